Background: an optimization exercise with open tools, aiming at small area, a short achievable clock period and few clock cycles. Do not read the settings as production practice. At most, simulation tests tie the RTL to the original design; equivalence was not proved. The runs stand in the order in which they began. Some may have run side by side, so a run need not build on the results above it, and the first need not be the original design. The series may have gaps, and a smaller design here may also do less where the tests do not look. No functional check of the RTL was part of runs 2 to 5. Power and IR drop assume default switching activity.

--- flow/constraint.sdc ---
create_clock -name core_clock -period 10.0 [get_ports {clk}]
set_input_delay 2.0000 -clock core_clock [delete_from_list [all_inputs] [get_ports {clk}]]
set_output_delay 2.0000 -clock core_clock [all_outputs]
set_load 0.01 [all_outputs]
--- flow/design.v ---
module mux2 #(parameter WIDTH = 8)
             (input  wire [WIDTH-1:0] d0, d1, 
              input  wire             s, 
              output wire [WIDTH-1:0] y);
  assign y = s ? d1 : d0; 
endmodule
module mux3 #(parameter WIDTH = 8)
             (input  wire [WIDTH-1:0] d0, d1, d2,
              input  wire [1:0]       s, 
              output wire [WIDTH-1:0] y);
  assign y = s[1] ? d2 : (s[0] ? d1 : d0); 
endmodule
module flopr #(parameter WIDTH = 8)
              (input                  clk, rst_n,
               input  [WIDTH-1:0]     d, 
               output reg [WIDTH-1:0] q);
  always @(posedge clk, negedge rst_n)
    if (!rst_n) q <= 0;
    else        q <= d;
endmodule
module flopenr #(parameter WIDTH = 8)
               (input                  clk, rst_n, en,
                input  [WIDTH-1:0]     d, 
                output reg [WIDTH-1:0] q);
    always @(posedge clk, negedge rst_n)
        if (!rst_n) q <= 0;
        else if (en) q <= d;
endmodule
module flopclr #(parameter WIDTH = 8)
                (input                  clk, rst_n, clr,
                 input  [WIDTH-1:0]     d, 
                 output reg [WIDTH-1:0] q);
  always @(posedge clk or negedge rst_n)
    if (!rst_n) q <= 0;
    else if (clr) q <= 0;
    else q <= d;
endmodule
module flopenclr #(parameter WIDTH = 8)
                  (input                  clk, rst_n, clr, en, 
                   input      [WIDTH-1:0] d, 
                   output reg [WIDTH-1:0] q);
  always @(posedge clk or negedge rst_n) begin
    if (!rst_n) 
        q <= 0;
    else if (en) begin       
        if (clr) q <= 0;     
        else     q <= d;     
    end
  end
endmodule
module Sign_Extend(Ins, sel_ext, ImmExt);
    input [2:0]  sel_ext;
    input [31:0] Ins;
    output reg [31:0] ImmExt;
    wire [2:0] funct3 = Ins[14:12];
    always@(*) begin
        case(sel_ext)
            3'b000: begin
            if (funct3 == 3'b110 || funct3  == 3'b100|| funct3 == 3'b111) begin
                ImmExt = {20'b0,Ins[31:20]};
            end else begin
                ImmExt = {{20{Ins[31]}}, Ins[31:20]};
                end
            end
            3'b001: ImmExt = {{20{Ins[31]}}, Ins[31:25], Ins[11:7]};
            3'b010: ImmExt = {{19{Ins[31]}}, Ins[31], Ins[7], Ins[30:25], Ins[11:8], 1'b0};
            3'b011: ImmExt = {Ins[31:12], 12'b0};
            3'b100: ImmExt = {{11{Ins[31]}}, Ins[31], Ins[19:12], Ins[20], Ins[30:21], 1'b0};
            default:   ImmExt = 32'b0;
        endcase
    end
endmodule
module ALU(
    input  signed [31:0] A, B,
    input         [3:0]  alu_control,  
    output [31:0]        Result,
    output               Zero
);
   reg [31:0] res;
   always @(*) begin
      case (alu_control)
          4'b0100:         res = A + B;
          4'b0110:         res = A - B; 
          4'b1001:         res = A ^ B;
          4'b1000:          res = A | B;
          4'b0111:         res = A & B;
          4'b0001:      res = A << B[4:0]; 
          4'b0010:      res = A >> B[4:0];  
          4'b0011: res = $signed(A) >>> B[4:0];
          4'b1011: res = (A < B) ? 32'b1 : 32'b0;  
          4'b1010:        res = ($unsigned(A) < $unsigned(B)) ? 32'b1 : 32'b0; 
          4'b1100:      res = B; 
          4'b0000:        res = A;
          default:          res = A;
      endcase
   end 
   assign Result = res;
   assign Zero = (res == 32'b0);  
endmodule
module ALU_Decoder(
    input  [1:0] ALUOp,   
    input  [2:0] funct3,
    input  funct7b5,
    input opb5,
    output reg [3:0] alu_control
);
    wire r_sub;
    assign r_sub = funct7b5 & opb5;
    always @(*) begin
        case (ALUOp)
            2'b00: alu_control = 4'b0100; 
            2'b01: alu_control = 4'b0110;
            2'b10: begin
                case (funct3)
                    3'b000: begin
                        if (r_sub)
                            alu_control = 4'b0110;
                        else
                            alu_control = 4'b0100;
                    end
                    3'b100: alu_control = 4'b1001;
                    3'b110: alu_control = 4'b1000;
                    3'b111: alu_control = 4'b0111;
                    3'b001: alu_control = 4'b0001;
                    3'b101: alu_control = (funct7b5) ? 4'b0011 : 4'b0010;
                    3'b010: alu_control = 4'b1011;
                    3'b011: alu_control = 4'b1010;
                    default: alu_control = 4'b0000;
                endcase
            end
            2'b11: begin
                alu_control = 4'b1100; 
            end
            default: alu_control = 4'b0000;
        endcase
    end
endmodule
module Op_Decoder(
    input      [6:0] Op,
    output reg       RegWrite,
    output reg [2:0] ImmSrc,
    output reg       ALUSrc,
    output reg       MemWrite,
    output reg [1:0] ResultSrc,
    output reg       Branch,
    output reg [1:0] ALUOp,
    output reg       Jump
);
    always @* begin
        RegWrite   = 1'b0;
        ImmSrc     = 3'b000;
        ALUSrc     = 1'b0;
        MemWrite   = 1'b0;
        ResultSrc  = 2'b00;
        ALUOp      = 2'b00;
        Branch     = 1'b0;
        Jump       = 1'b0;
        case (Op)
            7'b0000011: begin 
                RegWrite   = 1'b1;
                ImmSrc     = 3'b000;
                ALUSrc     = 1'b1;
                MemWrite   = 1'b0;
                ResultSrc  = 2'b01;
                ALUOp      = 2'b00;
                Branch     = 1'b0;
                Jump       = 1'b0;
            end
            7'b0100011: begin
                RegWrite   = 1'b0;
                ImmSrc     = 3'b001;
                ALUSrc     = 1'b1;
                MemWrite   = 1'b1;
                ResultSrc  = 2'b00;
                ALUOp      = 2'b00;
                Branch     = 1'b0;
                Jump       = 1'b0;
            end
            7'b0110011: begin  
                RegWrite   = 1'b1;
                ImmSrc     = 3'b000;
                ALUSrc     = 1'b0;
                MemWrite   = 1'b0;
                ResultSrc  = 2'b00;
                ALUOp      = 2'b10;
                Branch     = 1'b0;
                Jump       = 1'b0;
            end
            7'b0010011: begin  
                RegWrite   = 1'b1;
                ImmSrc     = 3'b000;
                ALUSrc     = 1'b1;
                MemWrite   = 1'b0;
                ResultSrc  = 2'b00;
                ALUOp      = 2'b10;
                Branch     = 1'b0;
                Jump       = 1'b0;
            end
            7'b1100011: begin
                RegWrite   = 1'b0;
                ImmSrc     = 3'b010;
                ALUSrc     = 1'b0;
                MemWrite   = 1'b0;
                ResultSrc  = 2'b00;
                ALUOp      = 2'b01;
                Branch     = 1'b1;
                Jump       = 1'b0;
            end
            7'b1101111: begin 
                RegWrite   = 1'b1;
                ImmSrc     = 3'b100;
                ALUSrc     = 1'b0;
                MemWrite   = 1'b0;
                ResultSrc  = 2'b10;
                ALUOp      = 2'b00;
                Branch     = 1'b0;
                Jump       = 1'b1;
            end
            7'b0110111: begin 
                RegWrite   = 1'b1;
                ImmSrc     = 3'b011;
                ALUSrc     = 1'b1;
                MemWrite   = 1'b0;
                ResultSrc  = 2'b00;
                ALUOp      = 2'b11;
                Branch     = 1'b0;
                Jump       = 1'b0;
            end
            default: ;
        endcase
    end
endmodule
module Hazard_Unit(
    input  wire [4:0] D_rf_a1, D_rf_a2,     
    input  wire [4:0] E_rf_a1, E_rf_a2,     
    input  wire [4:0] E_rf_a3, M_rf_a3, W_rf_a3,  
    input  wire       E_pcsrc,         
    input  wire       E_sel_result0,    
    input  wire       M_we_rf,      
    input  wire       W_we_rf,      
    output wire       F_stall,         
    output wire       D_flush,         
    output wire       D_stall,         
    output wire       E_flush,         
    output reg [1:0]  E_fd_A,      
    output reg [1:0]  E_fd_B       
);
    wire lwStall; 
    always @(*) begin
        if (((E_rf_a1 == M_rf_a3) && M_we_rf) && (E_rf_a1 != 0)) 
            E_fd_A = 2'b10;
        else if (((E_rf_a1 == W_rf_a3) && W_we_rf) && (E_rf_a1 != 0)) 
            E_fd_A = 2'b01;
        else 
            E_fd_A = 2'b00;
        if (((E_rf_a2 == M_rf_a3) && M_we_rf) && (E_rf_a2 != 0)) 
            E_fd_B = 2'b10;
        else if (((E_rf_a2 == W_rf_a3) && W_we_rf) && (E_rf_a2 != 0)) 
            E_fd_B = 2'b01;
        else 
            E_fd_B = 2'b00;
    end
    assign lwStall = ((D_rf_a1 == E_rf_a3) || (D_rf_a2 == E_rf_a3)) && E_sel_result0;
    assign F_stall = lwStall;
    assign D_stall = lwStall;
    assign D_flush = E_pcsrc;
    assign E_flush = lwStall || E_pcsrc;
endmodule
module Register_File(
    input  wire        clk,
    input  wire        rst_n,
    input  wire        WE,
    input  wire [31:0] WD,
    input  wire [4:0]  A1, A2, A3,
    output wire [31:0] RD1, RD2
);
    reg [31:0] Register [31:0];
    always @(posedge clk) begin
        if (WE && A3 != 5'd0) begin
            Register[A3] <= WD; 
        end
    end
    assign RD1 = (A1 == 5'd0) ? 32'd0 : 
                 ((WE && (A1 == A3)) ? WD : Register[A1]);
    assign RD2 = (A2 == 5'd0) ? 32'd0 : 
                 ((WE && (A2 == A3)) ? WD : Register[A2]);
endmodule
module Controller(
    input  clk, rst_n,
    input  axi_stall,           
    input  [6:0] op,           
    input  [2:0] funct3,        
    input  [6:0] funct7,      
    input  E_flush,        
    input  ZeroE,        
    output M_we_rf,    
    output W_we_rf,    
    output M_we_dm,    
    output E_pcsrc,        
    output [1:0] E_sel_result,   
    output [1:0] M_sel_result,  
    output [1:0] W_sel_result,   
    output [3:0] E_alu_control,  
    output E_sel_alu_src_b,      
    output [2:0] D_sel_ext,
    output E_we_rf       
);
    wire D_we_rf, D_we_dm, D_jump, D_branch, D_sel_alu_src_b;
    wire [1:0] D_sel_result;
    wire [3:0] D_alu_control;
    wire [1:0] ALUOp;
    Op_Decoder md(
        .Op(op), .RegWrite(D_we_rf), .ImmSrc(D_sel_ext),
        .ALUSrc(D_sel_alu_src_b), .MemWrite(D_we_dm),
        .ResultSrc(D_sel_result), .Branch(D_branch),
        .ALUOp(ALUOp), .Jump(D_jump)
    );
    ALU_Decoder alu_dec(
        .ALUOp(ALUOp), .funct3(funct3),
        .funct7b5(funct7[5]), .opb5(op[5]),
        .alu_control(D_alu_control)
    );
    wire E_we_dm, E_jump, E_branch;
    flopenclr #(1) RWE_reg(clk, rst_n, E_flush, ~axi_stall, D_we_rf, E_we_rf); 
    flopenclr #(2) RSE_reg(clk, rst_n, E_flush, ~axi_stall, D_sel_result, E_sel_result); 
    flopenclr #(1) MWE_reg(clk, rst_n, E_flush, ~axi_stall, D_we_dm, E_we_dm);
    flopenclr #(1) JE_reg(clk, rst_n, E_flush, ~axi_stall, D_jump, E_jump);
    flopenclr #(1) BE_reg(clk, rst_n, E_flush, ~axi_stall, D_branch, E_branch);
    flopenclr #(4) ALUConE_reg(clk, rst_n, E_flush, ~axi_stall, D_alu_control, E_alu_control);
    flopenclr #(1) ASrcE_reg(clk, rst_n, E_flush, ~axi_stall, D_sel_alu_src_b, E_sel_alu_src_b);
    assign E_pcsrc = (E_branch & ZeroE) | E_jump;
    flopenr #(1) RWM_reg(clk, rst_n, ~axi_stall, E_we_rf, M_we_rf);
    flopenr #(2) RSM_reg(clk, rst_n, ~axi_stall, E_sel_result, M_sel_result);
    flopenr #(1) MWM_reg(clk, rst_n, ~axi_stall, E_we_dm, M_we_dm);
    flopenr #(1) RWWB_reg(clk, rst_n, ~axi_stall, M_we_rf, W_we_rf);
    flopenr #(2) RSWB_reg(clk, rst_n, ~axi_stall, M_sel_result, W_sel_result);
endmodule
module Datapath(
    input  wire        clk, rst_n,
    input  wire        axi_stall,   
    output wire [31:0] F_pc,
    input  wire [31:0] F_instr,
    output wire [31:0] D_instr,
    input  wire        E_pcsrc,
    output wire [31:0] M_alu_o,
    output wire [31:0] M_rf_wd,
    input  wire [31:0] M_dm_rd,
    input  wire        W_we_rf,
    input  wire [1:0]  W_sel_result,
    input  wire        E_sel_alu_src_b,
    input  wire [2:0]  D_sel_ext,
    input  wire [3:0]  E_alu_control,
    output wire        ZeroE,
    input  wire        F_stall, D_flush, D_stall, E_flush,
    input  wire [1:0]  E_fd_A, E_fd_B,
    output wire [4:0]  D_rf_a1, D_rf_a2,
    output wire [4:0]  E_rf_a1, E_rf_a2, E_rf_a3, M_rf_a3, W_rf_a3,
    input  wire [31:0] D_rf_rd1, D_rf_rd2,
    output wire [31:0] W_result
);
    wire [31:0] F_PC_P4, E_target_PC, F_pc_next;
    wire [31:0] D_pc, D_PC_P4;
    wire [31:0] D_imm_ext;
    wire [31:0] E_rf_rd1, E_rf_rd2;
    wire [31:0] E_pc, E_imm_ext;
    wire [31:0] E_PC_P4;
    wire [31:0] E_alu_src_a, E_rf_wd_fwd, E_alu_src_b;
    wire [31:0] E_alu_result;
    wire [31:0] M_PC_P4;
    wire [31:0] W_alu_o;
    wire [31:0] W_dm_rd;
    wire [31:0] W_PC_P4;
    mux2 #(32) pcfmux(F_PC_P4, E_target_PC, E_pcsrc, F_pc_next);
    flopenr #(32) pcfflopen(clk, rst_n, ~F_stall & ~axi_stall, F_pc_next, F_pc);
    assign F_PC_P4 = F_pc + 32'd4;
    flopenclr #(32) InstrDflopenclr(clk, rst_n, D_flush, ~D_stall & ~axi_stall, F_instr, D_instr);
    flopenclr #(32) PCDflopenclr(clk, rst_n, D_flush, ~D_stall & ~axi_stall, F_pc, D_pc);
    flopenclr #(32) PCPlus4Dflopenclr(clk, rst_n, D_flush, ~D_stall & ~axi_stall, F_PC_P4, D_PC_P4);
    assign D_rf_a1 = D_instr[19:15];
    assign D_rf_a2 = D_instr[24:20];
    Sign_Extend ext(
        .Ins(D_instr),
        .sel_ext(D_sel_ext),
        .ImmExt(D_imm_ext)
    );
    flopenclr #(32) RD1Eflopclr(clk, rst_n, E_flush, ~axi_stall, D_rf_rd1, E_rf_rd1);
    flopenclr #(32) RD2Eflopclr(clk, rst_n, E_flush, ~axi_stall, D_rf_rd2, E_rf_rd2);
    flopenclr #(32) PCEflopclr(clk, rst_n, E_flush, ~axi_stall, D_pc, E_pc);
    flopenclr #(5)  Rs1Eflopclr(clk, rst_n, E_flush, ~axi_stall, D_rf_a1, E_rf_a1);
    flopenclr #(5)  Rs2Eflopclr(clk, rst_n, E_flush, ~axi_stall, D_rf_a2, E_rf_a2);
    flopenclr #(5)  RdEflopclr(clk, rst_n, E_flush, ~axi_stall, D_instr[11:7], E_rf_a3);
    flopenclr #(32) ImmExtEflopclr(clk, rst_n, E_flush, ~axi_stall, D_imm_ext, E_imm_ext);
    flopenclr #(32) PCPlus4Eflopclr(clk, rst_n, E_flush, ~axi_stall, D_PC_P4, E_PC_P4);
    mux3 #(32) SrcAEMux(E_rf_rd1, W_result, M_alu_o, E_fd_A, E_alu_src_a);
    mux3 #(32) WDEMux(E_rf_rd2, W_result, M_alu_o, E_fd_B, E_rf_wd_fwd);
    mux2 #(32) SrcBEmux(E_rf_wd_fwd, E_imm_ext, E_sel_alu_src_b, E_alu_src_b);
    assign E_target_PC = E_pc + E_imm_ext;
    ALU alu_inst(
        .A(E_alu_src_a),
        .B(E_alu_src_b),
        .alu_control(E_alu_control),
        .Result(E_alu_result),
        .Zero(ZeroE)
    );
    flopenr #(32) ALUReMflop(clk, rst_n, ~axi_stall, E_alu_result, M_alu_o);
    flopenr #(32) WMMflop(clk, rst_n, ~axi_stall, E_rf_wd_fwd, M_rf_wd);
    flopenr #(5)  RdMflop(clk, rst_n, ~axi_stall, E_rf_a3, M_rf_a3);
    flopenr #(32) PCPlus4Mflop(clk, rst_n, ~axi_stall, E_PC_P4, M_PC_P4);
    flopenr #(32) ALUReWBflop(clk, rst_n, ~axi_stall, M_alu_o, W_alu_o);
    flopenr #(32) rdWflop(clk, rst_n, ~axi_stall, M_dm_rd, W_dm_rd);
    flopenr #(5)  RdWflop(clk, rst_n, ~axi_stall, M_rf_a3, W_rf_a3);
    flopenr #(32) PCPlus4Wflop(clk, rst_n, ~axi_stall, M_PC_P4, W_PC_P4);
    mux3 #(32) ResultWMux(W_alu_o, W_dm_rd, W_PC_P4, W_sel_result, W_result);
endmodule
module rv_pl(
    (* X_INTERFACE_INFO = "xilinx.com:signal:clock:1.0 clk CLK" *)
    (* X_INTERFACE_PARAMETER = "ASSOCIATED_BUSIF M_INST_AXI:M_DATA_AXI, ASSOCIATED_RESET rst_n" *)
    input  wire        clk,
    (* X_INTERFACE_INFO = "xilinx.com:signal:reset:1.0 rst_n RST" *)
    (* X_INTERFACE_PARAMETER = "POLARITY ACTIVE_LOW" *)
    input  wire        rst_n,
    (* X_INTERFACE_INFO = "xilinx.com:interface:aximm:1.0 M_INST_AXI ARADDR" *)  output wire [31:0] m_inst_axi_araddr,
    (* X_INTERFACE_INFO = "xilinx.com:interface:aximm:1.0 M_INST_AXI ARVALID" *) output wire        m_inst_axi_arvalid,
    (* X_INTERFACE_INFO = "xilinx.com:interface:aximm:1.0 M_INST_AXI ARREADY" *) input  wire        m_inst_axi_arready,
    (* X_INTERFACE_INFO = "xilinx.com:interface:aximm:1.0 M_INST_AXI RDATA" *)   input  wire [31:0] m_inst_axi_rdata,
    (* X_INTERFACE_INFO = "xilinx.com:interface:aximm:1.0 M_INST_AXI RRESP" *)   input  wire [1:0]  m_inst_axi_rresp,
    (* X_INTERFACE_INFO = "xilinx.com:interface:aximm:1.0 M_INST_AXI RVALID" *)  input  wire        m_inst_axi_rvalid,
    (* X_INTERFACE_INFO = "xilinx.com:interface:aximm:1.0 M_INST_AXI RREADY" *)  output wire        m_inst_axi_rready,
    (* X_INTERFACE_INFO = "xilinx.com:interface:aximm:1.0 M_INST_AXI ARPROT" *)  output wire [2:0]  m_inst_axi_arprot,
    (* X_INTERFACE_INFO = "xilinx.com:interface:aximm:1.0 M_DATA_AXI AWADDR" *)  output wire [31:0] m_data_axi_awaddr,
    (* X_INTERFACE_INFO = "xilinx.com:interface:aximm:1.0 M_DATA_AXI AWVALID" *) output wire        m_data_axi_awvalid,
    (* X_INTERFACE_INFO = "xilinx.com:interface:aximm:1.0 M_DATA_AXI AWREADY" *) input  wire        m_data_axi_awready,
    (* X_INTERFACE_INFO = "xilinx.com:interface:aximm:1.0 M_DATA_AXI WDATA" *)   output wire [31:0] m_data_axi_wdata,
    (* X_INTERFACE_INFO = "xilinx.com:interface:aximm:1.0 M_DATA_AXI WSTRB" *)   output wire [3:0]  m_data_axi_wstrb,
    (* X_INTERFACE_INFO = "xilinx.com:interface:aximm:1.0 M_DATA_AXI WVALID" *)  output wire        m_data_axi_wvalid,
    (* X_INTERFACE_INFO = "xilinx.com:interface:aximm:1.0 M_DATA_AXI WREADY" *)  input  wire        m_data_axi_wready,
    (* X_INTERFACE_INFO = "xilinx.com:interface:aximm:1.0 M_DATA_AXI BRESP" *)   input  wire [1:0]  m_data_axi_bresp,
    (* X_INTERFACE_INFO = "xilinx.com:interface:aximm:1.0 M_DATA_AXI BVALID" *)  input  wire        m_data_axi_bvalid,
    (* X_INTERFACE_INFO = "xilinx.com:interface:aximm:1.0 M_DATA_AXI BREADY" *)  output wire        m_data_axi_bready,
    (* X_INTERFACE_INFO = "xilinx.com:interface:aximm:1.0 M_DATA_AXI ARADDR" *)  output wire [31:0] m_data_axi_araddr,
    (* X_INTERFACE_INFO = "xilinx.com:interface:aximm:1.0 M_DATA_AXI ARVALID" *) output wire        m_data_axi_arvalid,
    (* X_INTERFACE_INFO = "xilinx.com:interface:aximm:1.0 M_DATA_AXI ARREADY" *) input  wire        m_data_axi_arready,
    (* X_INTERFACE_INFO = "xilinx.com:interface:aximm:1.0 M_DATA_AXI RDATA" *)   input  wire [31:0] m_data_axi_rdata,
    (* X_INTERFACE_INFO = "xilinx.com:interface:aximm:1.0 M_DATA_AXI RRESP" *)   input  wire [1:0]  m_data_axi_rresp,
    (* X_INTERFACE_INFO = "xilinx.com:interface:aximm:1.0 M_DATA_AXI RVALID" *)  input  wire        m_data_axi_rvalid,
    (* X_INTERFACE_INFO = "xilinx.com:interface:aximm:1.0 M_DATA_AXI RREADY" *)  output wire        m_data_axi_rready,
    (* X_INTERFACE_INFO = "xilinx.com:interface:aximm:1.0 M_DATA_AXI ARPROT" *)  output wire [2:0]  m_data_axi_arprot,
    (* X_INTERFACE_INFO = "xilinx.com:interface:aximm:1.0 M_DATA_AXI AWPROT" *)  output wire [2:0]  m_data_axi_awprot,
    output reg         done
);
    wire [31:0] F_pc, F_instr, D_instr, D_rf_rd1, D_rf_rd2, W_result, M_alu_o, M_rf_wd, M_dm_rd;
    wire [4:0]  D_rf_a1, D_rf_a2, E_rf_a1, E_rf_a2, E_rf_a3, M_rf_a3, W_rf_a3;
    wire [3:0]  E_alu_control;
    wire [2:0]  D_sel_ext;
    wire [1:0]  E_sel_result, M_sel_result, W_sel_result, E_fd_A, E_fd_B;
    wire        E_pcsrc, E_sel_alu_src_b, E_we_rf, M_we_rf, M_we_dm, W_we_rf, ZeroE;
    wire        F_stall, D_flush, D_stall, E_flush;
    wire axi_stall; 
    localparam IF_REQ   = 2'd0;
    localparam IF_WAIT  = 2'd1;
    localparam IF_DONE  = 2'd2; 
    reg [1:0] if_state;
    reg [31:0] inst_latch; 
    wire data_waiting; 
    always @(posedge clk or negedge rst_n) begin
        if (!rst_n) begin
            if_state   <= IF_REQ;
            inst_latch <= 32'h00000013;  
        end else begin
            case (if_state)
                IF_REQ: begin
                    if (m_inst_axi_arready && !data_waiting) begin
                        if_state <= IF_WAIT;
                    end
                end
                IF_WAIT: begin
                    if (m_inst_axi_rvalid) begin
                        inst_latch <= m_inst_axi_rdata; 
                        if (axi_stall) begin
                            if_state <= IF_DONE;
                        end else begin
                            if_state <= IF_REQ; 
                        end
                    end
                end
                IF_DONE: begin
                    if (!axi_stall) begin
                        if_state <= IF_REQ;
                    end
                end
                default: if_state <= IF_REQ;
            endcase
        end
    end
   assign m_inst_axi_arvalid = rst_n && (if_state == IF_REQ) && !data_waiting;
    assign m_inst_axi_araddr  = F_pc + 32'h4000_0000;  
    assign m_inst_axi_arprot  = 3'b000;
    assign m_inst_axi_rready  = rst_n && (if_state == IF_WAIT);
    wire inst_waiting = (if_state == IF_REQ) || (if_state == IF_WAIT && !m_inst_axi_rvalid);
    assign F_instr = (if_state == IF_WAIT && m_inst_axi_rvalid) ? m_inst_axi_rdata : inst_latch;
    localparam MEM_IDLE  = 3'd0;
    localparam MEM_WADDR = 3'd1;
    localparam MEM_WDATA = 3'd2;
    localparam MEM_WRESP = 3'd3;
    localparam MEM_RADDR = 3'd4;
    localparam MEM_RDATA = 3'd5;
    localparam MEM_DONE  = 3'd6; 
    reg [2:0] mem_state;
    reg [31:0] data_latch;
    wire is_load  = (M_sel_result == 2'b01);
    wire is_store = M_we_dm;
    wire mem_req  = is_load || is_store;
    always @(posedge clk or negedge rst_n) begin
        if (!rst_n) begin
            mem_state  <= MEM_IDLE;
            data_latch <= 32'd0;
        end else begin
            case (mem_state)
                MEM_IDLE: begin
                    if (mem_req) begin
                        mem_state <= is_store ? MEM_WADDR : MEM_RADDR;
                    end
                end
                MEM_WADDR: if (m_data_axi_awready) mem_state <= MEM_WDATA;
                MEM_WDATA: if (m_data_axi_wready)  mem_state <= MEM_WRESP;
                MEM_WRESP: begin
                    if (m_data_axi_bvalid) begin
                        if (axi_stall) mem_state <= MEM_DONE;
                        else mem_state <= MEM_IDLE;
                    end
                end
                MEM_RADDR: if (m_data_axi_arready) mem_state <= MEM_RDATA;
                MEM_RDATA: begin
                    if (m_data_axi_rvalid) begin
                        data_latch <= m_data_axi_rdata;
                        if (axi_stall) mem_state <= MEM_DONE;
                        else mem_state <= MEM_IDLE;
                    end
                end
                MEM_DONE: begin
                    if (!axi_stall) mem_state <= MEM_IDLE;
                end
                default: mem_state <= MEM_IDLE;
            endcase
        end
    end
    assign m_data_axi_awvalid = rst_n && (mem_state == MEM_WADDR);
    assign m_data_axi_awaddr  = M_alu_o;
    assign m_data_axi_awprot  = 3'b000;
    assign m_data_axi_wvalid  = rst_n && (mem_state == MEM_WDATA);
    assign m_data_axi_wdata   = M_rf_wd;
    assign m_data_axi_wstrb   = 4'b1111;
    assign m_data_axi_bready  = rst_n && (mem_state == MEM_WRESP);
    assign m_data_axi_arvalid = rst_n && (mem_state == MEM_RADDR);
    assign m_data_axi_araddr  = M_alu_o;
    assign m_data_axi_arprot  = 3'b000;
    assign m_data_axi_rready  = rst_n && (mem_state == MEM_RDATA);
    assign data_waiting = mem_req && !(mem_state == MEM_DONE || 
                                      (mem_state == MEM_RDATA && m_data_axi_rvalid) || 
                                      (mem_state == MEM_WRESP && m_data_axi_bvalid) );
    assign M_dm_rd = (mem_state == MEM_RDATA && m_data_axi_rvalid) ? m_data_axi_rdata : data_latch;
    assign axi_stall = inst_waiting || data_waiting;
    always @(posedge clk or negedge rst_n) begin
        if (!rst_n) begin
            done <= 1'b0;
        end else if (mem_state == MEM_WRESP && m_data_axi_bvalid) begin
            if (M_alu_o == 32'h42001FFC && M_rf_wd == 32'hDEADBEEF)
                done <= 1'b1;
        end
    end
    Register_File RF (
        .clk(clk),            
        .rst_n(rst_n), 
        .WE(W_we_rf), .A1(D_rf_a1), .A2(D_rf_a2), .A3(W_rf_a3), 
        .WD(W_result), .RD1(D_rf_rd1), .RD2(D_rf_rd2)
    );
    Datapath datapath_inst ( 
        .clk(clk), .rst_n(rst_n), 
        .axi_stall(axi_stall), 
        .F_pc(F_pc), .F_instr(F_instr), .D_instr(D_instr), 
        .D_rf_a1(D_rf_a1), .D_rf_a2(D_rf_a2), .D_sel_ext(D_sel_ext), 
        .E_pcsrc(E_pcsrc), .E_sel_alu_src_b(E_sel_alu_src_b), .E_alu_control(E_alu_control), 
        .E_rf_a1(E_rf_a1), .E_rf_a2(E_rf_a2), .E_rf_a3(E_rf_a3), 
        .E_fd_A(E_fd_A), .E_fd_B(E_fd_B), .ZeroE(ZeroE), 
        .M_alu_o(M_alu_o), .M_rf_wd(M_rf_wd), .M_dm_rd(M_dm_rd), .M_rf_a3(M_rf_a3), 
        .W_we_rf(W_we_rf), .W_sel_result(W_sel_result), .W_rf_a3(W_rf_a3), 
        .D_rf_rd1(D_rf_rd1), .D_rf_rd2(D_rf_rd2), .W_result(W_result), 
        .F_stall(F_stall), .D_flush(D_flush), .D_stall(D_stall), .E_flush(E_flush)
    );
    Controller controller_inst ( 
        .clk(clk), .rst_n(rst_n), 
        .axi_stall(axi_stall), 
        .op(D_instr[6:0]), .funct3(D_instr[14:12]), .funct7(D_instr[31:25]), 
        .D_sel_ext(D_sel_ext), .E_flush(E_flush), .ZeroE(ZeroE), .E_pcsrc(E_pcsrc), 
        .E_sel_result(E_sel_result), .M_sel_result(M_sel_result), 
        .E_alu_control(E_alu_control), .E_sel_alu_src_b(E_sel_alu_src_b), 
        .E_we_rf(E_we_rf), .M_we_rf(M_we_rf), .M_we_dm(M_we_dm), 
        .W_we_rf(W_we_rf), .W_sel_result(W_sel_result)
    );
    Hazard_Unit hazard_inst ( 
        .D_rf_a1(D_rf_a1), .D_rf_a2(D_rf_a2), .E_rf_a1(E_rf_a1), .E_rf_a2(E_rf_a2), 
        .E_rf_a3(E_rf_a3), .E_pcsrc(E_pcsrc), .E_sel_result0(E_sel_result[0]), 
        .M_rf_a3(M_rf_a3), .M_we_rf(M_we_rf), .W_rf_a3(W_rf_a3), .W_we_rf(W_we_rf), 
        .F_stall(F_stall), .D_flush(D_flush), .D_stall(D_stall), .E_flush(E_flush), 
        .E_fd_A(E_fd_A), .E_fd_B(E_fd_B)
    );
endmodule
--- flow/run.sh ---
#!/bin/bash
# synth_recipe.tcl (not shown) runs the flow's synth.tcl, then flattens the netlist and writes it again
# the make line also repeats each setting of config.mk as NAME=value (left out here)
make -C /OpenROAD-flow-scripts/flow DESIGN_CONFIG=/design/flow/config.mk WORK_HOME=/design/flow/orfs CLKGATE_MAP_FILE= SYNTH_SCRIPT=/design/flow/synth_recipe.tcl finish
--- flow/config.mk ---
export PLATFORM = sky130hd
export DESIGN_NAME = rv_pl
export DESIGN_NICKNAME = rv_pl
export VERILOG_FILES = /design/flow/design.v
export SDC_FILE = /design/flow/constraint.sdc
export NUM_CORES = 8
export LEC_CHECK = 0
export CAP_MARGIN = 20
export CORE_MARGIN = 2
export CORE_UTILIZATION = 40
export SLEW_MARGIN = 20
==> impl_metrics.ini, run 1 <==
[clock_tree]
cts_buffers = 174
ctsResizeCount = 0
cts_tree = yes
postCtsSetupRepairBufs = 0
cts-root-buf = clkbuf_16
cts_buffer_depth = 3
clock_sinks = 1613
ctsHoldBuffers = 0
clk_latency_ns = 0.86
cts_max_level = 4
clk_pin_slew_worst_paths_ns = 0.06

[synthesis]
synth_edf_count = 1024
ys_warn_count = 16
async_flop_share = 0.3652
ys_ff_latch = 1613
synthCells = 6707
synth.area.top_cells = edfxtp_1, dfrtp_1, mux4_2, nand2_1, mux2i_1
synth_common_cells = edfxtp_1, nand2_1, mux4_2
syn_area_mm2 = 0.08605
synth.distinct_cells = 103
seq_area_frac_synth = 0.5287
synth.top_cell.area_share = 0.3574
avgSynthCellArea_um2 = 12.83
synth_area_leader_cell = edfxtp_1
synth_most_common_cell = edfxtp_1
synth_flop_cell = edfxtp_1

[floorplan]
rows = 170
die_area_mm2 = 0.2188
die_w_um = 467.8
core-area_mm2 = 0.2142
io_pins = 228
start_util = 0.4017
fp.dieH_um = 467.8

[placement]
dpl.hpwl_mm = 220.9
port_buffers = 208
gp_congestion = 1.040

[critical_path]
path_class = reg2reg
crit_arrival_ns = 10.15
cp_slowest_cell = dfrtp_1
start_kind = flip-flop
setup.worst_path.end_class = flip-flop
cp_max_fo = 25
worst_ep_required_time_ns = 10.70
max_stage_delay_ns = 1.00

[sta]
tns_ns = 0
fin_crit_sh = 0.9452
hold_viol = 0
worst_pin_slew_ns = 1.305
relSlewSlack = 0.1299
clock_skew_ns = 0.06918
finalSetupViolCount = 0
min_period_ns = 9.452
rsz0062_at_grt = no
slew_violations = 0
fmax_mhz = 105.8

[layout]
final_core_util = 0.4572
nFillCells = 18960
nets = 7020
drive_gt1_frac = 0.2033
areaGrowthSynthToFinish_pct = 13.82

[pwr]
leakagePower_uw = 0.03564
irDropWorstVdd_mv = 0.2208
cellPowerDensity_mw_per_mm2 = 347.3

[global_routing]
grt_max_degree = 190
grt_overflow = 0
grt_pass1_wl_mm = 459.1
grt_pass1_vias = 60260
grt_use_total = 0.2946
antenna_found_initial = 12

[flow_run]
cap_violations = 0

[route]
ant_nets = 0
viasPerCell = 6.308
first_iter_violations = 7845
detail_route.first_pass.iterations = 5
wl_mm = 325.5
vias = 61690
post_drt_wl_per_cell_um = 33.28
drc = 0

[min_path]
hold_class = reg2reg

[run_status]
status = complete, no violations
[registers in the layout, indices dropped and copies added (netlist names), 30 cells and up]
| name | count |
|---|---|
| datapath_inst.PCDflopenclr.q | 30 |
| datapath_inst.PCPlus4Wflop.q | 32 |
| datapath_inst.pcfflopen.q | 32 |
| datapath_inst.ImmExtEflopclr.q | 32 |
| datapath_inst.WMMflop.q | 32 |
| datapath_inst.PCEflopclr.q | 30 |
| datapath_inst.rdWflop.q | 32 |
| datapath_inst.PCPlus4Eflopclr.q | 32 |
| datapath_inst.ALUReMflop.q | 32 |
| RF.Register | 1024 |
| inst_latch | 32 |
| datapath_inst.PCPlus4Mflop.q | 32 |
| data_latch | 32 |
| datapath_inst.PCPlus4Dflopenclr.q | 32 |
| datapath_inst.RD2Eflopclr.q | 32 |
| datapath_inst.ALUReWBflop.q | 32 |
| datapath_inst.InstrDflopenclr.q | 32 |
| datapath_inst.RD1Eflopclr.q | 32 |
[critical path: cells and delay by family, from the launching register on]
kind	cells	cell delay, ns
and+or+nand+nor	8	2.47
AOI/OAI and AO/OA	10	3.07
adders and majority gates	1	0.47
xor gates and xnor gates	2	0.33
DFF	1	1.00
buffers and inverters	6	1.12
muxes	2	0.83
[layer usage]
metal / vias to the layer above / wire (µm) / GRT usage
met5: - / 51 / 0
met4: 8 / 19980 / 0.1531
met3: 709 / 27820 / 0.05267
met2: 3223 / 149000 / 0.4569
met1: 31800 / 128600 / 0.3969
li1: 25950 / - / -
[where the power goes]
part	total (µW)	internal [µW]	switching, µW	leakage, µW
clock network	6650	3850	2800	0.00287
registers	10300	8800	1520	0.0166
logic	17000	6430	10600	0.0161
total	34000	19100	14900	0.0356
[metrics by stage]
stage	hold slack [ns]	std cells	cell area, µm²	worst slack, ns	power (µW)
final	0.4578	9780	97940	0.5480	34010
after global routing	0.4880	9779	97930	0.3247	35260
after detailed placement	0.4589	9463	92020	0.8767	27030
after floorplan	0.4386	6750	86210	2.317	20220
after global placement	0.4574	9462	92010	0.9005	26950
after CTS	0.4536	9777	97910	0.8066	33710
[cell type report]
type                       count  area (µm²)  share of cell area
antenna                        2       5.005          0.00005110
clock buffer                 229        4830             0.04931
clock inverter                85        1051             0.01073
inverter                     122       457.9            0.004676
multi-input combinational   4409       38120              0.3892
sequential                  1613       45530              0.4649
tap                         2838        3551             0.03626
timing repair buffer         482        4395             0.04488
[logic make-up (layout without fill, tap and decap cells)]
group / after synthesis / count (layout) / synth area share
AND/OR/NAND/NOR: 1796 / 1796 / 0.09157
flip-flops: 1613 / 1613 / 0.5287
AO/OA/AOI/OAI: 1385 / 1385 / 0.1082
multiplexers: 921 / 921 / 0.2016
buffers and inverters: 728 / 918 / 0.03677
adder cells (fa/ha/maj): 140 / 140 / 0.02059
XOR/XNOR: 122 / 122 / 0.01242
other: 2 / 47 / 0.00008728
[cell usage in the layout (no fill, tap or decap), types with 27 or more instances in the layout]
master / n
and3_1: 29
a21o_1: 37
a221oi_1: 30
o21ai_2: 33
inv_1: 116
mux4_2: 642
a31oi_1: 45
a22oi_1: 27
a22o_1: 157
nor3_1: 125
xor2_1: 28
o31ai_1: 59
mux2_2: 78
mux2i_1: 201
or3_1: 30
xnor2_1: 94
o211ai_1: 50
edfxtp_1: 1024
clkbuf_1: 32
o21ai_0: 352
nand2_1: 967
a211oi_1: 64
buf_4: 252
nor4_1: 29
conb_1: 45
dfrtp_1: 574
nor2_1: 295
clkdlybuf4s50_1: 207
ha_1: 136
nand3_1: 113
clkbuf_16: 178
a21oi_1: 220
[path summary, 6_finish.rpt]
path	to	depth (start not counted)	from	slack [ns]
setup / recovery	datapath_inst.pcfflopen.q[14]	29	datapath_inst.RdWflop.q[2]	0.55
hold / removal	datapath_inst.PCPlus4Wflop.q[3]	2	datapath_inst.PCPlus4Mflop.q[3]	0.46
setup reg to reg	datapath_inst.pcfflopen.q[14]	29	datapath_inst.RdWflop.q[2]	0.55
hold reg to reg	datapath_inst.PCPlus4Wflop.q[3]	2	datapath_inst.PCPlus4Mflop.q[3]	0.46
max in group asynchronous	data_latch[17]	4	rst_n	6.19
min in group asynchronous	datapath_inst.PCEflopclr.q[15]	1	rst_n	1.04
Testbench counts, summed over its fixed seeds: cycles 441,894.
==> inputs of run 2 (changes only) <==
==> flow/design.v (replaced) <==
module rv_pl(
    input  wire        clk,
    input  wire        rst_n,
    output wire [31:0] m_inst_axi_araddr,
    output wire        m_inst_axi_arvalid,
    input  wire        m_inst_axi_arready,
    input  wire [31:0] m_inst_axi_rdata,
    input  wire [1:0]  m_inst_axi_rresp,
    input  wire        m_inst_axi_rvalid,
    output wire        m_inst_axi_rready,
    output wire [2:0]  m_inst_axi_arprot,
    output wire [31:0] m_data_axi_awaddr,
    output wire        m_data_axi_awvalid,
    input  wire        m_data_axi_awready,
    output wire [31:0] m_data_axi_wdata,
    output wire [3:0]  m_data_axi_wstrb,
    output wire        m_data_axi_wvalid,
    input  wire        m_data_axi_wready,
    input  wire [1:0]  m_data_axi_bresp,
    input  wire        m_data_axi_bvalid,
    output wire        m_data_axi_bready,
    output wire [31:0] m_data_axi_araddr,
    output wire        m_data_axi_arvalid,
    input  wire        m_data_axi_arready,
    input  wire [31:0] m_data_axi_rdata,
    input  wire [1:0]  m_data_axi_rresp,
    input  wire        m_data_axi_rvalid,
    output wire        m_data_axi_rready,
    output wire [2:0]  m_data_axi_arprot,
    output wire [2:0]  m_data_axi_awprot,
    output reg         done
);
    localparam QD      = 3;      
    localparam MAXOUT  = 4;      
    localparam [2:0] SKIPMAX = 3'd4;
    function [31:0] to_bus(input [31:0] pc);
        to_bus = {pc[31] ^ pc[30], ~pc[30], pc[29:0]};
    endfunction
    reg        ar_v;             
    reg [31:0] ar_addr;          
    reg        stale;            
    reg [2:0]  out_cnt;          
    reg [2:0]  drop_cnt;         
    reg [MAXOUT-1:0] out_pt;     
    reg [31:0] qd [0:QD-1];      
    reg [QD-1:0] qv;             
    reg [QD-1:0] qpt;            
    reg        bt_v;             
    reg [31:1] bt_tag, bt_tgt;
    reg [31:0] d_pc;             
    reg [2:0]  skip_cnt;         
    reg        ev;
    reg [31:0] op_a, op_b, e_x;  
    reg [4:0]  e_rd;
    reg [4:0]  e_sh;             
    reg        e_sub, e_sra, e_shl, e_wr, e_lw, e_sw, e_beq;
    reg        e_add, e_shf, e_slt, e_sltu, e_xor, e_or, e_and;    
    reg        e_skip;           
    reg [2:0]  e_skipn;
    reg        d_arv, d_awv, d_wv;
    reg        ld_busy, st_busy;
    reg [31:0] d_addr, d_wdata;
    reg [4:0]  ld_rd;
    reg [31:0] rf [1:31];
    wire [32:0] sum = {1'b0, op_a} + {1'b0, op_b ^ {32{e_sub}}} + {32'd0, e_sub};
    wire ltu = ~sum[32];
    wire lts = (op_a[31] ^ op_b[31]) ? op_a[31] : sum[31];
    function [31:0] rev32(input [31:0] x);
        integer k;
        for (k = 0; k < 32; k = k + 1) rev32[k] = x[31-k];
    endfunction
    wire [31:0] sh_in = e_shl ? rev32(op_a) : op_a;
    wire [32:0] sh_r  = $signed({e_sra & op_a[31], sh_in}) >>> e_sh;
    wire [31:0] e_res = ({32{e_add}} & sum[31:0])
                      | ({32{e_shf & ~e_shl}} & sh_r[31:0])
                      | ({32{e_shf & e_shl}} & rev32(sh_r[31:0]))
                      | {31'd0, (e_slt & lts) | (e_sltu & ltu)}
                      | ({32{e_xor}} & (op_a ^ op_b))
                      | ({32{e_or}} & (op_a | op_b))
                      | ({32{e_and}} & (op_a & op_b));
    wire e_mem   = e_lw | e_sw;
    wire mem_wait = (st_busy & ~m_data_axi_bvalid) | (ld_busy & ~m_data_axi_rvalid);
    wire e_block = ev & e_mem & mem_wait;      
    wire e_fire  = ev & ~e_block;
    wire e_taken = ev & e_beq & (op_a == op_b);
    wire e_redir = e_taken & ~e_skip;
    wire e_sk    = e_taken & e_skip;
    wire        ld_ret = ld_busy & m_data_axi_rvalid;
    wire        e_wb   = ev & e_wr;             
    wire        wb_en  = ld_busy ? m_data_axi_rvalid : e_wb;
    wire [4:0]  wb_rd  = ld_busy ? ld_rd : e_rd;
    wire [31:0] wb_val = ld_busy ? m_data_axi_rdata : e_res;
    always @(posedge clk) begin
        if (wb_en && wb_rd != 5'd0) rf[wb_rd] <= wb_val;
    end
    wire [31:0] ins = qd[0];
    wire        dv  = qv[0];
    wire [4:0]  opc = ins[6:2];
    wire is_lui = (opc == 5'b01101);
    wire is_jal = (opc == 5'b11011);
    wire is_beq = (opc == 5'b11000);
    wire is_lw  = (opc == 5'b00000);
    wire is_sw  = (opc == 5'b01000);
    wire is_opi = (opc == 5'b00100);
    wire is_op  = (opc == 5'b01100);
    wire [2:0] f3 = ins[14:12];
    wire [4:0] rs1 = ins[19:15];
    wire [4:0] rs2 = ins[24:20];
    wire sgn  = ins[31];
    wire zext = is_opi & f3[2] & (f3[1] | ~f3[0]);    
    wire [31:0] imm_i = {{20{sgn & ~zext}}, ins[31:20]};
    wire [31:0] imm_s = {{20{sgn}}, ins[31:25], ins[11:7]};
    wire [31:0] imm_b = {{20{sgn}}, ins[7], ins[30:25], ins[11:8], 1'b0};
    wire [31:0] imm_j = {{12{sgn}}, ins[19:12], ins[20], ins[30:21], 1'b0};
    wire [31:0] imm_u = {ins[31:12], 12'b0};
    reg [31:0] rf1, rf2;
    integer r;
    always @(*) begin
        rf1 = 32'd0;
        rf2 = 32'd0;
        for (r = 1; r < 32; r = r + 1) begin
            rf1 = rf1 | (rf[r] & {32{rs1 == r}});
            rf2 = rf2 | (rf[r] & {32{rs2 == r}});
        end
    end
    wire [31:0] d_pc4 = d_pc + 32'd4;
    wire [31:0] d_tgt = d_pc + (ins[2] ? imm_j : imm_b);
    wire d_mem   = is_lw | is_sw;
    wire d_dep   = ((rs1 == ld_rd) & (rs1 != 5'd0)) | (is_sw & (rs2 == ld_rd) & (rs2 != 5'd0));
    wire d_ok    = ~e_block & ~(ev & e_lw) & (~ld_busy | ld_ret | (d_mem & ~d_dep));
    wire squash  = (skip_cnt != 3'd0) | e_sk;
    wire d_load  = dv & d_ok;                            
    wire d_adv   = d_load & ~squash & ~e_redir;          
    wire d_sq    = dv & squash;                          
    wire d_take  = dv & (d_ok | squash);                 
    wire d_jal   = is_jal & ~squash;
    wire d_redir = d_take & ~e_redir & (d_jal ^ qpt[0]);
    wire [31:0] d_next = d_jal ? d_tgt : d_pc4;
    wire d_short = is_beq & ~sgn & (ins[30:25] == 6'd0) & ~ins[7] & ~ins[8]
                 & (ins[11:10] != 2'b00) & (ins[11:9] <= SKIPMAX);
    wire [2:0] skip_n = (e_sk ? e_skipn : skip_cnt) - {2'b0, d_sq};
    assign m_inst_axi_arvalid = ar_v;
    assign m_inst_axi_araddr  = ar_addr;
    assign m_inst_axi_arprot  = 3'b000;
    assign m_inst_axi_rready  = ~qv[QD-1];    
    wire redirect = e_redir | d_redir;
    wire [31:0] redir_pc = e_redir ? e_x : d_next;
    wire hs_ar   = ar_v & m_inst_axi_arready;
    wire hs_r    = m_inst_axi_rvalid & ~qv[QD-1];
    wire dropped = hs_r & (drop_cnt != 3'd0);
    wire keep    = hs_r & (drop_cnt == 3'd0) & ~redirect;
    wire pend_n  = ar_v & ~m_inst_axi_arready;
    wire bt_hit  = bt_v & (bt_tag == ar_addr[31:1]);
    wire [2:0] out_n  = out_cnt + {2'b0, hs_ar} - {2'b0, hs_r};
    wire [2:0] drop_n = redirect ? out_n : (drop_cnt - {2'b0, dropped} + {2'b0, hs_ar & stale});
    wire issue  = ~pend_n & (({2'b0, out_cnt} + {4'b0, ar_v}) < MAXOUT);
    wire [QD-1:0] qv_s = d_take ? (qv >> 1) : qv;
    wire [QD-1:0] qv_n = redirect ? {QD{1'b0}} : (keep ? {qv_s[QD-2:0], 1'b1} : qv_s);
    integer i;
    always @(posedge clk) begin
        for (i = 0; i < QD; i = i + 1) begin
            if (d_take) begin
                if (i + 1 < QD && qv[(i + 1) % QD]) qd[i] <= qd[(i + 1) % QD];
                else qd[i] <= m_inst_axi_rdata;
            end else if (!qv[i]) begin
                qd[i] <= m_inst_axi_rdata;
            end
        end
    end
    always @(posedge clk or negedge rst_n) begin
        if (!rst_n) begin
            ar_v     <= 1'b0;
            ar_addr  <= 32'h4000_0000;
            stale    <= 1'b0;
            out_cnt  <= 3'd0;
            drop_cnt <= 3'd0;
            out_pt   <= {MAXOUT{1'b0}};
            qv       <= {QD{1'b0}};
            qpt      <= {QD{1'b0}};
            bt_v     <= 1'b0;
            d_pc     <= 32'd0;
            skip_cnt <= 3'd0;
        end else begin
            out_cnt  <= out_n;
            drop_cnt <= drop_n;
            qv       <= qv_n;
            skip_cnt <= skip_n;
            begin : optq
                reg [MAXOUT-1:0] o;
                o = hs_r ? (out_pt >> 1) : out_pt;
                if (hs_ar) o[out_cnt - {2'b0, hs_r}] = bt_hit & ~stale;
                out_pt <= o;
            end
            begin : qptq
                reg [QD-1:0] q;
                q = d_take ? (qpt >> 1) : qpt;
                for (i = 0; i < QD; i = i + 1) if (!qv_s[i]) q[i] = out_pt[0];
                qpt <= q;
            end
            if (e_redir) d_pc <= e_x;
            else if (d_take) d_pc <= d_next;
            if (d_redir & d_jal) begin
                bt_v   <= 1'b1;
                bt_tag <= ar_tag(d_pc);
                bt_tgt <= ar_tag(d_tgt);
            end
            if (redirect & pend_n) stale <= 1'b1;
            else if (hs_ar) stale <= 1'b0;
            if (redirect) begin
                if (!pend_n) ar_addr <= to_bus(redir_pc);
            end else if (hs_ar) begin
                ar_addr <= stale ? to_bus(d_pc) : (bt_hit ? {bt_tgt, 1'b0} : ar_addr + 32'd4);
            end
            ar_v <= pend_n | issue;
        end
    end
    function [31:1] ar_tag(input [31:0] pc);
        reg [31:0] t;
        begin
            t = to_bus(pc);
            ar_tag = t[31:1];
        end
    endfunction
    wire uses_b = is_op | is_beq;
    wire fwdE1 = ~ld_busy & e_wb & (e_rd == rs1) & (rs1 != 5'd0);
    wire fwdE2 = ~ld_busy & e_wb & (e_rd == rs2) & (rs2 != 5'd0);
    wire fwdL1 = ld_ret & (ld_rd == rs1) & (rs1 != 5'd0);
    wire fwdL2 = ld_ret & (ld_rd == rs2) & (rs2 != 5'd0);
    wire [31:0] rv1 = fwdL1 ? m_data_axi_rdata : rf1;
    wire [31:0] rv2 = fwdL2 ? m_data_axi_rdata : rf2;
    wire [31:0] a_src = is_jal ? d_pc4 : (is_lui ? 32'd0 : rv1);
    wire [31:0] b_src = uses_b ? rv2 : (is_sw ? imm_s : (is_lui ? imm_u : (is_jal ? 32'd0 : imm_i)));
    wire [31:0] x_src = is_sw ? rv2 : d_tgt;
    wire is_sh = (is_op | is_opi) & (f3[1:0] == 2'b01);
    always @(posedge clk) begin
        if (d_load) begin
            op_a  <= (fwdE1 & ~is_jal & ~is_lui) ? e_res : a_src;
            op_b  <= (fwdE2 & uses_b) ? e_res : b_src;
            e_x   <= (fwdE2 & is_sw) ? e_res : x_src;
            e_sh  <= ~is_sh ? 5'd0 : ((fwdE2 & is_op) ? e_res[4:0] : b_src[4:0]);
            e_rd  <= ins[11:7];
            e_sub <= (is_op & ins[30] & (f3 == 3'd0)) | ((is_op | is_opi) & (f3[2:1] == 2'b01));
            e_sra <= ins[30];
            e_shl <= ~f3[2];
            e_add <= ~(is_op | is_opi) | (f3 == 3'd0);
            e_shf <= is_sh;
            e_slt <= (is_op | is_opi) & (f3 == 3'd2);
            e_sltu <= (is_op | is_opi) & (f3 == 3'd3);
            e_xor <= (is_op | is_opi) & (f3 == 3'd4);
            e_or  <= (is_op | is_opi) & (f3 == 3'd6);
            e_and <= (is_op | is_opi) & (f3 == 3'd7);
            e_wr  <= is_lui | is_jal | is_op | is_opi;
            e_lw  <= is_lw;
            e_sw  <= is_sw;
            e_beq <= is_beq;
            e_skip  <= d_short;
            e_skipn <= ins[11:9] - 3'd1;
        end
    end
    always @(posedge clk or negedge rst_n) begin
        if (!rst_n) ev <= 1'b0;
        else ev <= e_block | d_adv;
    end
    assign m_data_axi_araddr  = d_addr;
    assign m_data_axi_awaddr  = d_addr;
    assign m_data_axi_arvalid = d_arv;
    assign m_data_axi_awvalid = d_awv;
    assign m_data_axi_wvalid  = d_wv;
    assign m_data_axi_wdata   = d_wdata;
    assign m_data_axi_wstrb   = 4'b1111;
    assign m_data_axi_arprot  = 3'b000;
    assign m_data_axi_awprot  = 3'b000;
    assign m_data_axi_rready  = 1'b1;
    assign m_data_axi_bready  = 1'b1;
    always @(posedge clk) begin
        if (e_fire & e_mem) d_addr <= sum[31:0];
        if (e_fire & e_sw)  d_wdata <= e_x;
        if (e_fire & e_lw)  ld_rd <= e_rd;
    end
    always @(posedge clk or negedge rst_n) begin
        if (!rst_n) begin
            d_arv   <= 1'b0;
            d_awv   <= 1'b0;
            d_wv    <= 1'b0;
            ld_busy <= 1'b0;
            st_busy <= 1'b0;
            done    <= 1'b0;
        end else begin
            if (m_data_axi_arready) d_arv <= 1'b0;
            if (m_data_axi_awready) d_awv <= 1'b0;
            if (m_data_axi_wready)  d_wv  <= 1'b0;
            if (m_data_axi_rvalid)  ld_busy <= 1'b0;
            if (m_data_axi_bvalid) begin
                st_busy <= 1'b0;
                if (st_busy && d_addr == 32'h42001FFC && d_wdata == 32'hDEADBEEF) done <= 1'b1;
            end
            if (e_fire & e_lw) begin
                d_arv   <= 1'b1;
                ld_busy <= 1'b1;
            end
            if (e_fire & e_sw) begin
                d_awv   <= 1'b1;
                d_wv    <= 1'b1;
                st_busy <= 1'b1;
            end
        end
    end
endmodule
==> flow/flow/run.sh (new file) <==
#!/bin/bash
# Layout with the standard flow, with timing repair aimed past the clock period.
set -euo pipefail
bash standard.sh SETUP_SLACK_MARGIN=6.5 finish > standard_finish.log 2>&1
==> flow/standard.sh (new file) <==
#!/bin/bash
# synth_recipe.tcl (not shown) runs the flow's synth.tcl, then flattens the netlist and writes it again
# the make line also repeats each setting of config.mk as NAME=value (left out here)
make -C /OpenROAD-flow-scripts/flow DESIGN_CONFIG=/design/flow/config.mk WORK_HOME=/design/flow/orfs CLKGATE_MAP_FILE= SYNTH_SCRIPT=/design/flow/synth_recipe.tcl "${@:-finish}"
--- a/flow/config.mk
+++ b/flow/config.mk
@@ -8,4 +8,5 @@
 export CAP_MARGIN = 20
 export CORE_MARGIN = 2
 export CORE_UTILIZATION = 40
+export SETUP_SLACK_MARGIN = 5
 export SLEW_MARGIN = 20
removed: flow/run.sh
==> run 2 against run 1 <==
  * Maximum frequency up 120%
  * Synthesized area down 17%
  * Sequential power down 14%
  * Cell count down 7.4%
  * Sequential share of layout area down 0.27 points
  * First-iteration DRC count up 76%
  * Synthesized cell count down 11%
  * Combinational power down about 30%
  * Still clean
  * Design area down 7.4%
  * Clock skew down 0.0095 ns
  * Via count up 5.7%
  * Largest power group unchanged
  * Flip-flop and latch count down 183
==> impl_metrics.ini, run 2 <==
[global_routing]
grt_pass1_wl_mm = 476.5
grt_pass1_vias = 59770
grt_max_degree = 68
grt_use_total = 0.3768
grt_overflow = 0
antenna_found_initial = 17

[critical_path]
start_kind = flip-flop
worstSetupStartpoint = e_sub
setup.worst_path.end_class = flip-flop
rr_startpoint = e_sub
cp_slowest_cell = o211ai_1
max_stage_delay_ns = 0.59
regToRegEndpoint = e_x[21]
r2r_slack_ns = 5.63
worstPathCellList = buf_6 -> buf_12 -> xor2_2 -> ha_1 -> a21o_1 -> a21o_1 -> a2111o_1 -> a221o_1 -> buf_4 -> a31o_4 -> a221oi_4 -> xnor2_2 -> a21boi_4 -> o211ai_1 -> o21a_1
crit_end = e_x[21]
crit_top_cell = a21o_1
reg2regPathDepth = 15
cp_max_fo = 7
worst_ep_required_time_ns = 10.72
crit_arrival_ns = 5.09
path_class = reg2reg

[min_path]
hold_class = reg2reg
worstHoldPathCells = 0

[sta]
hold-worst-slack_ns = 0.4560
clock_skew_ns = 0.05971
fin_crit_sh = 0.4369
relSlewSlack = 0.2080
hold_viol = 0
worst_pin_slew_ns = 1.188
fmax_mhz = 228.9
min_period_ns = 4.369
tns_ns = 0
rsz0062_at_grt = yes
slew_violations = 0
finalSetupViolCount = 0

[route]
viasPerCell = 7.197
first_iter_violations = 13770
detail_route.first_pass.iterations = 12
post_drt_wl_per_cell_um = 39.70
vias = 65180
ant_nets = 0
drc = 0
wl_mm = 359.6

[floorplan]
io_pins = 228
die_w_um = 426.2
core-area_mm2 = 0.1767
start_util = 0.4036
die_area_mm2 = 0.1817
rows = 154
fp.dieH_um = 426.2

[clock_tree]
cts_buffers = 152
clk_pin_slew_worst_paths_ns = 0.07
cts_tree = yes
ctsHoldBuffers = 0
cts_buffer_depth = 3
clock_sinks = 1430
cts-root-buf = clkbuf_16
cts_max_level = 4
clk_latency_ns = 0.85

[synthesis]
avgSynthCellArea_um2 = 12.01
synth_common_cells = edfxtp_1, a22oi_1, nand2_1
synth.area.top_cells = edfxtp_1, a22oi_1, dfrtp_1, ha_1, nand2_1
synth_area_leader_cell = edfxtp_1
synth_edf_count = 1277
synth.top_cell.area_share = 0.5377
synth_most_common_cell = edfxtp_1
ys_ff_latch = 1430
seq_area_frac_synth = 0.5872
syn_area_mm2 = 0.07131
async_flop_share = 0.06503
ys_warn_count = 2
synth.distinct_cells = 99
synthCells = 5937
synth_flop_cell = edfxtp_1

[layout]
largest-register = rf
final_common_cell = edfxtp_1
mostFrequentLayoutCells = edfxtp_1, a22oi_1, nand2_1
reg_top3 = rf: 992 flops, qd: 90 flops
largest_register_ffs = 992
drive_gt1_frac = 0.2605
nets = 6799
areaGrowthSynthToFinish_pct = 27.19

[pwr]
leakagePower_uw = 0.03199
irDropWorstVdd_mv = 0.1860
cellPowerDensity_mw_per_mm2 = 291.7

[placement]
dpl.hpwl_mm = 193.5
gp_congestion = 1.026
port_buffers = 204

[flow_run]
cap_violations = 0

[run_status]
status = complete, no violations
run 2: cell count changes after synthesis, moves of 218 or more:
cell	before	now
mux4_2	642	51
dfrtp_1	586	92
edfxtp_1	1024	1277
o21ai_0	356	138
a22oi_1	27	894
nand2_1	968	427
run 2: power breakdown:
| part | leakage [µW] | internal, µW | switching [µW] |
|---|---|---|---|
| Sequential | 0.0130 | 8270 | 592 |
| Clock | 0.00239 | 3210 | 2500 |
| Combinational | 0.0166 | 4700 | 7200 |
run 2: logic make-up after synthesis:
| group | share of synthesized area |
|---|---|
| xor+xnor | 0.02395 |
| other cells | 0.0001053 |
| mux | 0.04746 |
| fa+ha+maj | 0.02534 |
| compound gates | 0.1832 |
| buf+inv | 0.03677 |
| flops | 0.5872 |
| simple gates | 0.09597 |
run 2: what timing repair did:
item                                    4_1_cts  5_1_grt
pin swaps                                   114      111
endpoints found under the setup margin     2489     1603
gates resized for setup                    1005      394
setup buffers                               345      103
cloned                                       60       29
run 2: how the worst min path moves through the flow:
stage | from | slack (ns) | endpoint
after floorplan | e_rd[1] | 0.42 | ld_rd[1]
after global placement | e_x[11] | 0.44 | d_wdata[11]
after detailed placement | e_x[11] | 0.44 | d_wdata[11]
after CTS | e_x[11] | 0.46 | d_wdata[11]
after global routing | e_x[11] | 0.46 | d_wdata[11]
final | e_x[11] | 0.46 | d_wdata[11]
run 2: layer usage:
layer / global-route usage / routed length, µm / vias to the layer above / part of all wire
met4: 0.2891 / 36760 / 20 / 0.10
met3: 0.1771 / 60890 / 2110 / 0.17
met1: 0.4418 / 116300 / 31340 / 0.32
li1: - / - / 24810 / -
met2: 0.5316 / 145200 / 6902 / 0.40
met5: 0.008730 / 471 / - / 0.0013
run 2: layout make-up:
class / count / area (µm²)
Timing Repair inverter: 1 / 7.507
Clock inverter: 90 / 938.4
Tap cell: 2340 / 2928
Fill cell: 14930 / 85990
Inverter: 178 / 685.7
Timing Repair Buffer: 874 / 8894
Antenna cell: 21 / 52.55
Multi-Input combinational cell: 3941 / 31310
Clock buffer: 182 / 3969
Sequential cell: 1430 / 41920
run 2: worst max-delay path, delay by kind of cell, from the launching register on:
family                     cells  cell delay [ns]
DFF                            1             0.43
buffers and inverters          3             0.46
adders and majority gates      1             0.31
AOI/OAI and AO/OA              9             2.70
xor gates and xnor gates       2             0.34
run 2: stage by stage:
| step | std cells | util | power [µW] | setup WS [ns] | instance area [µm²] |
|---|---|---|---|---|---|
| after floorplan | 5950 | - | 13400 | 5.212 | 72010 |
| after global placement | 8225 | 0.4348 | 16660 | 4.236 | 76820 |
| after detailed placement | 8225 | 0.4348 | 16780 | 4.223 | 76820 |
| after CTS | 8902 | 0.4973 | 24770 | 5.858 | 87870 |
| after global routing | 9044 | 0.5132 | 26990 | 5.579 | 90670 |
| final | 9057 | 0.5133 | 26460 | 5.631 | 90700 |
==> inputs of run 3 (changes only) <==
==> flow/flow/run.sh (replaced) <==
#!/bin/bash
# Layout with the standard flow, with timing repair aimed past the clock period.
set -euo pipefail
bash standard.sh SETUP_SLACK_MARGIN=6.0 finish > standard_finish.log 2>&1
==> run 3 against run 2 <==
  * Design area is 5.7% lower
  * Critical path depth stayed put
  * Non-clock buffer count is 268 lower
  * Hold slack worse by 0.0051 ns
  * Routed wire length is 3.8% lower
==> impl_metrics.ini, run 3 <==
[run_status]
status = complete, no violations

[critical_path]
worstPathCellList = buf_6 -> clkbuf_16 -> xor2_1 -> ha_1 -> nand3_2 -> nor3_2 -> a2111o_1 -> a221o_1 -> a31o_4 -> a221oi_4 -> xnor2_2 -> a21boi_4 -> buf_12 -> o211ai_1 -> o21a_1
cp_slowest_cell = o211ai_1
path_class = reg2reg
crit_family = compound AO/OA/AOI/OAI gates
start_kind = flip-flop
worst_ep_required_time_ns = 10.72
cp.buffers_inverters = 3
setup.worst_path.end_class = flip-flop
cp_max_fo = 5
max_stage_delay_ns = 0.65
crit_arrival_ns = 5.06

[sta]
tns_ns = 0
relSlewSlack = 0.1873
slew_violations = 0
fmax_mhz = 230.6
hold_viol = 0
rsz0062_at_grt = yes
finalSetupViolCount = 0
clock_skew_ns = 0.05617
worst_pin_slew_ns = 1.210
min_period_ns = 4.337
fin_crit_sh = 0.4337

[layout]
final_common_cell = edfxtp_1
nFillCells = 15510
final_cell_area_mm2 = 0.08556
nets = 6499
mostFrequentLayoutCells = edfxtp_1, a22oi_1, nand2_1
final_cells = 8764
drive_gt1_frac = 0.1751
reg_top3 = rf: 992 flops, qd: 90 flops
largest-register = rf
final_core_util = 0.4842
largest_register_ffs = 992
areaGrowthSynthToFinish_pct = 19.97

[synthesis]
seq_area_frac_synth = 0.5872
ys_warn_count = 2
syn_area_mm2 = 0.07131
synth.top_cell.area_share = 0.5377
synth_edf_count = 1277
async_flop_share = 0.06503
synth_area_leader_cell = edfxtp_1
synthCells = 5937
synth_most_common_cell = edfxtp_1
ys_ff_latch = 1430
synth_common_cells = edfxtp_1, a22oi_1, nand2_1
synth.area.top_cells = edfxtp_1, a22oi_1, dfrtp_1, ha_1, nand2_1
synth.distinct_cells = 99
synth_flop_cell = edfxtp_1
avgSynthCellArea_um2 = 12.01

[global_routing]
grt_overflow = 0
grt_use_total = 0.3669
grt_pass1_vias = 57310
grt_max_degree = 72
grt_pass1_wl_mm = 462.7
antenna_found_initial = 26

[placement]
gp_congestion = 1.042
dp_cells = 8246
postPlaceCellArea_mm2 = 0.07671
port_buffers = 204
dpl.hpwl_mm = 196.4

[flow_run]
cap_violations = 0

[pwr]
leakagePower_uw = 0.02967
total_power_uw = 24310
cellPowerDensity_mw_per_mm2 = 284.2
irDropWorstVdd_mv = 0.1854

[clock_tree]
clock_sinks = 1430
cts_buffers = 150
cts_tree = yes
cts_buffer_depth = 3
ctsHoldBuffers = 0
cts-root-buf = clkbuf_16
clk_pin_slew_worst_paths_ns = 0.06
clk_latency_ns = 0.85
cts_max_level = 4

[floorplan]
io_pins = 228
core-area_mm2 = 0.1767
rows = 154
die_area_mm2 = 0.1817
die_w_um = 426.2
start_util = 0.4036
fp.dieH_um = 426.2

[route]
vias = 62490
detail_route.first_pass.iterations = 13
ant_nets = 0
drc = 0
post_drt_wl_per_cell_um = 39.46
viasPerCell = 7.130
wl_mm = 345.8
first_iter_violations = 13770

[min_path]
hold_class = reg2reg
## run 3: layout make-up
class	count	area [µm²]	area share
clock buffers	188	4008	0.04684
diodes	21	52.55	0.0006142
multi-input cells	3912	29040	0.3394
well taps	2340	2928	0.03422
flip-flops and latches	1430	41890	0.4897
clock inverters	89	1196	0.01398
inverters	178	668.1	0.007809
repair buffers	606	5771	0.06745
## run 3: path summary, 6_finish.rpt
check,start,to,slack [ns],depth (start not counted)
max in group asynchronous,rst_n,ld_busy,7.42,2
hold reg to reg,e_x[15],d_wdata[15],0.45,0
setup reg to reg,e_sub,e_x[21],5.66,15
setup / recovery,e_sub,e_x[21],5.66,15
min in group asynchronous,rst_n,ar_addr[11],1.11,1
hold / removal,e_x[15],d_wdata[15],0.45,0
## run 3: power breakdown
part	leakage [µW]	total [µW]	switching [µW]	internal (µW)
sequential	0.0130	8940	671	8270
clock	0.00252	5960	2530	3430
combinational	0.0141	9410	6110	3300
## run 3: cells by family after synthesis
kind of cell	count (synthesis)	share of synthesized area
AND/OR/NAND/NOR	1466	0.09597
flip-flops	1430	0.5872
XOR/XNOR	195	0.02395
other	2	0.0001053
adder cells (fa/ha/maj)	142	0.02534
buffers and inverters	621	0.03677
AO/OA/AOI/OAI	1822	0.1832
multiplexers	259	0.04746
## run 3: per-layer routing
metal / global-route usage / up-vias / share of wire
li1: - / 24140 / -
met1: 0.4353 / 30070 / 0.33
met5: 0.003175 / - / 0.00067
met4: 0.2763 / 20 / 0.099
met3: 0.1603 / 1818 / 0.16
met2: 0.5236 / 6444 / 0.41
## run 3: timing repair
item	CTS	global route
pin swaps	43	37
buffers inserted	134	53
gates cloned	15	18
endpoints found under the setup margin	1278	966
resized for setup	144	194
## run 3: metrics by stage
step,setup WS (ns),hold slack (ns)
floorplan,5.212,0.4206
CTS,5.820,0.4522
finish,5.663,0.4509
detailed placement,4.586,0.4385
global placement,4.638,0.4417
global route,5.624,0.4701
==> inputs of run 4 (changes only) <==
--- a/flow/design.v
+++ b/flow/design.v
@@ -62,9 +62,9 @@
     reg [31:0] d_addr, d_wdata;
     reg [4:0]  ld_rd;
     reg [31:0] rf [1:31];
-    wire [32:0] sum = {1'b0, op_a} + {1'b0, op_b ^ {32{e_sub}}} + {32'd0, e_sub};
+    wire [32:0] sum = {1'b0, op_a} + {1'b0, op_b} + {32'd0, e_sub};
     wire ltu = ~sum[32];
-    wire lts = (op_a[31] ^ op_b[31]) ? op_a[31] : sum[31];
+    wire lts = (op_a[31] ^ ~op_b[31]) ? op_a[31] : sum[31];
     function [31:0] rev32(input [31:0] x);
         integer k;
         for (k = 0; k < 32; k = k + 1) rev32[k] = x[31-k];
@@ -232,14 +232,15 @@
     wire [31:0] b_src = uses_b ? rv2 : (is_sw ? imm_s : (is_lui ? imm_u : (is_jal ? 32'd0 : imm_i)));
     wire [31:0] x_src = is_sw ? rv2 : d_tgt;
     wire is_sh = (is_op | is_opi) & (f3[1:0] == 2'b01);
+    wire d_sub = (is_op & ins[30] & (f3 == 3'd0)) | ((is_op | is_opi) & (f3[2:1] == 2'b01));
     always @(posedge clk) begin
         if (d_load) begin
             op_a  <= (fwdE1 & ~is_jal & ~is_lui) ? e_res : a_src;
-            op_b  <= (fwdE2 & uses_b) ? e_res : b_src;
+            op_b  <= ((fwdE2 & uses_b) ? e_res : b_src) ^ {32{d_sub}};
             e_x   <= (fwdE2 & is_sw) ? e_res : x_src;
             e_sh  <= ~is_sh ? 5'd0 : ((fwdE2 & is_op) ? e_res[4:0] : b_src[4:0]);
             e_rd  <= ins[11:7];
-            e_sub <= (is_op & ins[30] & (f3 == 3'd0)) | ((is_op | is_opi) & (f3[2:1] == 2'b01));
+            e_sub <= d_sub;
             e_sra <= ins[30];
             e_shl <= ~f3[2];
             e_add <= ~(is_op | is_opi) | (f3 == 3'd0);
==> run 4 against run 3 <==
  * Non-clock buffer count decreased by 11
  * Synthesized area rose by 0.70%
  * Register-to-register slack got worse by 0.08 ns
  * Routed wire length rose by 1.2%
  * Design area increased by 0.37%
  * Largest power group is now sequential cells
  * Maximum frequency shrank 1.8%
  * Flip-flop and latch count did not move
==> impl_metrics.ini, run 4 <==
[route]
viasPerCell = 7.137
drc = 0
ant_nets = 0
first_iter_violations = 13460
wl_mm = 349.9
post_drt_wl_per_cell_um = 39.31
vias = 63510
detail_route.first_pass.iterations = 13

[critical_path]
cp.buffers_inverters = 1
crit_end = rf[4][0]
worst_ep_required_time_ns = 10.54
crit_arrival_ns = 4.96
reg2regPathDepth = 16
max_stage_delay_ns = 0.68
start_kind = flip-flop
setup.worst_path.end_class = flip-flop
path_class = reg2reg
cp.depth = 16
worstPathCellList = inv_2 -> ha_4 -> o21ai_0 -> o21bai_1 -> and3_4 -> o21ai_4 -> a21boi_2 -> o22ai_2 -> o21ai_2 -> a21o_1 -> a21oi_2 -> fa_2 -> a222oi_1 -> o211ai_1 -> or4_4 -> mux2_4
crit_family = compound AO/OA/AOI/OAI gates
rr_startpoint = op_a[6]
cp_slowest_cell = or4_4
cp_max_fo = 8
regToRegEndpoint = rf[4][0]
worstSetupStartpoint = op_a[6]
r2r_slack_ns = 5.59

[pwr]
power.switching_uw = 8747
pwr-share-clk = 0.251
p_seq_frac = 0.381
p_sw_frac = 0.3827
combPwrFrac = 0.368
total_power_uw = 22860
irDropWorstVdd_mv = 0.1775
internal-power_uw = 14110
leakagePower_uw = 0.02952
cellPowerDensity_mw_per_mm2 = 266.2

[clock_tree]
ctsHoldBuffers = 0
cts_buffers = 155
cts_max_level = 4
clk_latency_ns = 0.85
clock_sinks = 1430
cts_tree = yes
cts_buffer_depth = 3
clk_pin_slew_worst_paths_ns = 0.07
cts-root-buf = clkbuf_16

[global_routing]
grt_use_total = 0.3698
grt_overflow = 0
grt_max_degree = 72
grt_pass1_vias = 58280
grt_pass1_wl_mm = 470.4
antenna_found_initial = 18

[synthesis]
synth.top_cell.area_share = 0.5340
ys_ff_latch = 1430
synth_edf_count = 1277
seq_area_frac_synth = 0.5831
synth.distinct_cells = 100
synth_area_leader_cell = edfxtp_1
avgSynthCellArea_um2 = 11.75
synth.area.top_cells = edfxtp_1, a22oi_1, dfrtp_1, nand2_1, nor2_1
ys_warn_count = 2
synth_most_common_cell = edfxtp_1
synth_flop_cell = edfxtp_1
syn_area_mm2 = 0.07182
synthCells = 6112
async_flop_share = 0.06503
synth_common_cells = edfxtp_1, a22oi_1, nand2_1

[layout]
reg_top3 = rf: 992 flops, qd: 90 flops
multi_input_area_mm2 = 0.02993
nets = 6604
largest-register = rf
regArea_mm2 = 0.04190
final_cells = 8899
drive_gt1_frac = 0.1799
mostFrequentLayoutCells = edfxtp_1, a22oi_1, nand2_1
largest_register_ffs = 992
areaGrowthSynthToFinish_pct = 19.58
final_common_cell = edfxtp_1
nFillCells = 15870

[min_path]
worstHoldPathCells = 1
hold_class = reg2reg

[sta]
rsz0062_at_grt = yes
hold-worst-slack_ns = 0.4760
min_period_ns = 4.415
clock_skew_ns = 0.06081
fin_crit_sh = 0.4415
relSlewSlack = 0.1412
timing.final.ws_setup_ns = 5.585
hold_viol = 0
fmax_mhz = 226.5
worst_pin_slew_ns = 1.284
slew_violations = 0
tns_ns = 0
finalSetupViolCount = 0

[flow_run]
cap_violations = 0

[run_status]
status = complete, no violations

[floorplan]
fp.dieH_um = 427.7
die_area_mm2 = 0.1829
rows = 155
core-area_mm2 = 0.1784
die_w_um = 427.7
start_util = 0.4025
io_pins = 228

[placement]
dpl.hpwl_mm = 205.1
port_buffers = 204
dp_worst_setup_slack_ns = 4.041
dp_cells = 8404
gp_congestion = 1.000
[run 4: cells by family (layout without fill, tap and decap cells)]
| group | Yosys count | in the layout | synth area share |
|---|---|---|---|
| compound gates | 1844 | 1847 | 0.1822 |
| xor+xnor | 195 | 195 | 0.02378 |
| fa+ha+maj | 113 | 113 | 0.02031 |
| buf+inv | 631 | 1028 | 0.03662 |
| flops | 1430 | 1430 | 0.5831 |
| mux | 250 | 257 | 0.04870 |
| other cells | 2 | 23 | 0.0001046 |
| simple gates | 1647 | 1651 | 0.1052 |
[run 4: final cells by class]
| class | instances | area share |
|---|---|---|
| sequential | 1430 | 0.4879 |
| multi-input combinational | 4078 | 0.3485 |
| timing repair buffer | 595 | 0.06440 |
| clock buffer | 198 | 0.04788 |
| tap | 2355 | 0.03431 |
| clock inverter | 83 | 0.009995 |
| inverter | 152 | 0.006760 |
| antenna | 8 | 0.0002331 |
[run 4: how the worst min path moves through the flow]
stage	slack, ns	from	end
5_1_grt	0.49	bt_v	bt_v
3_3_place_gp	0.45	bt_v	bt_v
3_5_place_dp	0.46	bt_v	bt_v
2_1_floorplan	0.42	e_x[22]	d_wdata[22]
6_report	0.48	bt_v	bt_v
4_1_cts	0.48	bt_v	bt_v
[run 4: metrics by stage]
stage                     utilization  area [µm²]
after global placement         0.4319       77060
final                          0.4813       85870
after global routing           0.4812       85860
after CTS                      0.4740       84560
after floorplan                     -       72080
after detailed placement       0.4323       77120
[run 4: what timing repair did]
action                                   CTS  global route
pin swaps                                 56            48
buffers inserted                         134            50
endpoints found under the setup margin  1436          1472
gates resized for setup                  281           169
endpoints found under the hold margin      0             0
gates cloned                              14             8
[run 4: metal layers]
metal  vias to the layer above  share of wire  global-route usage
met2                      6475           0.41              0.5240
met4                        36          0.092              0.2518
met1                     30580           0.33              0.4512
met5                         -         0.0020             0.01484
li1                      24540              -                   -
met3                      1882           0.17              0.1623
[run 4: power by group through the flow]
stage	logic [µW]	clock network, µW	registers (µW)
floorplan	4140	0	8550
global placement	6800	0	8890
detailed placement	6880	0	8910
CTS	7640	5720	8690
global route	8710	5950	8750
finish	8400	5740	8710
==> inputs of run 5 (changes only) <==
--- a/flow/design.v
+++ b/flow/design.v
@@ -62,7 +62,31 @@
     reg [31:0] d_addr, d_wdata;
     reg [4:0]  ld_rd;
     reg [31:0] rf [1:31];
-    wire [32:0] sum = {1'b0, op_a} + {1'b0, op_b} + {32'd0, e_sub};
+    function [32:0] padd(input [31:0] x, input [31:0] y, input cin);
+        reg [31:0] g, p, gg, pp, g2, p2;
+        integer i, k;
+        begin
+            g = x & y;
+            p = x ^ y;
+            gg = g;
+            pp = p;
+            gg[0] = g[0] | (p[0] & cin);
+            for (k = 1; k < 32; k = k * 2) begin
+                g2 = gg;
+                p2 = pp;
+                for (i = k; i < 32; i = i + 1) begin
+                    g2[i] = gg[i] | (pp[i] & gg[i-k]);
+                    p2[i] = pp[i] & pp[i-k];
+                end
+                gg = g2;
+                pp = p2;
+            end
+            padd[0] = p[0] ^ cin;
+            for (i = 1; i < 32; i = i + 1) padd[i] = p[i] ^ gg[i-1];
+            padd[32] = gg[31];
+        end
+    endfunction
+    wire [32:0] sum = padd(op_a, op_b, e_sub);
     wire ltu = ~sum[32];
     wire lts = (op_a[31] ^ ~op_b[31]) ? op_a[31] : sum[31];
     function [31:0] rev32(input [31:0] x);
==> run 5 against run 4 <==
  * Non-clock buffer count is 25 lower
  * Critical endpoint is now op_a[0]
  * Clock skew down 0.0076 ns
  * Sequential share of layout area increased by 0.93 points
  * Highest routed layer unchanged
  * Total power fell by 2.8%
  * Critical path type unchanged
  * Critical path depth grew 4
  * Synthesized cell count down 2.7%
  * Still clean on timing, DRC and antenna
  * Clock-buffer cell count down 2
  * Cell count fell by 2.0%
==> impl_metrics.ini, run 5 <==
[critical_path]
setup.worst_path.end_class = flip-flop
worstSetupStartpoint = op_a[10]
start_kind = flip-flop
reg2regPathDepth = 20
cp_slowest_cell = edfxtp_1
crit_arrival_ns = 5.15
path_class = reg2reg
worstPathCellList = buf_4 -> ha_1 -> a21oi_2 -> o21ai_1 -> a211oi_2 -> o41a_1 -> a211oi_2 -> nor2_2 -> o21bai_1 -> a21oi_1 -> o21bai_1 -> a21oi_1 -> fa_2 -> a22oi_2 -> o211ai_1 -> a221o_1 -> a21oi_4 -> buf_12 -> o21ai_4 -> a22o_4
crit_end = op_a[0]
cp_max_fo = 5
max_stage_delay_ns = 0.42
worst_ep_required_time_ns = 10.59
rr_startpoint = op_a[10]
r2r_slack_ns = 5.44
regToRegEndpoint = op_a[0]

[floorplan]
start_util = 0.4025
fp.dieH_um = 425.0
die_w_um = 425.0
die_area_mm2 = 0.1806
core-area_mm2 = 0.1761
rows = 154
io_pins = 228

[clock_tree]
cts_buffer_depth = 3
cts_tree = yes
cts-root-buf = clkbuf_16
cts_max_level = 4
clock_sinks = 1430
cts_buffers = 151
clk_pin_slew_worst_paths_ns = 0.06
clk_latency_ns = 0.85

[run_status]
status = complete, no violations

[synthesis]
synth_most_common_cell = edfxtp_1
async_flop_share = 0.06503
synth.top_cell.area_share = 0.5410
synth_flop_cell = edfxtp_1
synth.area.top_cells = edfxtp_1, a22oi_1, dfrtp_1, nand2_1, clkbuf_1
yosys.area_share.simple = 0.09518
synth_compound_area_frac = 0.1889
ys_warn_count = 2
synth_common_cells = edfxtp_1, a22oi_1, nand2_1
seq_area_frac_synth = 0.5908
synthCells = 5946
ys_ff_latch = 1430
syn_area_mm2 = 0.07088
synth_edf_count = 1277
synthAdderAreaFrac = 0.02058
synth_mux_area_frac = 0.04182
synth_area_leader_cell = edfxtp_1
avgSynthCellArea_um2 = 11.92
synth_xor_area_frac = 0.02459
synth_top_family_by_area = compound AO/OA/AOI/OAI gates
synth.distinct_cells = 92

[global_routing]
grt_pass1_vias = 57560
antenna_found_initial = 16
grt_use_total = 0.3664
grt_pass1_wl_mm = 462.5
grt_overflow = 0
grt_max_degree = 65

[placement]
gp_congestion = 1.002
port_buffers = 204
dpl.hpwl_mm = 201.5
dp_worst_setup_slack_ns = 4.283
postPlaceCellArea_mm2 = 0.07627

[sta]
hold-worst-slack_ns = 0.4808
fmax_mhz = 219.5
hold_viol = 0
rsz0062_at_grt = yes
tns_ns = 0
finalSetupViolCount = 0
timing.final.ws_setup_ns = 5.444
slew_violations = 0
clock_skew_ns = 0.05323
fin_crit_sh = 0.4556
worst_pin_slew_ns = 1.163
relSlewSlack = 0.2225
min_period_ns = 4.556

[route]
viasPerCell = 7.109
first_iter_violations = 13390
vias = 62000
wl_mm = 342.6
detail_route.first_pass.iterations = 10
post_drt_wl_per_cell_um = 39.28
drc = 0
ant_nets = 0

[layout]
largest_register_ffs = 992
nets = 6430
reg_top3 = rf: 992 flops, qd: 90 flops
mostFrequentLayoutCells = edfxtp_1, a22oi_1, nand2_1
final_cell_area_mm2 = 0.08427
largest-register = rf
nFillCells = 15650
drive_gt1_frac = 0.1707
areaGrowthSynthToFinish_pct = 18.89
final_common_cell = edfxtp_1

[pwr]
irDropWorstVdd_mv = 0.1965
leakagePower_uw = 0.02882
cellPowerDensity_mw_per_mm2 = 263.7

[min_path]
worstHoldPathCells = 1
hold_class = reg2reg
min_from = bt_v

[flow_run]
cap_violations = 0
run 5: cell count changes after synthesis, moves of 21 or more:
cell,delta
a21oi_1,+39
a221oi_1,+103
a22o_1,+115
a22oi_1,-229
a31oi_1,-38
clkbuf_1,-21
inv_1,+37
nand2_1,-61
nor2_1,-99
nor4_1,+22
o211ai_1,+23
run 5: cell families after synthesis:
logic type      count (synthesis)
compound gates               1873
simple gates                 1457
flops                        1430
buf+inv                       654
mux                           218
xor+xnor                      199
fa+ha+maj                     113
other cells                     2
run 5: worst max-delay path, delay by kind of cell, from the launching register on:
| kind | cells | cell delay (ns) |
|---|---|---|
| adder cells (fa/ha/maj) | 2 | 0.75 |
| flip-flops | 1 | 0.42 |
| AND/OR/NAND/NOR | 1 | 0.08 |
| AO/OA/AOI/OAI | 15 | 2.62 |
| buffers and inverters | 2 | 0.41 |
run 5: per-stage QoR:
step | total power [µW] | utilization | std cells
2_1_floorplan | 12480 | - | 5959
3_3_place_gp | 15370 | 0.4330 | 8223
3_5_place_dp | 15440 | 0.4330 | 8223
4_1_cts | 21510 | 0.4731 | 8659
5_1_grt | 22760 | 0.4783 | 8708
6_report | 22220 | 0.4785 | 8721
run 5: layout make-up:
| cell class | instances | area [µm²] | area share |
|---|---|---|---|
| Inverter | 191 | 723.2 | 0.008582 |
| Antenna cell | 19 | 47.55 | 0.0005642 |
| Clock buffer | 196 | 4063 | 0.04821 |
| Tap cell | 2340 | 2928 | 0.03474 |
| Clock inverter | 81 | 640.6 | 0.007602 |
| Sequential cell | 1430 | 41900 | 0.4972 |
| Timing Repair inverter | 1 | 7.507 | 0.00008909 |
| Multi-Input combinational cell | 3893 | 28720 | 0.3408 |
| Timing Repair Buffer | 570 | 5249 | 0.06229 |
run 5: metal layers:
layer  share of wire  wire (µm)  track usage  up-vias
li1                -          -            -    24060
met2            0.41     141500       0.5295     6044
met3            0.16      54730       0.1554     1770
met4           0.095      32680       0.2669       23
met5         0.00083        286     0.006085        -
met1            0.33     113400       0.4355    30100
run 5: worst min-delay path by stage:
stage                 endpoint  slack [ns]
detailed placement    qd[2][9]        0.47
finish                    bt_v        0.48
CTS                   qd[2][5]        0.49
global placement          bt_v        0.46
global route        d_wdata[6]        0.50
floorplan           d_wdata[1]        0.42
run 5: power by group:
group | leakage (µW) | total, µW | switching, µW | internal (µW)
sequential | 0.0130 | 8640 | 615 | 8030
combinational | 0.0135 | 8080 | 5330 | 2750
clock | 0.00227 | 5500 | 2510 | 2990
total | 0.0288 | 22200 | 8450 | 13800
run 5: what timing repair did:
item,in CTS,in global routing
setup buffers,140,40
pin swaps,54,37
cloned,19,3
hold buffers,0,0
gates resized for setup,222,119
endpoints found under the setup margin,1782,994
==> inputs of run 6 (changes only) <==
--- a/flow/design.v
+++ b/flow/design.v
@@ -53,6 +53,10 @@
     reg [31:0] op_a, op_b, e_x;  
     reg [4:0]  e_rd;
     reg [4:0]  e_sh;             
+    reg        e_fa, e_fb, e_fx, e_fs;   
+    reg        w_v;
+    reg [4:0]  w_rd;
+    reg [31:0] w_res;
     reg        e_sub, e_sra, e_shl, e_wr, e_lw, e_sw, e_beq;
     reg        e_add, e_shf, e_slt, e_sltu, e_xor, e_or, e_and;    
     reg        e_skip;           
@@ -62,58 +66,48 @@
     reg [31:0] d_addr, d_wdata;
     reg [4:0]  ld_rd;
     reg [31:0] rf [1:31];
-    function [32:0] padd(input [31:0] x, input [31:0] y, input cin);
-        reg [31:0] g, p, gg, pp, g2, p2;
-        integer i, k;
-        begin
-            g = x & y;
-            p = x ^ y;
-            gg = g;
-            pp = p;
-            gg[0] = g[0] | (p[0] & cin);
-            for (k = 1; k < 32; k = k * 2) begin
-                g2 = gg;
-                p2 = pp;
-                for (i = k; i < 32; i = i + 1) begin
-                    g2[i] = gg[i] | (pp[i] & gg[i-k]);
-                    p2[i] = pp[i] & pp[i-k];
-                end
-                gg = g2;
-                pp = p2;
-            end
-            padd[0] = p[0] ^ cin;
-            for (i = 1; i < 32; i = i + 1) padd[i] = p[i] ^ gg[i-1];
-            padd[32] = gg[31];
-        end
-    endfunction
-    wire [32:0] sum = padd(op_a, op_b, e_sub);
+    wire [31:0] ea = e_fa ? w_res : op_a;
+    wire [31:0] eb = e_fb ? w_res : op_b;
+    wire [31:0] ex = e_fx ? w_res : e_x;
+    wire [4:0]  es = e_fs ? w_res[4:0] : e_sh;
+    wire [32:0] sum = {1'b0, ea} + {1'b0, eb ^ {32{e_sub}}} + {32'd0, e_sub};
     wire ltu = ~sum[32];
-    wire lts = (op_a[31] ^ ~op_b[31]) ? op_a[31] : sum[31];
+    wire lts = (ea[31] ^ eb[31]) ? ea[31] : sum[31];
     function [31:0] rev32(input [31:0] x);
         integer k;
         for (k = 0; k < 32; k = k + 1) rev32[k] = x[31-k];
     endfunction
-    wire [31:0] sh_in = e_shl ? rev32(op_a) : op_a;
-    wire [32:0] sh_r  = $signed({e_sra & op_a[31], sh_in}) >>> e_sh;
+    wire [31:0] sh_in = e_shl ? rev32(ea) : ea;
+    wire [32:0] sh_r  = $signed({e_sra & ea[31], sh_in}) >>> es;
     wire [31:0] e_res = ({32{e_add}} & sum[31:0])
                       | ({32{e_shf & ~e_shl}} & sh_r[31:0])
                       | ({32{e_shf & e_shl}} & rev32(sh_r[31:0]))
                       | {31'd0, (e_slt & lts) | (e_sltu & ltu)}
-                      | ({32{e_xor}} & (op_a ^ op_b))
-                      | ({32{e_or}} & (op_a | op_b))
-                      | ({32{e_and}} & (op_a & op_b));
+                      | ({32{e_xor}} & (ea ^ eb))
+                      | ({32{e_or}} & (ea | eb))
+                      | ({32{e_and}} & (ea & eb));
     wire e_mem   = e_lw | e_sw;
     wire mem_wait = (st_busy & ~m_data_axi_bvalid) | (ld_busy & ~m_data_axi_rvalid);
     wire e_block = ev & e_mem & mem_wait;      
     wire e_fire  = ev & ~e_block;
-    wire e_taken = ev & e_beq & (op_a == op_b);
+    wire e_taken = ev & e_beq & (ea == eb);
     wire e_redir = e_taken & ~e_skip;
     wire e_sk    = e_taken & e_skip;
     wire        ld_ret = ld_busy & m_data_axi_rvalid;
     wire        e_wb   = ev & e_wr;             
-    wire        wb_en  = ld_busy ? m_data_axi_rvalid : e_wb;
-    wire [4:0]  wb_rd  = ld_busy ? ld_rd : e_rd;
-    wire [31:0] wb_val = ld_busy ? m_data_axi_rdata : e_res;
+    wire        wb_en  = ld_busy ? m_data_axi_rvalid : w_v;
+    wire [4:0]  wb_rd  = ld_busy ? ld_rd : w_rd;
+    wire [31:0] wb_val = ld_busy ? m_data_axi_rdata : w_res;
+    always @(posedge clk or negedge rst_n) begin
+        if (!rst_n) w_v <= 1'b0;
+        else w_v <= e_wb;
+    end
+    always @(posedge clk) begin
+        if (e_wb) begin
+            w_res <= e_res;
+            w_rd  <= e_rd;
+        end
+    end
     always @(posedge clk) begin
         if (wb_en && wb_rd != 5'd0) rf[wb_rd] <= wb_val;
     end
@@ -158,7 +152,8 @@
     wire d_sq    = dv & squash;                          
     wire d_take  = dv & (d_ok | squash);                 
     wire d_jal   = is_jal & ~squash;
-    wire d_redir = d_take & ~e_redir & (d_jal ^ qpt[0]);
+    wire d_redir_raw = d_take & (d_jal ^ qpt[0]);
+    wire d_redir = d_redir_raw & ~e_redir;
     wire [31:0] d_next = d_jal ? d_tgt : d_pc4;
     wire d_short = is_beq & ~sgn & (ins[30:25] == 6'd0) & ~ins[7] & ~ins[8]
                  & (ins[11:10] != 2'b00) & (ins[11:9] <= SKIPMAX);
@@ -168,7 +163,6 @@
     assign m_inst_axi_arprot  = 3'b000;
     assign m_inst_axi_rready  = ~qv[QD-1];    
     wire redirect = e_redir | d_redir;
-    wire [31:0] redir_pc = e_redir ? e_x : d_next;
     wire hs_ar   = ar_v & m_inst_axi_arready;
     wire hs_r    = m_inst_axi_rvalid & ~qv[QD-1];
     wire dropped = hs_r & (drop_cnt != 3'd0);
@@ -230,11 +224,9 @@
             end
             if (redirect & pend_n) stale <= 1'b1;
             else if (hs_ar) stale <= 1'b0;
-            if (redirect) begin
-                if (!pend_n) ar_addr <= to_bus(redir_pc);
-            end else if (hs_ar) begin
-                ar_addr <= stale ? to_bus(d_pc) : (bt_hit ? {bt_tgt, 1'b0} : ar_addr + 32'd4);
-            end
+            if (e_redir & ~pend_n) ar_addr <= to_bus(e_x);
+            else if (d_redir_raw & ~pend_n) ar_addr <= to_bus(d_next);
+            else if (hs_ar) ar_addr <= stale ? to_bus(d_pc) : (bt_hit ? {bt_tgt, 1'b0} : ar_addr + 32'd4);
             ar_v <= pend_n | issue;
         end
     end
@@ -246,25 +238,28 @@
         end
     endfunction
     wire uses_b = is_op | is_beq;
-    wire fwdE1 = ~ld_busy & e_wb & (e_rd == rs1) & (rs1 != 5'd0);
-    wire fwdE2 = ~ld_busy & e_wb & (e_rd == rs2) & (rs2 != 5'd0);
-    wire fwdL1 = ld_ret & (ld_rd == rs1) & (rs1 != 5'd0);
-    wire fwdL2 = ld_ret & (ld_rd == rs2) & (rs2 != 5'd0);
-    wire [31:0] rv1 = fwdL1 ? m_data_axi_rdata : rf1;
-    wire [31:0] rv2 = fwdL2 ? m_data_axi_rdata : rf2;
+    wire fwdE1 = e_wb & (e_rd == rs1) & (rs1 != 5'd0);
+    wire fwdE2 = e_wb & (e_rd == rs2) & (rs2 != 5'd0);
+    wire fwdW1 = wb_en & (wb_rd == rs1) & (rs1 != 5'd0);
+    wire fwdW2 = wb_en & (wb_rd == rs2) & (rs2 != 5'd0);
+    wire [31:0] rv1 = fwdW1 ? wb_val : rf1;
+    wire [31:0] rv2 = fwdW2 ? wb_val : rf2;
     wire [31:0] a_src = is_jal ? d_pc4 : (is_lui ? 32'd0 : rv1);
     wire [31:0] b_src = uses_b ? rv2 : (is_sw ? imm_s : (is_lui ? imm_u : (is_jal ? 32'd0 : imm_i)));
     wire [31:0] x_src = is_sw ? rv2 : d_tgt;
     wire is_sh = (is_op | is_opi) & (f3[1:0] == 2'b01);
-    wire d_sub = (is_op & ins[30] & (f3 == 3'd0)) | ((is_op | is_opi) & (f3[2:1] == 2'b01));
     always @(posedge clk) begin
         if (d_load) begin
-            op_a  <= (fwdE1 & ~is_jal & ~is_lui) ? e_res : a_src;
-            op_b  <= ((fwdE2 & uses_b) ? e_res : b_src) ^ {32{d_sub}};
-            e_x   <= (fwdE2 & is_sw) ? e_res : x_src;
-            e_sh  <= ~is_sh ? 5'd0 : ((fwdE2 & is_op) ? e_res[4:0] : b_src[4:0]);
+            op_a  <= a_src;
+            op_b  <= b_src;
+            e_x   <= x_src;
+            e_sh  <= is_sh ? b_src[4:0] : 5'd0;
+            e_fa  <= fwdE1 & ~is_jal & ~is_lui;
+            e_fb  <= fwdE2 & uses_b;
+            e_fx  <= fwdE2 & is_sw;
+            e_fs  <= fwdE2 & is_op & is_sh;
             e_rd  <= ins[11:7];
-            e_sub <= d_sub;
+            e_sub <= (is_op & ins[30] & (f3 == 3'd0)) | ((is_op | is_opi) & (f3[2:1] == 2'b01));
             e_sra <= ins[30];
             e_shl <= ~f3[2];
             e_add <= ~(is_op | is_opi) | (f3 == 3'd0);
@@ -299,7 +294,7 @@
     assign m_data_axi_bready  = 1'b1;
     always @(posedge clk) begin
         if (e_fire & e_mem) d_addr <= sum[31:0];
-        if (e_fire & e_sw)  d_wdata <= e_x;
+        if (e_fire & e_sw)  d_wdata <= ex;
         if (e_fire & e_lw)  ld_rd <= e_rd;
     end
     always @(posedge clk or negedge rst_n) begin
==> flow/flow/run.sh (replaced) <==
#!/bin/bash
# Layout with the standard flow, with timing repair aimed past the clock period.
set -euo pipefail
bash standard.sh SETUP_SLACK_MARGIN=6.2 finish > standard_finish.log 2>&1
--- a/flow/config.mk
+++ b/flow/config.mk
@@ -7,6 +7,7 @@
 export LEC_CHECK = 0
 export CAP_MARGIN = 20
 export CORE_MARGIN = 2
-export CORE_UTILIZATION = 40
-export SETUP_SLACK_MARGIN = 5
+export CORE_UTILIZATION = 55
+export CTS_BUF_LIST = sky130_fd_sc_hd__clkbuf_8
+export CTS_CLUSTER_SIZE = 30
 export SLEW_MARGIN = 20
==> run 6 against run 5 <==
  * Still clean
  * Sequential power rose by 2%
  * Synthesized area up 3.0%
  * Die area down 25%
  * Routed wire length increased by 2.5%
  * Sequential share of layout area decreased by 0.66 points
  * Flip-flop and latch count increased by 42
  * Total power is 8.1% higher
  * Critical path depth decreased by 4
  * Clock-buffer cell count rose by 41
  * Clock power shrank 4.7%
  * Via count increased by 4.9%
  * Critical path type unchanged
  * Highest routed layer unchanged
==> impl_metrics.ini, run 6 <==
[clock_tree]
cts_buffers = 233
cts_buffer_depth = 3
ctsHoldBuffers = 0
clock_sinks = 1472
cts-root-buf = clkbuf_8
clk_latency_ns = 1.02
cts_tree = yes
clk_pin_slew_worst_paths_ns = 0.07
cts_max_level = 4

[sta]
worst_pin_slew_ns = 1.304
fmax_mhz = 247.4
fin_crit_sh = 0.4043
slew_violations = 0
tns_ns = 0
relSlewSlack = 0.1300
finalSetupViolCount = 0
min_period_ns = 4.043
hold_viol = 0
rsz0062_at_grt = yes
clock_skew_ns = 0.06171

[route]
post_drt_wl_per_cell_um = 41.78
viasPerCell = 7.743
drc = 0
detail_route.first_pass.iterations = 12
ant_nets = 0
wl_mm = 351.0
vias = 65050
first_iter_violations = 14240

[synthesis]
avgSynthCellArea_um2 = 12.27
ys_ff_latch = 1472
async_flop_share = 0.06386
synthCells = 5948
synth_most_common_cell = edfxtp_1
synth_common_cells = edfxtp_1, a22oi_1, nand2_1
synth_area_leader_cell = edfxtp_1
synth_flop_cell = edfxtp_1
syn_area_mm2 = 0.07298
seq_area_frac_synth = 0.5910
synth.area.top_cells = edfxtp_1, a22oi_1, dfrtp_1, ha_1, mux2_2
synth.distinct_cells = 94
ys_warn_count = 2
synth.top_cell.area_share = 0.5423
synth_edf_count = 1318

[layout]
largest_register_ffs = 992
nFillCells = 9906
regArea_mm2 = 0.04317
final_common_cell = edfxtp_1
mostFrequentLayoutCells = edfxtp_1, a22oi_1, nand2_1
multi_input_area_mm2 = 0.03094
largest-register = rf
nets = 6654
areaGrowthSynthToFinish_pct = 20.58
final_core_util = 0.6685
drive_gt1_frac = 0.2228
reg_top3 = rf: 992 flops, qd: 90 flops

[critical_path]
worst_ep_required_time_ns = 10.88
r2r_slack_ns = 5.96
rr_startpoint = e_fb
crit_arrival_ns = 4.93
cp_slowest_cell = or4_4
path_class = reg2reg
max_stage_delay_ns = 0.51
start_kind = flip-flop
cp_max_fo = 8
reg2regPathDepth = 16
worstPathCellList = buf_8 -> buf_12 -> buf_16 -> mux2i_4 -> ha_1 -> nor4b_4 -> nand3_4 -> or4_4 -> nand3_4 -> buf_12 -> o211ai_4 -> a21oi_4 -> buf_8 -> nor2_4 -> a31o_4 -> o31ai_2
setup.worst_path.end_class = flip-flop
regToRegEndpoint = ar_addr[1]

[floorplan]
die_w_um = 368.3
io_pins = 228
start_util = 0.5544
rows = 133
core-area_mm2 = 0.1316
die_area_mm2 = 0.1356
fp.dieH_um = 368.3

[min_path]
holdPathEnd = qd[1][24]
min_from = qd[1][24]
worstHoldPathCells = 2
hold_class = reg2reg

[global_routing]
antenna_found_initial = 21
grt_max_degree = 78
grt_pass1_wl_mm = 469.7
grt_overflow = 0
grt_pass1_vias = 59650
grt_use_total = 0.5004

[flow_run]
cap_violations = 0

[pwr]
irDropWorstVdd_mv = 0.1690
leakagePower_uw = 0.03052
cellPowerDensity_mw_per_mm2 = 273.0
total_power_uw = 24030

[placement]
port_buffers = 204
gp_congestion = 1.031
dpl.hpwl_mm = 198.5

[run_status]
status = complete, no violations
==> run 6: cell types whose count changed after synthesis, sizes merged, moves of 34 or more <==
cell and delta:
mux2i +89, clkbuf -46, a22oi -59, nand4 +59, a221oi +55, a21oi -64
mux2 +48, a22o +43, inv -44, a31oi +34, nand2 -50, a211oi -38
edfxtp +41
==> run 6: cell families after synthesis <==
kind of cell               share of synthesized area
AOI/OAI and AO/OA                             0.1765
xor gates and xnor gates                     0.02568
adders and majority gates                    0.02476
buffers and inverters                        0.03461
DFF                                           0.5910
muxes                                        0.05582
other                                      0.0001029
and+or+nand+nor                              0.09153
==> run 6: layer usage <==
layer  track usage  share of wire
met4        0.3637           0.10
met1        0.6120           0.32
met5       0.01318        0.00097
met2        0.7005           0.40
met3        0.2204           0.17
==> run 6: power by group <==
part	internal (µW)	switching [µW]	leakage, µW
sequential	8010	774	0.0135
combinational	3560	6440	0.0144
clock	2670	2570	0.00262
total	14200	9780	0.0305
==> run 6: worst max-delay path: cells and delay by family, from the launching register on <==
family / cells / cell delay, ns
compound gates: 4 / 0.85
simple gates: 5 / 1.26
flops: 1 / 0.39
buf+inv: 5 / 0.78
fa+ha+maj: 1 / 0.40
mux: 1 / 0.22
==> run 6: timing repair <==
item                       in CTS  in global routing
buffers inserted              207                 69
resized for setup             522                224
cloned                         26                 12
setup endpoints to repair     731                368
hold endpoints to repair        0                  0
pin swaps                      95                 80
==> run 6: worst max-delay path by stage <==
stage                     slack [ns]               from  cells after the start          end
after floorplan                 3.83  m_data_axi_rvalid                     10  ar_addr[18]
after global placement          3.11  m_data_axi_bvalid                     12  ar_addr[26]
after detailed placement        3.01  m_data_axi_bvalid                     12  ar_addr[26]
after CTS                       6.08               e_fb                     18  ar_addr[30]
after global routing            5.89               e_fb                     18  ar_addr[30]
final                           5.96               e_fb                     16   ar_addr[1]
==> run 6: final cells by class <==
| type | count | area share |
|---|---|---|
| Multi-Input combinational cell | 3910 | 0.3515 |
| Clock inverter | 199 | 0.01563 |
| Inverter | 147 | 0.006540 |
| Tap cell | 1755 | 0.02495 |
| Antenna cell | 13 | 0.0003697 |
| Timing Repair Buffer | 668 | 0.07325 |
| Sequential cell | 1472 | 0.4906 |
| Clock buffer | 237 | 0.03707 |
| Timing Repair inverter | 1 | 0.00005687 |
==> run 6: metrics by stage <==
step                hold WS, ns  std cells  setup slack, ns  cell area, µm²
floorplan                0.4389       5961            3.828           73500
CTS                      0.4722       8307            6.076           86010
global route             0.4827       8392            5.886           87970
global placement         0.4518       7638            3.111           77580
finish                   0.4721       8402            5.957           88000
detailed placement       0.4582       7638            3.014           77590
Testbench counts for the RTL of run 6, summed over its fixed seeds: cycles 188,293.
==> inputs of run 7 (changes only) <==
--- a/flow/design.v
+++ b/flow/design.v
@@ -53,7 +53,6 @@
     reg [31:0] op_a, op_b, e_x;  
     reg [4:0]  e_rd;
     reg [4:0]  e_sh;             
-    reg        e_fa, e_fb, e_fx, e_fs;   
     reg        w_v;
     reg [4:0]  w_rd;
     reg [31:0] w_res;
@@ -66,10 +65,10 @@
     reg [31:0] d_addr, d_wdata;
     reg [4:0]  ld_rd;
     reg [31:0] rf [1:31];
-    wire [31:0] ea = e_fa ? w_res : op_a;
-    wire [31:0] eb = e_fb ? w_res : op_b;
-    wire [31:0] ex = e_fx ? w_res : e_x;
-    wire [4:0]  es = e_fs ? w_res[4:0] : e_sh;
+    wire [31:0] ea = op_a;
+    wire [31:0] eb = op_b;
+    wire [31:0] ex = e_x;
+    wire [4:0]  es = e_sh;
     wire [32:0] sum = {1'b0, ea} + {1'b0, eb ^ {32{e_sub}}} + {32'd0, e_sub};
     wire ltu = ~sum[32];
     wire lts = (ea[31] ^ eb[31]) ? ea[31] : sum[31];
@@ -217,7 +216,7 @@
             end
             if (e_redir) d_pc <= e_x;
             else if (d_take) d_pc <= d_next;
-            if (d_redir & d_jal) begin
+            if (dv & is_jal & ~qpt[0]) begin
                 bt_v   <= 1'b1;
                 bt_tag <= ar_tag(d_pc);
                 bt_tgt <= ar_tag(d_tgt);
@@ -250,14 +249,10 @@
     wire is_sh = (is_op | is_opi) & (f3[1:0] == 2'b01);
     always @(posedge clk) begin
         if (d_load) begin
-            op_a  <= a_src;
-            op_b  <= b_src;
-            e_x   <= x_src;
-            e_sh  <= is_sh ? b_src[4:0] : 5'd0;
-            e_fa  <= fwdE1 & ~is_jal & ~is_lui;
-            e_fb  <= fwdE2 & uses_b;
-            e_fx  <= fwdE2 & is_sw;
-            e_fs  <= fwdE2 & is_op & is_sh;
+            op_a  <= (fwdE1 & ~is_jal & ~is_lui) ? e_res : a_src;
+            op_b  <= (fwdE2 & uses_b) ? e_res : b_src;
+            e_x   <= (fwdE2 & is_sw) ? e_res : x_src;
+            e_sh  <= ~is_sh ? 5'd0 : ((fwdE2 & is_op) ? e_res[4:0] : b_src[4:0]);
             e_rd  <= ins[11:7];
             e_sub <= (is_op & ins[30] & (f3 == 3'd0)) | ((is_op | is_opi) & (f3[2:1] == 2'b01));
             e_sra <= ins[30];
==> flow/flow/run.sh (replaced) <==
#!/bin/bash
# Layout with the standard flow, with timing repair aimed past the clock period.
set -euo pipefail
bash standard.sh SETUP_SLACK_MARGIN=6.5 finish > standard_finish.log 2>&1
--- a/flow/config.mk
+++ b/flow/config.mk
@@ -7,7 +7,7 @@
 export LEC_CHECK = 0
 export CAP_MARGIN = 20
 export CORE_MARGIN = 2
-export CORE_UTILIZATION = 55
+export CORE_UTILIZATION = 58
 export CTS_BUF_LIST = sky130_fd_sc_hd__clkbuf_8
 export CTS_CLUSTER_SIZE = 30
 export SLEW_MARGIN = 20
==> run 7 against run 6 <==
  * Maximum frequency up 4.9%
  * Cell count up 1.5%
  * Register-to-register slack better by 0.19 ns
  * Total power up 5.6%
  * Critical path depth down 2
  * First-iteration DRC count up 4.6%
  * Largest cell class unchanged
  * Synthesized cell count up 0.77%
  * Sequential power down 0.8%
  * Via count up 2.2%
  * Sequential share of layout area down 1.1 points
  * Worst setup slack better by 0.19 ns
==> impl_metrics.ini, run 7 <==
[clock_tree]
ctsHoldBuffers = 0
clock_sinks = 1468
clk_latency_ns = 1.07
cts_buffer_depth = 3
cts_tree = yes
cts_buffers = 228
cts_max_level = 4
cts-root-buf = clkbuf_8
clk_pin_slew_worst_paths_ns = 0.06

[synthesis]
async_flop_share = 0.06403
synth.top_cell.area_share = 0.5393
synth_flop_cell = edfxtp_1
seq_area_frac_synth = 0.5879
synthCells = 5994
synth.area.top_cells = edfxtp_1, a22oi_1, dfrtp_1, nand2_1, ha_1
syn_area_mm2 = 0.07317
synth_common_cells = edfxtp_1, a22oi_1, nand2_1
synth_area_leader_cell = edfxtp_1
synth.distinct_cells = 105
avgSynthCellArea_um2 = 12.21
synth_edf_count = 1314
ys_warn_count = 2
synth_most_common_cell = edfxtp_1
ys_ff_latch = 1468

[global_routing]
grt_use_met3 = 0.2414
antenna_found_initial = 18
grt_overflow = 0
grt_use_total = 0.5162
global_route.usage.met1 = 0.6304
grt_util_met2 = 0.7044
grt_pass1_vias = 60600
grt_max_degree = 77
grt_pass1_wl_mm = 466.0
busiest_layer = met2

[sta]
rsz0062_at_grt = yes
clock_skew_ns = 0.1160
fmax_mhz = 259.5
worst_pin_slew_ns = 1.097
slew_violations = 0
tns_ns = 0
fin_crit_sh = 0.3854
finalSetupViolCount = 0
min_period_ns = 3.854
hold_viol = 0
relSlewSlack = 0.2689

[layout]
areaGrowthSynthToFinish_pct = 22.76
drive_gt1_frac = 0.2725
largest_register_ffs = 992
nets = 6893
reg_top3 = rf: 992 flops, qd: 90 flops
mostFrequentLayoutCells = edfxtp_1, a22oi_1, buf_4
largest-register = rf
final_common_cell = edfxtp_1

[route]
post_drt_wl_per_cell_um = 41.03
wl_mm = 349.8
ant_nets = 0
drc = 0
vias = 66490
detail_route.first_pass.iterations = 15
first_iter_violations = 14890
viasPerCell = 7.799

[critical_path]
worst_ep_required_time_ns = 10.75
start_kind = flip-flop
path_class = reg2reg
crit_arrival_ns = 4.60
cp_slowest_cell = a221o_2
crit_family = compound AO/OA/AOI/OAI gates
cp_max_fo = 8
setup.worst_path.end_class = flip-flop
max_stage_delay_ns = 0.53
worstPathCellList = buf_6 -> buf_16 -> xor2_1 -> ha_1 -> buf_4 -> a21oi_1 -> o211ai_1 -> o21bai_4 -> a31o_4 -> a41o_1 -> a21oi_2 -> xnor2_2 -> a221o_2 -> mux2_4
cp.buffers_inverters = 3

[pwr]
leakagePower_uw = 0.03198
irDropWorstVdd_mv = 0.1736
cellPowerDensity_mw_per_mm2 = 282.5
total_power_uw = 25380

[run_status]
status = complete, no violations

[floorplan]
io_pins = 228
die_area_mm2 = 0.1290
rows = 130
fp.dieH_um = 359.2
die_w_um = 359.2
core-area_mm2 = 0.1254
start_util = 0.5834

[placement]
port_buffers = 204
gp_congestion = 0.9887
dpl.hpwl_mm = 197.0

[flow_run]
cap_violations = 0

[min_path]
hold_class = reg2reg
==> run 7: changes by cell type after synthesis, sizes merged, moves of 42 or more <==
cell	before	now
a221oi	183	75
a22o	170	58
a22oi	604	827
mux2i	153	84
nand2	439	498
nor2	373	303
o211ai	54	96
xnor2	157	111
xor2	57	101
==> run 7: what timing repair did <==
action,in CTS,in global routing
setup endpoints to repair,1402,538
pin swaps,145,159
gates cloned,17,9
buffers inserted,324,179
gates resized for setup,991,404
==> run 7: final timing paths <==
kind                        start          to  slack (ns)  cells past startpoint
max                         e_sub    op_a[24]        6.15                     14
min reg2reg                e_x[3]  d_wdata[3]        0.47                      0
max reg2reg                 e_sub    op_a[24]        6.15                     14
max in group asynchronous   rst_n  ar_addr[8]        7.65                      2
min in group asynchronous   rst_n  ar_addr[0]        0.96                      1
min                        e_x[3]  d_wdata[3]        0.47                      0
==> run 7: cells by family after synthesis <==
logic type / Yosys count / share of synthesized area
adder cells (fa/ha/maj): 142 / 0.02469
flip-flops: 1468 / 0.5879
buffers and inverters: 621 / 0.03781
other: 2 / 0.0001026
AO/OA/AOI/OAI: 1879 / 0.1855
XOR/XNOR: 212 / 0.02538
multiplexers: 256 / 0.04568
AND/OR/NAND/NOR: 1414 / 0.09294
==> run 7: where the power goes <==
group,switching (µW),internal (µW)
Combinational,7160,4420
Clock,2560,2520
Sequential,683,8020
Total,10400,15000
==> run 7: per-layer routing <==
metal / vias to the layer above / share of wire
met4: 32 / 0.11
met5: - / 0.0021
li1: 25230 / -
met2: 7460 / 0.39
met3: 2269 / 0.18
met1: 31500 / 0.32
==> run 7: layout make-up <==
cell class	instances	area, µm²
tap	1650	2064
clock buffer	232	3193
inverter	155	604.3
clock inverter	192	1275
sequential	1468	43060
fill	8570	35590
multi-input combinational	3925	31160
timing repair inverter	1	7.507
antenna	10	25.02
timing repair buffer	893	8438
==> run 7: metrics by stage <==
| step | instances | hold WS, ns | setup WS [ns] | cell area, µm² | util |
|---|---|---|---|---|---|
| 2_1_floorplan | 6007 | 0.4262 | 6.002 | 73870 | - |
| 3_3_place_gp | 7563 | 0.4410 | 4.399 | 77410 | 0.6173 |
| 3_5_place_dp | 7563 | 0.4523 | 4.377 | 77410 | 0.6173 |
| 4_1_cts | 8328 | 0.4660 | 6.278 | 86390 | 0.6888 |
| 5_1_grt | 8520 | 0.4790 | 6.113 | 89810 | 0.7161 |
| 6_report | 8526 | 0.4695 | 6.146 | 89820 | 0.7162 |
==> run 7: worst reg2reg max path, stage by stage (launching register included) <==
cell and delay (ns):
edfxtp_1 0.38, buf_6 0.16, buf_16 0.15, xor2_1 0.16, ha_1 0.33, buf_4 0.17
a21oi_1 0.28, o211ai_1 0.19, o21bai_4 0.22, a31o_4 0.25, a41o_1 0.20, a21oi_2 0.18
xnor2_2 0.09, a221o_2 0.53, mux2_4 0.31
Testbench counts for the RTL of run 7, summed over its fixed seeds: cycles 188,293.
==> inputs of run 8 (changes only) <==
==> flow/flow/run.sh (replaced) <==
#!/bin/bash
# Layout with the standard flow: timing repair aimed past the clock period,
# and plain buf_2 cells (instead of the default weak delay cells) as port buffers.
set -euo pipefail
bash standard.sh SETUP_SLACK_MARGIN=6.4 "BUFFER_PORTS_ARGS=-buffer_cell sky130_fd_sc_hd__buf_2" finish > standard_finish.log 2>&1
--- a/flow/config.mk
+++ b/flow/config.mk
@@ -7,7 +7,7 @@
 export LEC_CHECK = 0
 export CAP_MARGIN = 20
 export CORE_MARGIN = 2
-export CORE_UTILIZATION = 58
+export CORE_UTILIZATION = 62
 export CTS_BUF_LIST = sky130_fd_sc_hd__clkbuf_8
 export CTS_CLUSTER_SIZE = 30
 export SLEW_MARGIN = 20
==> run 8 against run 7 <==
  * Maximum frequency decreased by 2.3%
  * First-iteration DRC count increased by 4.2%
  * Still clean
  * Routed wire length decreased by 2.4%
  * Worst setup slack got worse by 0.090 ns
  * Design area decreased by 2.5%
  * Synthesized cell count unchanged
  * Sequential share of layout area increased by 1.2 points
  * Highest routed layer unchanged
  * Cell count decreased by 3.1%
  * Synthesized area unchanged
==> impl_metrics.ini, run 8 <==
[run_status]
status = complete, no violations

[layout]
largest_register_ffs = 992
reg_top3 = rf: 992 flops, qd: 90 flops
mostFrequentLayoutCells = edfxtp_1, a22oi_1, nand2_1
largest-register = rf
final_cells = 8258
multi_input_area_mm2 = 0.03102
drive_gt1_frac = 0.2612
regArea_mm2 = 0.04305
final_common_cell = edfxtp_1
areaGrowthSynthToFinish_pct = 19.65
nFillCells = 7697
nets = 6736

[clock_tree]
cts_tree = yes
cts-root-buf = clkbuf_8
clk_latency_ns = 1.05
clk_pin_slew_worst_paths_ns = 0.07
cts_buffer_depth = 3
clock_sinks = 1468
cts_max_level = 4
cts_buffers = 226

[placement]
dp_worst_setup_slack_ns = 4.547
port_buffers = 204
gp_congestion = 1.015
dpl.hpwl_mm = 188.9
dp_cells = 7434

[synthesis]
synth_edf_count = 1314
synth.top_cell.area_share = 0.5393
synth.distinct_cells = 105
synthCells = 5994
ys_ff_latch = 1468
avgSynthCellArea_um2 = 12.21
async_flop_share = 0.06403
synth_most_common_cell = edfxtp_1
synth_flop_cell = edfxtp_1
syn_area_mm2 = 0.07317
synth.area.top_cells = edfxtp_1, a22oi_1, dfrtp_1, nand2_1, ha_1
synth_common_cells = edfxtp_1, a22oi_1, nand2_1
seq_area_frac_synth = 0.5879
synth_area_leader_cell = edfxtp_1
ys_warn_count = 2

[sta]
relSlewSlack = 0.2053
timing.final.ws_setup_ns = 6.056
fin_crit_sh = 0.3944
tns_ns = 0
slew_violations = 0
hold_viol = 0
worst_pin_slew_ns = 1.184
fmax_mhz = 253.6
min_period_ns = 3.944
rsz0062_at_grt = yes
clock_skew_ns = 0.1037
finalSetupViolCount = 0

[critical_path]
worst_ep_required_time_ns = 10.74
setup.worst_path.end_class = flip-flop
cp_max_fo = 8
path_class = reg2reg
reg2regPathDepth = 15
worstSetupStartpoint = e_sub
crit_arrival_ns = 4.68
regToRegEndpoint = op_a[24]
start_kind = flip-flop
rr_startpoint = e_sub
r2r_slack_ns = 6.06

[pwr]
p_seq_frac = 0.345
combPwrFrac = 0.446
irDropWorstVdd_mv = 0.1728
leakagePower_uw = 0.03091
cellPowerDensity_mw_per_mm2 = 288.1
pwr-share-clk = 0.210
power.switching_uw = 10320
internal-power_uw = 14900
p_sw_frac = 0.4092

[floorplan]
io_pins = 228
core-area_mm2 = 0.1176
die_area_mm2 = 0.1208
rows = 126
die_w_um = 347.5
fp.dieH_um = 347.5
start_util = 0.6221

[flow_run]
cap_violations = 0

[route]
ant_nets = 0
wl_mm = 341.3
viasPerCell = 8.018
vias = 66210
post_drt_wl_per_cell_um = 41.33
detail_route.first_pass.iterations = 14
first_iter_violations = 15520
drc = 0

[global_routing]
grt_max_degree = 125
grt_pass1_vias = 59590
grt_overflow = 0
grt_use_total = 0.5412
grt_pass1_wl_mm = 453.2
antenna_found_initial = 22

[min_path]
holdPathEnd = d_wdata[14]
min_from = e_x[14]
hold_class = reg2reg
worstHoldPathCells = 0
==> run 8: cell families (layout without fill, tap and decap cells) <==
kind of cell / after synthesis / after routing / synth area share
fa+ha+maj: 142 / 142 / 0.02469
xor+xnor: 212 / 212 / 0.02538
other cells: 2 / 34 / 0.0001026
buf+inv: 621 / 1310 / 0.03781
compound gates: 1879 / 1880 / 0.1855
simple gates: 1414 / 1420 / 0.09294
flops: 1468 / 1468 / 0.5879
mux: 256 / 256 / 0.04568
==> run 8: metrics by stage <==
| stage | total power, µW | hold WS (ns) | utilization | instance area (µm²) |
|---|---|---|---|---|
| CTS | 23120 | 0.4717 | 0.7178 | 84420 |
| detailed placement | 16760 | 0.4427 | 0.6469 | 76080 |
| global placement | 16650 | 0.4372 | 0.6468 | 76070 |
| global route | 25610 | 0.4890 | 0.7440 | 87510 |
| finish | 25220 | 0.4750 | 0.7443 | 87540 |
| floorplan | 13530 | 0.4262 | - | 73670 |
==> run 8: per-layer routing <==
layer,track usage,routed length [µm],vias to the layer above
met5,0.01681,683,-
met4,0.4077,37690,41
met3,0.2807,63930,2464
met2,0.7352,134000,7894
met1,0.6500,105000,30920
li1,-,-,24890
==> run 8: critical path: stages (launching register included) <==
cell and delay (ns):
edfxtp_1 0.40, buf_6 0.15, buf_12 0.13, buf_16 0.17, xor2_4 0.21, ha_4 0.32, and3_4 0.18, nor2b_4 0.17
nand2_1 0.16, o21bai_1 0.34, a31o_4 0.25, a41o_1 0.18, a21oi_2 0.07, xnor2_2 0.15, a221o_2 0.48, mux2_4 0.30
==> run 8: worst max-delay path by stage <==
stage                endpoint  slack (ns)  depth (start not counted)
global route         op_a[24]        5.97                         15
floorplan           rf[21][0]        5.89                          3
detailed placement    e_x[18]        4.55                         10
finish               op_a[24]        6.06                         15
CTS                   e_x[18]        6.31                         12
global placement      e_x[18]        4.60                         10
==> run 8: cell type report <==
cell class | count | share of cell area
antenna | 19 | 0.0005431
clock buffer | 234 | 0.03679
clock inverter | 182 | 0.01624
inverter | 155 | 0.006889
multi-input combinational | 3925 | 0.3544
sequential | 1468 | 0.4918
tap | 1536 | 0.02195
timing repair buffer | 738 | 0.07134
timing repair inverter | 1 | 0.00008576
==> run 8: power groups by stage <==
stage          clock network, µW  logic (µW)  registers [µW]
2_1_floorplan                  0        4970            8560
3_3_place_gp                   0        7720            8940
3_5_place_dp                   0        7800            8960
4_1_cts                     5210        9260            8640
5_1_grt                     5480       11400            8710
6_report                    5290       11200            8700
==> run 8: what timing repair did <==
action / CTS / global route
setup buffers: 232 / 135
setup endpoints to repair: 650 / 333
endpoints found under the hold margin: 0 / 0
pin swaps: 89 / 129
cloned: 11 / 11
resized for setup: 333 / 364
hold buffers: 0 / 0

afterwards: timing with drivers on the ports:
How much do the figures lean on ideal ports? The routed layouts below were timed once more, with nothing changed but the port constraints. Step 1 sets driving cells, clkbuf_16 on the clock port and buf_2 on the other inputs (assumed; they add their load-dependent delay and slew). Step 2 adds t to the input delays and takes it off the output delays; t is the mean of the earliest and latest rising clock arrival at the registers after step 1. Input paths then give back, and output paths get back, about the clock's delay inside the block. Three values: ideal ports, drivers, drivers and shift; two values: the first two.
run | shift t [ns] | setup WS [ns] | worst hold slack (ns) | clock arrival spread, ns | cell pins on the clock port's net
run 1 | 0.905 | 0.548 / 0.548 / 0.548 | 0.458 / 0.458 / 0.458 | 0.070 / 0.070 | 1
run 2 | 0.911 | 5.631 / 5.631 / 5.282 | 0.456 / 0.456 / 0.456 | 0.067 / 0.067 | 1
run 3 | 0.907 | 5.663 / 5.663 / 5.038 | 0.451 / 0.451 / 0.451 | 0.060 / 0.059 | 1
run 4 | 0.901 | 5.585 / 5.585 / 5.089 | 0.476 / 0.476 / 0.476 | 0.061 / 0.061 | 1
run 5 | 0.919 | 5.444 / 5.444 / 5.222 | 0.481 / 0.481 / 0.481 | 0.058 / 0.058 | 1
run 6 | 1.075 | 5.957 / 5.957 / 4.962 | 0.472 / 0.472 / 0.472 | 0.063 / 0.063 | 1
run 7 | 1.087 | 6.146 / 6.146 / 5.190 | 0.470 / 0.470 / 0.470 | 0.144 / 0.144 | 1
run 8 | 1.083 | 6.056 / 6.056 / 5.073 | 0.475 / 0.475 / 0.475 | 0.107 / 0.106 | 1
After both steps setup and hold are still met in every run listed. For run 6, which loses most, drivers alone change the setup slack by 0.000 ns; drivers and shift together by -0.995 ns.
